From an optimization exercise on the open Yosys and OpenROAD flow, aimed at small area; shortcuts taken in it are not production practice.
Function was checked by simulation only, so behaviour that the tests miss may differ from the original.
Order is by start time. A run may have started before the one above it ended, and the first run may already hold edits.
The series may have gaps, and a smaller design here may also do less where the tests do not look.

==> design.v <==
package mcd212_pkg;
endpackage
module mcd212 (
    input clk,
    input reset,
    input [22:1] cpu_address,
    input [15:0] cpu_din,
    output bit [15:0] cpu_dout,
    input cpu_uds,
    input cpu_lds,
    input cpu_write_strobe,
    output bit cpu_bus_ack,
    input cs,
    output     [7:0] r,
    output     [7:0] g,
    output     [7:0] b,
    output           hsync,
    output           vsync,
    output bit       hblank,
    output           vblank,
    output bit [24:0] sdram_addr,
    output bit        sdram_rd,
    output bit        sdram_wr,
    output bit        sdram_word,
    output bit [15:0] sdram_din,
    input      [15:0] sdram_dout,
    input             sdram_busy,
    output bit        sdram_burst,
    output bit        sdram_refresh,
    input             sdram_burstdata_valid,
    output irq
);
    bit dcr1_cf;   
    bit dcr1_fd;   
    bit ic0;   
    bit dc0;   
    bit ic1;   
    bit dc1;   
    bit ft0;   
    bit ft1;   
    bit di1;   
    bit crsr_st;   
    bit di2;   
    bit it1;   
    bit it2;
    bit [2:0] early_rom_cnt;
    wire cs_early_rom = !early_rom_cnt[2];
    always_ff @(posedge clk) begin
        if (reset) begin
            early_rom_cnt <= 0;
        end else if (cs && cpu_uds && cs_early_rom && cpu_bus_ack) begin
            early_rom_cnt <= early_rom_cnt + 1;
        end
    end
    wire [22:0] cpu_addressb = {cpu_address[22:1], 1'b0};
    wire cs_ram = cpu_addressb <= 23'h3fffff && cs && !cs_early_rom;   
    wire cs_rom = cpu_addressb >= 23'h400000 && cpu_addressb <= 23'h4ffbff && cs;
    wire cs_channel2 = cpu_addressb >= 23'h4fffe0 && cpu_addressb <= 23'h4fffef && cs;
    wire cs_channel1 = cpu_addressb >= 23'h4ffff0 && cpu_addressb <= 23'h4fffff && cs;
    wire cs_rom_fused = (cs_rom || cs_early_rom) && cs;
    wire [19:1] ram_address = {cpu_address[21], cpu_address[18], cpu_address[17:1]};
    bit sdram_busy_q;
    bit parity;
    wire cpu_sdram_access = (cs_ram || cs_rom_fused) && (cpu_uds || cpu_lds);
    wire sdram_refresh_request;
    typedef enum bit [2:0] {
        REFRESH,
        ICA_DCA0,
        ICA_DCA1,
        FILE0,
        FILE1,
        CPU
    } e_arbit_target;
    e_arbit_target sdram_owner;
    e_arbit_target sdram_owner_q;
    e_arbit_target sdram_owner_next;
    bit [21:0] ica0_adr, ica1_adr, file0_adr, file1_adr;
    bit ica0_as, ica1_as, file0_as, file1_as;
    bit ica0_bus_ack, ica1_bus_ack, file0_bus_ack, file1_bus_ack;
    bit ica0_burstdata_valid, ica1_burstdata_valid, file0_burstdata_valid, file1_burstdata_valid;
    always_comb begin
        sdram_owner_next = CPU;
        if (file0_as) sdram_owner_next = FILE0;
        if (file1_as) sdram_owner_next = FILE1;
        if (ica0_as) sdram_owner_next = ICA_DCA0;
        if (ica1_as) sdram_owner_next = ICA_DCA1;
        if (sdram_refresh_request) sdram_owner_next = REFRESH;
        if (sdram_busy) sdram_owner = sdram_owner_q;
        else sdram_owner = sdram_owner_next;
    end
    assign irq = (it1 && !di1) || (it2 && !di2);
    wire [8:0] video_y;
    wire [15:0] status_register1 = {8'b0, video_y == 0, 1'b0, parity, 5'b0};
    wire [15:0] status_register2 = {13'b0, it1, it2, 1'b0};
    always_comb begin
        cpu_dout = 0;
        sdram_burst = 0;
        sdram_refresh = 0;
        cpu_bus_ack = !cpu_sdram_access;
        file0_bus_ack = 0;
        file0_burstdata_valid = 0;
        ica0_bus_ack = 0;
        ica0_burstdata_valid = 0;
        file1_bus_ack = 0;
        file1_burstdata_valid = 0;
        ica1_bus_ack = 0;
        ica1_burstdata_valid = 0;
        sdram_rd = 0;
        sdram_wr = 0;
        sdram_word = 0;
        sdram_addr = 0;
        if (!reset) begin
            case (sdram_owner)
                REFRESH: begin
                    sdram_refresh = 1;
                    sdram_rd = !sdram_busy;
                end
                ICA_DCA0: begin
                    sdram_word = 1;
                    if (ica0_as) begin
                        sdram_addr[19:1] = ica0_adr[19:1];
                        sdram_rd = !sdram_busy && !sdram_busy_q;
                        sdram_burst = 1;
                    end
                end
                FILE0: begin
                    sdram_word = 1;
                    if (file0_as) begin
                        sdram_addr[19:1] = file0_adr[19:1];
                        sdram_rd = !sdram_busy && !sdram_busy_q;
                        sdram_burst = 1;
                    end
                end
                ICA_DCA1: begin
                    sdram_word = 1;
                    if (ica1_as) begin
                        sdram_addr[18:1] = ica1_adr[18:1];
                        sdram_addr[19] = 1;
                        sdram_rd = !sdram_busy && !sdram_busy_q;
                        sdram_burst = 1;
                    end
                end
                FILE1: begin
                    sdram_word = 1;
                    if (file1_as) begin
                        sdram_addr[18:1] = file1_adr[18:1];
                        sdram_addr[19] = 1;
                        sdram_rd = !sdram_busy && !sdram_busy_q;
                        sdram_burst = 1;
                    end
                end
                CPU: begin
                    if (cpu_sdram_access) begin
                        if (cs_rom_fused) begin
                            sdram_word = 1;
                            sdram_addr[24:1] = {3'b001, cpu_address[21:1]};
                            sdram_addr[0] = 1'b0;
                            sdram_rd = !sdram_busy && !sdram_busy_q;
                            sdram_wr = 1'b0;
                        end else begin
                            sdram_addr[24:1] = {5'b0, ram_address[19:1]};
                            sdram_addr[0] = cpu_write_strobe ? !cpu_lds && cpu_uds : 1'b0;
                            sdram_word = (cpu_lds && cpu_uds) || !cpu_write_strobe;
                            sdram_rd = cs_ram && !cpu_write_strobe && !sdram_busy && !sdram_busy_q;
                            sdram_wr = cs_ram && cpu_write_strobe && !sdram_busy && !sdram_busy_q;
                        end
                    end
                end
                default: begin
                end
            endcase
            case (sdram_owner_q)
                CPU: begin
                    if (cpu_sdram_access) cpu_bus_ack = !sdram_busy && sdram_busy_q;
                end
                FILE0: begin
                    if (file0_as) begin
                        file0_bus_ack = !sdram_busy && sdram_busy_q;
                        file0_burstdata_valid = sdram_burstdata_valid;
                    end
                end
                ICA_DCA0: begin
                    if (ica0_as) begin
                        ica0_bus_ack = !sdram_busy && sdram_busy_q;
                        ica0_burstdata_valid = sdram_burstdata_valid;
                    end
                end
                FILE1: begin
                    if (file1_as) begin
                        file1_bus_ack = !sdram_busy && sdram_busy_q;
                        file1_burstdata_valid = sdram_burstdata_valid;
                    end
                end
                ICA_DCA1: begin
                    if (ica1_as) begin
                        ica1_bus_ack = !sdram_busy && sdram_busy_q;
                        ica1_burstdata_valid = sdram_burstdata_valid;
                    end
                end
                default: begin
                end
            endcase
        end
        sdram_din = cpu_din;
        if (cs_ram || cs_rom_fused) begin
            cpu_dout = sdram_dout;
        end else if (cs_channel1) begin
            if (cpu_addressb[7:0] == 8'hf0) cpu_dout = status_register1;
        end else if (cs_channel2) begin
            if (cpu_addressb[7:0] == 8'he0) cpu_dout = status_register2;
        end
    end
    always_ff @(posedge clk) begin
        if (reset) begin
            sdram_busy_q <= 0;
            sdram_owner_q <= CPU;
        end else begin
            sdram_busy_q  <= sdram_busy;
            sdram_owner_q <= sdram_owner;
        end
    end
    bit [12:0] video_x;
    bit [8:0] video_y_q;
    assign video_y = video_y_q;
    bit vt_hsync, vt_vsync, hblank_vt, vt_vblank, new_frame, new_line;
    assign hsync = vt_hsync;
    assign vsync = vt_vsync;
    assign vblank = vt_vblank;
    bit [12:0] h_total, h_active, h_start, h_sync;
    always_comb begin
        if (crsr_st && dcr1_cf) begin
            h_total  = 120 * 16;
            h_active = 90 * 16;
            h_start  = 23 * 16;
            h_sync   = 9 * 16;
        end else if (dcr1_cf) begin
            h_total  = 120 * 16;
            h_active = 96 * 16;
            h_start  = 20 * 16;
            h_sync   = 9 * 16;
        end else begin
            h_total  = 112 * 16;
            h_active = 90 * 16;
            h_start  = 19 * 16;
            h_sync   = 8 * 16;
        end
    end
    bit [8:0] v_total, v_active, v_start;
    always_comb begin
        if (dcr1_fd) begin
            v_total = 262;
            v_active = 240;
            v_start = 18;
        end else if (crsr_st) begin
            v_total = 312;
            v_active = 240;
            v_start = 46;
        end else begin
            v_total = 312;
            v_active = 280;
            v_start = 26;
        end
    end
    always_ff @(posedge clk) begin
        if (reset) begin
            video_x <= 0;
            video_y_q <= 0;
        end else begin
            if (video_x == (h_total - 1)) begin
                video_x <= 0;
                if (video_y_q == (v_total - 1)) video_y_q <= 0;
                else video_y_q <= video_y_q + 1;
            end else begin
                video_x <= video_x + 1;
            end
        end
    end
    always_ff @(posedge clk) begin
        vt_hsync <= video_x < h_sync;
        vt_vsync <= video_y_q < 3;
        new_frame <= video_x == 0 && video_y_q == 0;
        new_line <= video_x == 0;
        hblank_vt <= !(video_x >= h_start && video_x < (h_start + h_active));
        vt_vblank <= !(video_y_q >= v_start && video_y_q < (v_start + v_active));
    end
    wire new_pixel = video_x[1:0] == 1 && !hblank_vt && !vt_vblank;
    wire new_pixel_hires = video_x[0] == 1 && !hblank_vt && !vt_vblank;
    bit hblank_vt_q;
    assign sdram_refresh_request = video_x < 80 && video_x > 20;
    always_ff @(posedge clk) begin
        if (reset) begin
            hblank_vt_q <= 0;
            hblank <= 0;
            parity <= 0;
        end else begin
            hblank_vt_q <= hblank_vt;
            hblank <= hblank_vt_q;
            if (new_frame) parity <= !parity;
        end
    end
    bit ica0_strobe, ica0_ft1, ica1_strobe, ica1_ft1, ica0_irq, ica1_irq;
    always_ff @(posedge clk) begin
        if (reset) begin
            dcr1_cf <= 0;
            dcr1_fd <= 0;
            ic0 <= 0;
            dc0 <= 0;
            ic1 <= 0;
            dc1 <= 0;
            ft0 <= 0;
            ft1 <= 0;
            di1 <= 0;
            crsr_st <= 0;
            di2 <= 0;
            it1 <= 0;
            it2 <= 0;
        end else begin
            if (ica0_strobe) ft0 <= ica0_ft1;
            if (ica1_strobe) ft1 <= ica1_ft1;
            if ((cpu_lds || cpu_uds) && cs_channel1 && cpu_write_strobe) begin
                if (cpu_addressb[3:0] == 4'h2) begin
                    dcr1_cf <= cpu_din[14];
                    dcr1_fd <= cpu_din[13];
                    ic0 <= cpu_din[9];
                    dc0 <= cpu_din[8];
                end
                if (cpu_addressb[3:0] == 4'h0 && cpu_uds) di1 <= cpu_din[15];
                if (cpu_addressb[3:0] == 4'h0 && cpu_lds) crsr_st <= cpu_din[1];
            end
            if ((cpu_lds || cpu_uds) && cs_channel2 && cpu_write_strobe) begin
                if (cpu_addressb[3:0] == 4'h2) begin
                    ic1 <= cpu_din[9];
                    dc1 <= cpu_din[8];
                end
                if (cpu_addressb[3:0] == 4'h0) di2 <= cpu_din[15];
            end
            if (cpu_lds && cs_channel2 && !cpu_write_strobe && cpu_addressb[3:0] == 0) begin
                it1 <= 0;
                it2 <= 0;
            end
            if (ica0_irq) it1 <= 1;
            if (ica1_irq) it2 <= 1;
        end
    end
    bit plane_a_en;   
    bit plane_b_en;
    wire ica0_reset = new_frame || reset || !ic0;
    wire dca0_read = hblank_vt && !hblank_vt_q && !vt_vblank && dc0;
    bit [21:0] ica0_pointer;
    bit [21:0] dca0_pointer;
    bit [21:0] dca0_next_line_pointer;
    bit [2:0] dca0_burst_cnt;
    bit [31:0] ica0_instruction;
    bit ica0_ended;
    bit dca0_active;
    bit ica0_execute;
    typedef enum bit [3:0] {
        C0_IDLE,
        C0_ICA_READ0,
        C0_ICA_READ1,
        C0_ICA_WAIT_FOR_ACK,
        C0_ICA_EXECUTE,
        C0_DCA_READ0,
        C0_DCA_READ1,
        C0_DCA_READ2,
        C0_DCA_READ3
    } e_ica0_state;
    e_ica0_state ica0_state;
    wire [6:0] ch0_register_adr = ica0_instruction[30:24];
    wire [23:0] ch0_register_data = ica0_instruction[23:0];
    wire ch0_register_write = ica0_execute && ica0_instruction[31];
    wire ica0_reload_vsr = (ica0_execute && ica0_instruction[31:28] == 5) ||
                           (ica0_execute && ica0_ended && ica0_instruction[31:28] == 4);
    always_ff @(posedge clk) begin
        ica0_irq <= 0;
        ica0_strobe <= 0;
        ica0_execute <= 0;
        if (ica0_reset) begin
            ica0_pointer <= 22'h400;
            ica0_as <= 0;
            ica0_state <= C0_IDLE;
            ica0_ended <= 0;
            dca0_burst_cnt <= 0;
            dca0_active <= 0;
            ica0_ft1 <= 0;
            ica0_instruction <= 0;
        end else begin
            case (ica0_state)
                C0_IDLE: begin
                    if (!ica0_ended) begin
                        ica0_state <= C0_ICA_READ0;
                        ica0_adr <= ica0_pointer;
                        ica0_pointer <= ica0_pointer + 4;
                        ica0_as <= 1;
                    end else if (dca0_read) begin
                        dca0_active <= 1;
                        ica0_state <= C0_DCA_READ0;
                        ica0_as <= 1;
                        ica0_adr <= dca0_pointer;
                        dca0_pointer <= dca0_pointer + 8;
                        dca0_next_line_pointer <= dca0_pointer + 8 * 8;
                        dca0_burst_cnt <= 7;
                    end
                end
                C0_ICA_READ0: begin
                    if (ica0_burstdata_valid) begin
                        ica0_instruction[31:16] <= sdram_dout;
                        ica0_state <= C0_ICA_READ1;
                    end
                end
                C0_ICA_READ1: begin
                    if (ica0_burstdata_valid) begin
                        ica0_instruction[15:0] <= sdram_dout;
                        ica0_state <= C0_ICA_WAIT_FOR_ACK;
                        ica0_execute <= 1;
                    end
                end
                C0_ICA_WAIT_FOR_ACK: begin
                    if (ica0_bus_ack) begin
                        ica0_as <= 0;
                        ica0_state <= C0_ICA_EXECUTE;
                    end
                end
                C0_ICA_EXECUTE: begin
                    ica0_state <= C0_IDLE;
                end
                C0_DCA_READ0: begin
                    if (ica0_burstdata_valid) begin
                        ica0_instruction[31:16] <= sdram_dout;
                        ica0_state <= C0_DCA_READ1;
                    end
                end
                C0_DCA_READ1: begin
                    if (ica0_burstdata_valid) begin
                        ica0_instruction[15:0] <= sdram_dout;
                        ica0_state <= C0_DCA_READ2;
                        ica0_execute <= dca0_active;
                    end
                end
                C0_DCA_READ2: begin
                    if (ica0_burstdata_valid) begin
                        ica0_instruction[31:16] <= sdram_dout;
                        ica0_state <= C0_DCA_READ3;
                    end
                end
                C0_DCA_READ3: begin
                    if (ica0_burstdata_valid) begin
                        ica0_instruction[15:0] <= sdram_dout;
                        ica0_execute <= dca0_active;
                    end
                    if (ica0_bus_ack) begin
                        if (dca0_burst_cnt == 0 || !dca0_active) begin
                            ica0_state <= C0_IDLE;
                            dca0_pointer <= dca0_next_line_pointer;
                            dca0_active <= 0;
                            ica0_as <= 0;
                        end else begin
                            ica0_state <= C0_DCA_READ0;
                            ica0_as <= 1;
                            ica0_adr <= dca0_pointer;
                            dca0_pointer <= dca0_pointer + 8;
                            dca0_burst_cnt <= dca0_burst_cnt - 1;
                        end
                    end
                end
                default: begin
                end
            endcase
            if (ica0_execute) begin
                case (ica0_instruction[31:28])
                    0: begin
                        ica0_ended <= 1;
                        dca0_active <= 0;
                    end
                    2: begin
                        if (!ica0_ended) dca0_pointer <= ica0_instruction[21:0];
                    end
                    3: begin
                        dca0_pointer <= ica0_instruction[21:0];
                        dca0_next_line_pointer <= ica0_instruction[21:0];
                        dca0_active <= 0;
                        ica0_ended <= 1;
                    end
                    4: begin
                        ica0_pointer <= ica0_instruction[21:0];
                    end
                    5: begin
                        ica0_ended <= 1;
                        dca0_active <= 0;
                    end
                    6: begin
                        ica0_irq <= 1;
                    end
                    7: begin
                        if (ica0_instruction[27]) begin
                            ica0_ft1 <= ica0_instruction[1];
                            ica0_strobe <= 1;
                        end
                    end
                    default: begin
                    end
                endcase
            end
        end
    end
    wire file0_reset = new_frame || reset || !ic0;
    wire file0_read_pixels = !vt_vblank && plane_a_en;
    bit [21:0] file0_vsr;
    assign file0_adr = file0_vsr;
    bit file0_state;   
    bit [2:0] file0_count;
    wire file0_can_hold_burst = file0_count < 4;
    bit [2:0] file0_burst_index;
    wire file0_burst_overflow = file0_burst_index > 0 && file0_vsr[2:1] == 0 && file0_burstdata_valid;
    wire file0_din_valid = !file0_burst_overflow && file0_burstdata_valid;
    always_ff @(posedge clk) begin
        if (file0_reset) begin
            file0_as <= 0;
            file0_state <= 0;
            file0_vsr <= 0;
            file0_burst_index <= 0;
        end else if (ica0_reload_vsr) begin
            file0_state <= 0;
            file0_vsr <= ica0_instruction[21:0];
            file0_burst_index <= 0;
        end else begin
            if (file0_burstdata_valid) file0_burst_index <= file0_burst_index + 1;
            if (!file0_state) begin
                if (file0_read_pixels && file0_can_hold_burst) begin
                    file0_state <= 1;
                    file0_as <= 1;
                    file0_burst_index <= 0;
                end
            end else begin
                if (file0_bus_ack) begin
                    file0_as <= 0;
                    file0_state <= 0;
                end
                if (file0_din_valid) file0_vsr <= file0_vsr + 2;
            end
        end
    end
    bit [7:0][15:0] file0_mem;
    wire [7:0][15:0] file0_mem_nxt;
    bit [2:0] file0_read_index_d;
    bit [2:0] file0_read_index_q;
    bit [2:0] file0_write_index;
    bit file0_lower_byte;
    bit file0_ieq_q;
    bit file0_out_write;
    bit [7:0] file0_out_pixel;
    bit file0_out_strobe;
    assign file0_out_write = file0_count != 0 && !file0_reset && !file0_ieq_q;
    wire file0_pop = file0_out_strobe && file0_out_write;
    wire file0_fifo_clear = file0_reset || ica0_reload_vsr;
    always_comb begin
        file0_read_index_d = file0_read_index_q;
        if (file0_pop && file0_lower_byte) file0_read_index_d = file0_read_index_q + 1;
    end
    always_ff @(posedge clk) begin
        if (file0_fifo_clear) begin
            file0_write_index <= 0;
            file0_read_index_q <= 0;
            file0_count <= 0;
            file0_lower_byte <= 0;
            file0_ieq_q <= 0;
        end else begin
            if (file0_din_valid && !(file0_pop && file0_lower_byte)) file0_count <= file0_count + 1;
            if (!file0_din_valid && (file0_pop && file0_lower_byte)) file0_count <= file0_count - 1;
            if (file0_din_valid) file0_write_index <= file0_write_index + 1;
            if (file0_pop) file0_lower_byte <= !file0_lower_byte;
            file0_read_index_q <= file0_read_index_d;
            file0_ieq_q <= file0_write_index == file0_read_index_d && file0_din_valid;
        end
    end
    wire [7:0] file0_mem_we;
    for (genvar k = 0; k < 8; k++) begin : g_file0_mem
        assign file0_mem_we[k] = !file0_fifo_clear && file0_din_valid && file0_write_index == 3'(k);
        clut_hold_word #(16) u_hold (.en(file0_mem_we[k]), .d(sdram_dout), .q(file0_mem[k]), .y(file0_mem_nxt[k]));
    end
    always_ff @(posedge clk) file0_mem <= file0_mem_nxt;
    wire [15:0] file0_word = file0_mem[file0_read_index_q];
    assign file0_out_pixel = file0_lower_byte ? file0_word[7:0] : file0_word[15:8];
    wire rle0_reset = vt_vblank || reset || ica0_reload_vsr;
    wire rle0_passthrough = !ft0;
    bit rle0_out_write;
    bit [7:0] rle0_out_pixel;
    bit [1:0] rle0_state;   
    bit [7:0] rle0_counter;
    bit [6:0] rle0_stored_pixel;
    bit [10:0] rle0_pixelcounter;
    always_ff @(posedge clk) begin
        if (rle0_reset || rle0_pixelcounter == 0) rle0_pixelcounter <= 384;
        else if (rle0_out_write && new_pixel) rle0_pixelcounter <= rle0_pixelcounter - 1;
    end
    always_comb begin
        rle0_out_write = 0;
        file0_out_strobe = 0;
        rle0_out_pixel = {1'b0, rle0_stored_pixel};
        if (rle0_passthrough || rle0_reset) begin
            rle0_out_pixel = file0_out_pixel;
            file0_out_strobe = new_pixel;
            rle0_out_write = file0_out_write;
        end else begin
            case (rle0_state)
                0: begin
                    if (file0_out_pixel[7]) begin
                        file0_out_strobe = file0_out_write;
                    end else begin
                        rle0_out_pixel = {1'b0, file0_out_pixel[6:0]};
                        rle0_out_write = file0_out_write;
                        file0_out_strobe = new_pixel;
                    end
                end
                1: begin
                    if (file0_out_write) file0_out_strobe = 1;
                end
                2: begin
                    if (rle0_counter != 0) rle0_out_write = 1;
                end
                3: begin
                    if (rle0_pixelcounter != 0) rle0_out_write = 1;
                end
            endcase
        end
    end
    always_ff @(posedge clk) begin
        if (rle0_reset || rle0_passthrough) begin
            rle0_state <= 0;
            rle0_counter <= 0;
        end else begin
            case (rle0_state)
                0: begin
                    if (file0_out_write && file0_out_pixel[7]) begin
                        rle0_stored_pixel <= file0_out_pixel[6:0];
                        rle0_state <= 1;
                    end
                end
                1: begin
                    if (file0_out_write) begin
                        rle0_counter <= file0_out_pixel;
                        if (file0_out_pixel == 0) rle0_state <= 3;
                        else rle0_state <= 2;
                    end
                end
                2: begin
                    if (rle0_counter == 0) rle0_state <= 0;
                    else if (new_pixel) rle0_counter <= rle0_counter - 1;
                end
                3: begin
                    if (rle0_pixelcounter == 0) rle0_state <= 0;
                end
            endcase
        end
    end
    bit [6:0] synchronized_pixel0;
    always_ff @(posedge clk) begin
        if (new_line) synchronized_pixel0 <= 0;
        else if (rle0_out_write && new_pixel) synchronized_pixel0 <= rle0_out_pixel[6:0];
    end
    wire ica1_reset = new_frame || reset || !ic1;
    wire dca1_read = hblank_vt && !hblank_vt_q && !vt_vblank && dc1;
    bit [21:0] ica1_pointer;
    bit [21:0] dca1_pointer;
    bit [21:0] dca1_next_line_pointer;
    bit [2:0] dca1_burst_cnt;
    bit [31:0] ica1_instruction;
    bit ica1_ended;
    bit dca1_active;
    bit ica1_execute;
    typedef enum bit [3:0] {
        C1_IDLE,
        C1_ICA_READ0,
        C1_ICA_READ1,
        C1_ICA_WAIT_FOR_ACK,
        C1_ICA_EXECUTE,
        C1_DCA_READ0,
        C1_DCA_READ1,
        C1_DCA_READ2,
        C1_DCA_READ3
    } e_ica1_state;
    e_ica1_state ica1_state;
    wire [6:0] ch1_register_adr = ica1_instruction[30:24];
    wire [23:0] ch1_register_data = ica1_instruction[23:0];
    wire ch1_register_write = ica1_execute && ica1_instruction[31];
    wire ica1_reload_vsr = (ica1_execute && ica1_instruction[31:28] == 5) ||
                           (ica1_execute && ica1_ended && ica1_instruction[31:28] == 4);
    always_ff @(posedge clk) begin
        ica1_irq <= 0;
        ica1_strobe <= 0;
        ica1_execute <= 0;
        if (ica1_reset) begin
            ica1_pointer <= 22'h400;
            ica1_as <= 0;
            ica1_state <= C1_IDLE;
            ica1_ended <= 0;
            dca1_burst_cnt <= 0;
            dca1_active <= 0;
            ica1_ft1 <= 0;
            ica1_instruction <= 0;
        end else begin
            case (ica1_state)
                C1_IDLE: begin
                    if (!ica1_ended) begin
                        ica1_state <= C1_ICA_READ0;
                        ica1_adr <= ica1_pointer;
                        ica1_pointer <= ica1_pointer + 4;
                        ica1_as <= 1;
                    end else if (dca1_read) begin
                        dca1_active <= 1;
                        ica1_state <= C1_DCA_READ0;
                        ica1_as <= 1;
                        ica1_adr <= dca1_pointer;
                        dca1_pointer <= dca1_pointer + 8;
                        dca1_next_line_pointer <= dca1_pointer + 8 * 8;
                        dca1_burst_cnt <= 7;
                    end
                end
                C1_ICA_READ0: begin
                    if (ica1_burstdata_valid) begin
                        ica1_instruction[31:16] <= sdram_dout;
                        ica1_state <= C1_ICA_READ1;
                    end
                end
                C1_ICA_READ1: begin
                    if (ica1_burstdata_valid) begin
                        ica1_instruction[15:0] <= sdram_dout;
                        ica1_state <= C1_ICA_WAIT_FOR_ACK;
                        ica1_execute <= 1;
                    end
                end
                C1_ICA_WAIT_FOR_ACK: begin
                    if (ica1_bus_ack) begin
                        ica1_as <= 0;
                        ica1_state <= C1_ICA_EXECUTE;
                    end
                end
                C1_ICA_EXECUTE: begin
                    ica1_state <= C1_IDLE;
                end
                C1_DCA_READ0: begin
                    if (ica1_burstdata_valid) begin
                        ica1_instruction[31:16] <= sdram_dout;
                        ica1_state <= C1_DCA_READ1;
                    end
                end
                C1_DCA_READ1: begin
                    if (ica1_burstdata_valid) begin
                        ica1_instruction[15:0] <= sdram_dout;
                        ica1_state <= C1_DCA_READ2;
                        ica1_execute <= dca1_active;
                    end
                end
                C1_DCA_READ2: begin
                    if (ica1_burstdata_valid) begin
                        ica1_instruction[31:16] <= sdram_dout;
                        ica1_state <= C1_DCA_READ3;
                    end
                end
                C1_DCA_READ3: begin
                    if (ica1_burstdata_valid) begin
                        ica1_instruction[15:0] <= sdram_dout;
                        ica1_execute <= dca1_active;
                    end
                    if (ica1_bus_ack) begin
                        if (dca1_burst_cnt == 0 || !dca1_active) begin
                            ica1_state <= C1_IDLE;
                            dca1_pointer <= dca1_next_line_pointer;
                            dca1_active <= 0;
                            ica1_as <= 0;
                        end else begin
                            ica1_state <= C1_DCA_READ0;
                            ica1_as <= 1;
                            ica1_adr <= dca1_pointer;
                            dca1_pointer <= dca1_pointer + 8;
                            dca1_burst_cnt <= dca1_burst_cnt - 1;
                        end
                    end
                end
                default: begin
                end
            endcase
            if (ica1_execute) begin
                case (ica1_instruction[31:28])
                    0: begin
                        ica1_ended <= 1;
                        dca1_active <= 0;
                    end
                    2: begin
                        if (!ica1_ended) dca1_pointer <= ica1_instruction[21:0];
                    end
                    3: begin
                        dca1_pointer <= ica1_instruction[21:0];
                        dca1_next_line_pointer <= ica1_instruction[21:0];
                        dca1_active <= 0;
                        ica1_ended <= 1;
                    end
                    4: begin
                        ica1_pointer <= ica1_instruction[21:0];
                    end
                    5: begin
                        ica1_ended <= 1;
                        dca1_active <= 0;
                    end
                    6: begin
                        ica1_irq <= 1;
                    end
                    7: begin
                        if (ica1_instruction[27]) begin
                            ica1_ft1 <= ica1_instruction[1];
                            ica1_strobe <= 1;
                        end
                    end
                    default: begin
                    end
                endcase
            end
        end
    end
    wire file1_reset = new_frame || reset || !ic1;
    wire file1_read_pixels = !vt_vblank && plane_b_en;
    bit [21:0] file1_vsr;
    assign file1_adr = file1_vsr;
    bit file1_state;   
    bit [2:0] file1_count;
    wire file1_can_hold_burst = file1_count < 4;
    bit [2:0] file1_burst_index;
    wire file1_burst_overflow = file1_burst_index > 0 && file1_vsr[2:1] == 0 && file1_burstdata_valid;
    wire file1_din_valid = !file1_burst_overflow && file1_burstdata_valid;
    always_ff @(posedge clk) begin
        if (file1_reset) begin
            file1_as <= 0;
            file1_state <= 0;
            file1_vsr <= 0;
            file1_burst_index <= 0;
        end else if (ica1_reload_vsr) begin
            file1_state <= 0;
            file1_vsr <= ica1_instruction[21:0];
            file1_burst_index <= 0;
        end else begin
            if (file1_burstdata_valid) file1_burst_index <= file1_burst_index + 1;
            if (!file1_state) begin
                if (file1_read_pixels && file1_can_hold_burst) begin
                    file1_state <= 1;
                    file1_as <= 1;
                    file1_burst_index <= 0;
                end
            end else begin
                if (file1_bus_ack) begin
                    file1_as <= 0;
                    file1_state <= 0;
                end
                if (file1_din_valid) file1_vsr <= file1_vsr + 2;
            end
        end
    end
    bit [7:0][15:0] file1_mem;
    wire [7:0][15:0] file1_mem_nxt;
    bit [2:0] file1_read_index_d;
    bit [2:0] file1_read_index_q;
    bit [2:0] file1_write_index;
    bit file1_lower_byte;
    bit file1_ieq_q;
    bit file1_out_write;
    bit [7:0] file1_out_pixel;
    bit file1_out_strobe;
    assign file1_out_write = file1_count != 0 && !file1_reset && !file1_ieq_q;
    wire file1_pop = file1_out_strobe && file1_out_write;
    wire file1_fifo_clear = file1_reset || ica1_reload_vsr;
    always_comb begin
        file1_read_index_d = file1_read_index_q;
        if (file1_pop && file1_lower_byte) file1_read_index_d = file1_read_index_q + 1;
    end
    always_ff @(posedge clk) begin
        if (file1_fifo_clear) begin
            file1_write_index <= 0;
            file1_read_index_q <= 0;
            file1_count <= 0;
            file1_lower_byte <= 0;
            file1_ieq_q <= 0;
        end else begin
            if (file1_din_valid && !(file1_pop && file1_lower_byte)) file1_count <= file1_count + 1;
            if (!file1_din_valid && (file1_pop && file1_lower_byte)) file1_count <= file1_count - 1;
            if (file1_din_valid) file1_write_index <= file1_write_index + 1;
            if (file1_pop) file1_lower_byte <= !file1_lower_byte;
            file1_read_index_q <= file1_read_index_d;
            file1_ieq_q <= file1_write_index == file1_read_index_d && file1_din_valid;
        end
    end
    wire [7:0] file1_mem_we;
    for (genvar k = 0; k < 8; k++) begin : g_file1_mem
        assign file1_mem_we[k] = !file1_fifo_clear && file1_din_valid && file1_write_index == 3'(k);
        clut_hold_word #(16) u_hold (.en(file1_mem_we[k]), .d(sdram_dout), .q(file1_mem[k]), .y(file1_mem_nxt[k]));
    end
    always_ff @(posedge clk) file1_mem <= file1_mem_nxt;
    wire [15:0] file1_word = file1_mem[file1_read_index_q];
    assign file1_out_pixel = file1_lower_byte ? file1_word[7:0] : file1_word[15:8];
    wire rle1_reset = vt_vblank || reset || ica1_reload_vsr;
    wire rle1_passthrough = !ft1;
    bit rle1_out_write;
    bit [7:0] rle1_out_pixel;
    bit [1:0] rle1_state;   
    bit [7:0] rle1_counter;
    bit [6:0] rle1_stored_pixel;
    bit [10:0] rle1_pixelcounter;
    always_ff @(posedge clk) begin
        if (rle1_reset || rle1_pixelcounter == 0) rle1_pixelcounter <= 384;
        else if (rle1_out_write && new_pixel) rle1_pixelcounter <= rle1_pixelcounter - 1;
    end
    always_comb begin
        rle1_out_write = 0;
        file1_out_strobe = 0;
        rle1_out_pixel = {1'b0, rle1_stored_pixel};
        if (rle1_passthrough || rle1_reset) begin
            rle1_out_pixel = file1_out_pixel;
            file1_out_strobe = new_pixel;
            rle1_out_write = file1_out_write;
        end else begin
            case (rle1_state)
                0: begin
                    if (file1_out_pixel[7]) begin
                        file1_out_strobe = file1_out_write;
                    end else begin
                        rle1_out_pixel = {1'b0, file1_out_pixel[6:0]};
                        rle1_out_write = file1_out_write;
                        file1_out_strobe = new_pixel;
                    end
                end
                1: begin
                    if (file1_out_write) file1_out_strobe = 1;
                end
                2: begin
                    if (rle1_counter != 0) rle1_out_write = 1;
                end
                3: begin
                    if (rle1_pixelcounter != 0) rle1_out_write = 1;
                end
            endcase
        end
    end
    always_ff @(posedge clk) begin
        if (rle1_reset || rle1_passthrough) begin
            rle1_state <= 0;
            rle1_counter <= 0;
        end else begin
            case (rle1_state)
                0: begin
                    if (file1_out_write && file1_out_pixel[7]) begin
                        rle1_stored_pixel <= file1_out_pixel[6:0];
                        rle1_state <= 1;
                    end
                end
                1: begin
                    if (file1_out_write) begin
                        rle1_counter <= file1_out_pixel;
                        if (file1_out_pixel == 0) rle1_state <= 3;
                        else rle1_state <= 2;
                    end
                end
                2: begin
                    if (rle1_counter == 0) rle1_state <= 0;
                    else if (new_pixel) rle1_counter <= rle1_counter - 1;
                end
                3: begin
                    if (rle1_pixelcounter == 0) rle1_state <= 0;
                end
            endcase
        end
    end
    bit [6:0] synchronized_pixel1;
    always_ff @(posedge clk) begin
        if (new_line) synchronized_pixel1 <= 0;
        else if (rle1_out_write && new_pixel) synchronized_pixel1 <= rle1_out_pixel[6:0];
    end
    bit [1:0] clut_bank0;
    bit [1:0] clut_bank1;
    bit [9:0] cursor_y;
    bit [9:0] cursor_x;
    bit cursor_en;
    bit cursor_cuw;
    bit cursor_yb, cursor_r, cursor_g, cursor_b;
    bit [3:0] backdrop;   
    bit [5:0] weight_a;
    bit [5:0] weight_b;
    bit [17:0] trans_color_plane_a;
    bit [17:0] trans_color_plane_b;
    bit plane_b_in_front_of_a;
    wire [17:0] ch0_color = {ch0_register_data[23:18], ch0_register_data[15:10], ch0_register_data[7:2]};
    wire [17:0] ch1_color = {ch1_register_data[23:18], ch1_register_data[15:10], ch1_register_data[7:2]};
    always_ff @(posedge clk) begin
        if (reset) begin
            clut_bank0 <= 0;
            cursor_y <= 0;
            cursor_x <= 0;
            cursor_en <= 0;
            cursor_cuw <= 0;
            cursor_yb <= 0;
            cursor_r <= 0;
            cursor_g <= 0;
            cursor_b <= 0;
            backdrop <= 0;
            plane_a_en <= 0;
            plane_b_en <= 0;
        end else if (ch0_register_write) begin
            case (ch0_register_adr)
                7'h40: begin
                    plane_b_en <= ch0_register_data[11:8] != 0;
                    plane_a_en <= ch0_register_data[3:0] != 0;
                end
                7'h43: clut_bank0 <= ch0_register_data[1:0];
                7'h4d: begin
                    cursor_y <= ch0_register_data[21:12];
                    cursor_x <= ch0_register_data[9:0];
                end
                7'h4e: begin
                    cursor_en <= ch0_register_data[23];
                    cursor_cuw <= ch0_register_data[15];
                    cursor_yb <= ch0_register_data[3];
                    cursor_r <= ch0_register_data[2];
                    cursor_g <= ch0_register_data[1];
                    cursor_b <= ch0_register_data[0];
                end
                7'h58: backdrop <= ch0_register_data[3:0];
                default: begin
                end
            endcase
        end
    end
    always_ff @(posedge clk) begin
        if (!reset && ch0_register_write) begin
            case (ch0_register_adr)
                7'h42: plane_b_in_front_of_a <= ch0_register_data[0];
                7'h44: trans_color_plane_a <= ch0_color;
                7'h5b: weight_a <= ch0_register_data[5:0];
                default: begin
                end
            endcase
        end
        if (!reset && ch1_register_write) begin
            case (ch1_register_adr)
                7'h46: trans_color_plane_b <= ch1_color;
                7'h5c: weight_b <= ch1_register_data[5:0];
                default: begin
                end
            endcase
        end
    end
    always_ff @(posedge clk) begin
        if (reset) clut_bank1 <= 0;
        else if (ch1_register_write && ch1_register_adr == 7'h43) clut_bank1 <= ch1_register_data[1:0];
    end
    bit [15:0][15:0] cursor;
    wire [15:0][15:0] cursor_nxt;
    for (genvar k = 0; k < 16; k++) begin : g_cursor
        clut_hold_word #(16) u_hold (
            .en(!reset && ch0_register_write && ch0_register_adr == 7'h4f && ch0_register_data[19:16] == 4'(k)),
            .d(ch0_register_data[15:0]), .q(cursor[k]), .y(cursor_nxt[k]));
    end
    always_ff @(posedge clk) cursor <= cursor_nxt;
    bit [9:0] active_line;
    bit [9:0] active_pixel;
    bit [15:0] active_cursor_line;
    bit cursor_pixel;
    bit inside_cursor_window;
    always_ff @(posedge clk) begin
        if (hblank) active_pixel <= 1;
        else if (new_pixel_hires) active_pixel <= active_pixel + 1;
        if (vt_vblank) active_line <= -1;
        else if (new_line) active_line <= active_line + 1;
        active_cursor_line <= cursor[4'(active_line - cursor_y)];
        if (cursor_cuw) begin
            inside_cursor_window <= (active_line >= cursor_y) && (active_line < cursor_y + 16) &&
                                    (active_pixel > cursor_x) && (active_pixel <= cursor_x + 16);
            cursor_pixel <= active_cursor_line[4'(cursor_x - active_pixel)];
        end else begin
            inside_cursor_window <= (active_line >= cursor_y) && (active_line < cursor_y + 16) &&
                                    (active_pixel > cursor_x) && (active_pixel <= cursor_x + 32);
            cursor_pixel <= active_cursor_line[4'((cursor_x - active_pixel) >> 1)];
        end
    end
    wire clut_we0 = ch0_register_adr <= 7'h3f && ch0_register_write;
    wire clut_we1 = ch1_register_adr <= 7'h3f && ch1_register_write;
    wire clut_we = clut_we0 || clut_we1;
    wire [7:0] clut_wa = clut_we0 ? {clut_bank0, ch0_register_adr[5:0]} : {clut_bank1, ch1_register_adr[5:0]};
    wire [17:0] clut_wd = clut_we0 ? ch0_color : ch1_color;
    bit clut_ph;
    always_ff @(posedge clk) clut_ph <= !clut_ph;
    wire clut_now = clut_we && (clut_wa[0] != clut_ph);
    bit clut_pend;
    bit [7:0] clut_pend_a;
    bit [17:0] clut_pend_d;
    always_ff @(posedge clk) begin
        clut_pend <= clut_we && !clut_now;
        clut_pend_a <= clut_wa;
        clut_pend_d <= clut_wd;
    end
    wire clut_cv = clut_now || clut_pend;
    wire [6:0] clut_cm = clut_pend ? clut_pend_a[7:1] : clut_wa[7:1];
    wire [17:0] clut_cd = clut_pend ? clut_pend_d : clut_wd;
    bit [127:0][17:0] clut_head;
    bit [127:0][17:0] clut_tail;
    wire [127:0][17:0] clut_head_nxt;
    for (genvar k = 0; k < 128; k++) begin : g_clut
        clut_hold_word #(18) u_hold (.en(clut_cv && clut_cm == 7'(k)), .d(clut_cd), .q(clut_tail[k]), .y(clut_head_nxt[k]));
    end
    always_ff @(posedge clk) begin
        clut_head <= clut_head_nxt;
        clut_tail <= clut_head;
    end
    wire [6:0] clut_ra0 = {synchronized_pixel0[6:1], synchronized_pixel0[0] ^ clut_ph};
    wire [6:0] clut_ra1 = {synchronized_pixel1[6:1], synchronized_pixel1[0] ^ clut_ph};
    bit [127:0] clut_sel0, clut_sel1;
    always_comb begin
        for (int k = 0; k < 128; k++) begin
            clut_sel0[k] = clut_ra0 == 7'(k);
            clut_sel1[k] = clut_ra1 == 7'(k);
        end
    end
    wire [17:0] clut_ring0, clut_ring1;
    for (genvar j = 0; j < 18; j++) begin : g_clut_rd
        wire [127:0] d0, d1;
        for (genvar k = 0; k < 64; k++) begin : g_col
            assign d0[2*k] = clut_head[k][j];
            assign d0[2*k+1] = clut_tail[k][j];
            assign d1[2*k] = clut_head[64+k][j];
            assign d1[2*k+1] = clut_tail[64+k][j];
        end
        clut_rd128 u_rd0 (.sel(clut_sel0), .d(d0), .y(clut_ring0[j]));
        clut_rd128 u_rd1 (.sel(clut_sel1), .d(d1), .y(clut_ring1[j]));
    end
    wire [17:0] clut_rd0 = clut_pend && clut_pend_a == {1'b0, synchronized_pixel0} ? clut_pend_d : clut_ring0;
    wire [17:0] clut_rd1 = clut_pend && clut_pend_a == {1'b1, synchronized_pixel1} ? clut_pend_d : clut_ring1;
    bit [17:0] clut_out0;
    bit [17:0] clut_out1;
    always_ff @(posedge clk) begin
        clut_out0 <= clut_we0 ? ch0_color : clut_rd0;
        clut_out1 <= clut_we1 ? ch1_color : clut_rd1;
    end
    bit [23:0] plane_a;
    bit [23:0] plane_b;
    bit [23:0] vidout;
    assign {r, g, b} = vidout;
    bit plane_a_visible;
    bit plane_b_visible;
    always_comb begin
        plane_a[23:16] = 8'((12'(clut_out0[17:12]) * (12'(weight_a) + 12'd1)) >> 4);
        plane_a[15:8] = 8'((12'(clut_out0[11:6]) * (12'(weight_a) + 12'd1)) >> 4);
        plane_a[7:0] = 8'((12'(clut_out0[5:0]) * (12'(weight_a) + 12'd1)) >> 4);
        plane_a_visible = (clut_out0 != trans_color_plane_a) && ic0 && plane_a_en;
        plane_b[23:16] = 8'((12'(clut_out1[17:12]) * (12'(weight_b) + 12'd1)) >> 4);
        plane_b[15:8] = 8'((12'(clut_out1[11:6]) * (12'(weight_b) + 12'd1)) >> 4);
        plane_b[7:0] = 8'((12'(clut_out1[5:0]) * (12'(weight_b) + 12'd1)) >> 4);
        plane_b_visible = (clut_out1 != trans_color_plane_b) && ic1 && plane_b_en;
    end
    always_comb begin
        vidout = {{8{backdrop[2]}}, {8{backdrop[1]}}, {8{backdrop[0]}}};
        if (!backdrop[3]) begin
            vidout[23] = 0;
            vidout[15] = 0;
            vidout[7] = 0;
        end
        if (plane_b_in_front_of_a) begin
            if (plane_a_visible) vidout = plane_a;
            if (plane_b_visible) vidout = plane_b;
        end else begin
            if (plane_b_visible) vidout = plane_b;
            if (plane_a_visible) vidout = plane_a;
        end
        if (cursor_pixel && inside_cursor_window && cursor_en) begin
            vidout = {{8{cursor_r}}, {8{cursor_g}}, {8{cursor_b}}};
            if (!cursor_yb) begin
                vidout[23] = 0;
                vidout[15] = 0;
                vidout[7] = 0;
            end
        end
    end
endmodule
module clut_hold_word #(
    parameter int W = 18
) (
    input en,
    input [W-1:0] d,
    input [W-1:0] q,
    output [W-1:0] y
);
    wire en_n = !en;
    for (genvar j = 0; j < W; j++) begin : g
        clut_hold u (.en(en), .en_n(en_n), .d(d[j]), .q(q[j]), .y(y[j]));
    end
endmodule
module clut_hold (
    input en,
    input en_n,
    input d,
    input q,
    output y
);
    assign y = (en && d) || (en_n && q);
endmodule
module clut_aoi3 (
    input s0, d0, s1, d1, s2, d2,
    output y
);
    assign y = !((s0 && d0) || (s1 && d1) || (s2 && d2));
endmodule
module clut_aoi2 (
    input s0, d0, s1, d1,
    output y
);
    assign y = !((s0 && d0) || (s1 && d1));
endmodule
module clut_nand4 (
    input a, b, c, d,
    output y
);
    assign y = !(a && b && c && d);
endmodule
module clut_nand3 (
    input a, b, c,
    output y
);
    assign y = !(a && b && c);
endmodule
module clut_nor4 (
    input a, b, c, d,
    output y
);
    assign y = !(a || b || c || d);
endmodule
module clut_nor3 (
    input a, b, c,
    output y
);
    assign y = !(a || b || c);
endmodule
module clut_rd128 (
    input [127:0] sel,
    input [127:0] d,
    output y
);
    wire [42:0] l1;
    wire [10:0] l2;
    wire [2:0] l3;
    for (genvar i = 0; i < 42; i++) begin : g1
        clut_aoi3 u (
            .s0(sel[3*i]), .d0(d[3*i]), .s1(sel[3*i+1]), .d1(d[3*i+1]),
            .s2(sel[3*i+2]), .d2(d[3*i+2]), .y(l1[i]));
    end
    clut_aoi2 u42 (.s0(sel[126]), .d0(d[126]), .s1(sel[127]), .d1(d[127]), .y(l1[42]));
    for (genvar i = 0; i < 10; i++) begin : g2
        clut_nand4 u (.a(l1[4*i]), .b(l1[4*i+1]), .c(l1[4*i+2]), .d(l1[4*i+3]), .y(l2[i]));
    end
    clut_nand3 u10 (.a(l1[40]), .b(l1[41]), .c(l1[42]), .y(l2[10]));
    clut_nor4 u20 (.a(l2[0]), .b(l2[1]), .c(l2[2]), .d(l2[3]), .y(l3[0]));
    clut_nor4 u21 (.a(l2[4]), .b(l2[5]), .c(l2[6]), .d(l2[7]), .y(l3[1]));
    clut_nor3 u22 (.a(l2[8]), .b(l2[9]), .c(l2[10]), .y(l3[2]));
    clut_nand3 u30 (.a(l3[0]), .b(l3[1]), .c(l3[2]), .y(y));
endmodule
==> run.sh <==
#!/bin/bash
# synth_recipe.tcl (not shown) runs the flow's synth.tcl, then flattens the netlist and writes it again
# the make line also repeats each setting of config.mk as NAME=value (left out here)
make -C /OpenROAD-flow-scripts/flow DESIGN_CONFIG=/design/flow/config.mk WORK_HOME=/design/flow/orfs CLKGATE_MAP_FILE= SYNTH_SCRIPT=/design/flow/synth_recipe.tcl finish
==> config.mk <==
export PLATFORM = sky130hd
export DESIGN_NAME = mcd212
export DESIGN_NICKNAME = mcd212
export VERILOG_FILES = /design/flow/design.v
export SDC_FILE = /design/flow/constraint.sdc
export NUM_CORES = 4
export LEC_CHECK = 0
export CAP_MARGIN = 10
export CORE_MARGIN = 2
export CORE_UTILIZATION = 65
export CTS_BUF_LIST = sky130_fd_sc_hd__clkbuf_8 sky130_fd_sc_hd__clkbuf_16
export CTS_CLUSTER_DIAMETER = 80
export CTS_CLUSTER_SIZE = 25
export GPL_TIMING_DRIVEN = 0
export PLACE_DENSITY = 0.75
export SLEW_MARGIN = 10
export SYNTH_HIERARCHICAL = 1
export SYNTH_MEMORY_MAX_BITS = 8192
export SYNTH_MINIMUM_KEEP_SIZE = 0
==> constraint.sdc <==
create_clock -name core_clock -period 15.0 [get_ports {clk}]
set_input_delay 3.0000 -clock core_clock [delete_from_list [all_inputs] [get_ports {clk}]]
set_output_delay 3.0000 -clock core_clock [all_outputs]
set_load 0.01 [all_outputs]
==> results of run 1 <==
[synthesized netlist by cell type (13+ instances only)]
cell type  number  area [um^2]
a22oi_1        67          503
fa_1          124         2480
and2_1        118          738
xnor2_1       150         1310
a22o_1       2830        24800
nand3_1       183          916
a31oi_1        46          288
a22oi_2        37          463
buf_2          22          110
nor3_2         42          420
or3_1          33          206
a21o_1         19          143
nand4_1       420         2630
clkbuf_1      257          965
nor3_1         97          485
nor4_2         73          913
xor2_1        146         1280
nand3b_1       13         97.6
inv_1         403         1510
a222oi_1     1514        15200
nand2b_1       50          313
buf_4          19          143
mux4_2        158         3560
and3_1         52          325
edfxtp_1      174         5230
a311oi_1       14          123
a21oi_1       243         1220
o21ai_0       228         1140
buf_1          24         90.1
ha_1          212         2650
nor4_1         34          213
nand2_1       524         1970
nor2b_1       152          951
a211oi_1      102          766
mux2_2         63          709
nor2_1        892         3350
mux2i_1       178         1780
dfxtp_1      5563       111000
[worst max-delay path by stage]
stage | from | end | slack [ns] | cells after the start
6_report | weight_b[0] | r[6] | 4.23 | 19
5_1_grt | weight_b[0] | r[6] | 3.95 | 19
4_1_cts | weight_a[0] | b[6] | 4.39 | 19
3_5_place_dp | weight_a[0] | b[6] | 5.42 | 19
3_3_place_gp | sdram_busy | ica0_adr[13] | 4.94 | 6
2_1_floorplan | reset | ica0_adr[10] | 7.06 | 6
[per-module statistics from Yosys, one instance, submodules excluded, excerpt]
| module | flip-flops and latches | cell area (um^2) | times used |
|---|---|---|---|
| clut_nand4 | 0 | 6.26 | 360 |
| clut_nor3 | 0 | 10.0 | 36 |
| clut_nor4 | 0 | 12.5 | 72 |
| clut_nand3 | 0 | 5.00 | 72 |
| mcd212 | 5737 | 148000 | 1 |
| clut_aoi2 | 0 | 12.5 | 36 |
[final cells by class]
| cell class | count | area (um^2) |
|---|---|---|
| diodes | 7 | 17.5 |
| inverters | 404 | 1520 |
| plain buffers | 327 | 1360 |
| clock inverters | 52 | 490 |
| fillers | 21009 | 84400 |
| well taps | 3939 | 4930 |
| repair buffers | 363 | 4890 |
| flip-flops and latches | 5737 | 117000 |
| clock buffers | 280 | 6980 |
| multi-input cells | 9014 | 74900 |
[layer usage]
metal	track usage, %	up-vias	wire length [um]	part of all wire [%]
met5	0.380	-	271	0.044
met4	19.5	25	35500	5.7
met3	10.7	1552	80800	13
met2	57.3	9309	259000	42
met1	55.2	72926	245000	39
li1	-	63218	-	-
[per-stage QoR]
stage,instances,hold WS [ns],setup slack (ns),instance area [um^2]
final,20123,0.304,4.23,212000
after global routing,20117,0.323,3.95,212000
after CTS,20115,0.314,4.39,212000
after detailed placement,19783,0.335,5.42,204000
after global placement,19561,0.330,4.94,199000
after floorplan,15482,0.330,7.06,193000
[flip-flops by register name, summed over array words and instances (netlist names), 19 cells and up]
| register | flops |
|---|---|
| ica1_instruction | 32 |
| file1_mem | 128 |
| cursor | 256 |
| dca0_next_line_pointer | 19 |
| dca0_pointer | 19 |
| ica0_adr | 19 |
| clut_tail | 2304 |
| file0_vsr | 19 |
| ica0_pointer | 19 |
| file0_mem | 128 |
| clut_head | 2304 |
| ica0_instruction | 32 |
[critical path, stage by stage, from the launching register on]
cell,delay [ns]
edfxtp_1,0.56
nand3_1,0.16
xor2_1,0.75
clkbuf_1,0.55
nor2b_1,0.15
fa_1,0.57
inv_1,0.05
fa_1,0.48
fa_1,0.55
inv_1,0.04
ha_1,0.34
a21oi_1,0.15
o31ai_1,0.13
a211oi_1,0.38
o21bai_1,0.12
a21oi_1,0.19
xor2_1,0.11
a22o_1,0.22
o21ai_0,0.65
clkdlybuf4s50_1,0.68
[logic make-up after synthesis]
group,synth area share [%]
adders and majority gates,2.66
muxes,3.13
other,0.00389
buffers and inverters,1.49
xor gates and xnor gates,1.34
and+or+nand+nor,7.32
DFF,60.4
AOI/OAI and AO/OA,23.6
==> out/metrics.csv, run 1 <==
metric,value,unit
clock.fmax,0.0928,GHz
setup_viol,0,
final_common_cell,dfxtp_1,
clock_skew,0.0639,ns
synth-edff-count,174,
die_h,549,um
r2r_start,synchronized_pixel1[5],
status,failed layout checks,
cp_max_fo,10,
final_cell_mix,"5551 x dfxtp_1, 2830 x a22o_1, 1514 x a222oi_1",
hold_violations,0,
ff2ff_setup_slack,8.56,ns
path_clk_slew,0.10,ns
overflow,0,
check.faults,"capacitance limit, slew limit",
async_flop_share,0,%
dr.pass1.iters,13,
cp-start-kind,flip-flop,
viasPerCell,7.31,
drv_slew,32,
row_count,200,
period_share,71.8,%
hpwl,400,mm
synth_flop_cell,dfxtp_1,
cts_buffers,272,
cts-root-buf,clkbuf_16,
relSlewSlack,-4.00,%
hold_buffers,0,
cts_tree,yes,
crit_type,flip-flop to primary output,
worstPathRequired,12.00,ns
die_w,549,um
cts_max_level,5,
rsz0062_at_grt,no,
cts_resized,0,
utilization,71.5,%
numClockSinks,5737,
grt_max_degree,77,
grt_usage,39.7,%
core_area,296000,um^2
ant_nets,0,
post_cts_buffers,0,
dieArea,301000,um^2
drv_cap,5,
tns,0,ns
r2r_end,clut_out1[1],
io_pins,154,
portBuffers,140,
worstHoldEndpoint,clut_tail[1022],
hold_depth,0,
ys_seq_area_share,60.4,%
antenna_found_initial,18,
synthCells,15480,
routed_wl,621,mm
ys_ff_latch,5737,
endpoint_kind,primary output,
clk_latency,0.98,ns
drc_errors,0,
ys_warn_count,7,
finalCriticalPeriod,10.77,ns
grt_pass1_vias,139744,
via_count,147030,
nets,16517,
hp-class,flip-flop to flip-flop,
worst_pin_slew,1.56,ns
syn_area,193000,um^2
cp.arrival,7.77,ns
gp_congestion,0.982,
initial_utilization,65.2,%
hold_start,clut_head[1022],
grt_first_pass_wirelength,914,mm
rr_worst_depth,12,
routedWlPerCell,30.8,um
syn_area_per_cell,12.5,um^2
synth.distinct_cells,92,
cts_max_path_buffers,4,
drtIter0Drc,24970,
drive_above_1_share,8.88,%
areaGrowthSynthToFinish,9.69,%
Power of run 1 is not shown: the default activity estimate is doubtful for this run.
==> run 2, diff against run 1 <==
--- a/design.v
+++ b/design.v
@@ -380,10 +380,7 @@
             ica0_as <= 0;
             ica0_state <= C0_IDLE;
             ica0_ended <= 0;
-            dca0_burst_cnt <= 0;
             dca0_active <= 0;
-            ica0_ft1 <= 0;
-            ica0_instruction <= 0;
         end else begin
             case (ica0_state)
                 C0_IDLE: begin
@@ -579,8 +576,18 @@
         clut_hold_word #(16) u_hold (.en(file0_mem_we[k]), .d(sdram_dout), .q(file0_mem[k]), .y(file0_mem_nxt[k]));
     end
     always_ff @(posedge clk) file0_mem <= file0_mem_nxt;
-    wire [15:0] file0_word = file0_mem[file0_read_index_q];
-    assign file0_out_pixel = file0_lower_byte ? file0_word[7:0] : file0_word[15:8];
+    bit [15:0] file0_bsel;
+    always_comb begin
+        for (int k = 0; k < 16; k++) file0_bsel[k] = {file0_read_index_q, file0_lower_byte} == 4'(k);
+    end
+    for (genvar j = 0; j < 8; j++) begin : g_file0_rd
+        wire [15:0] d;
+        for (genvar k = 0; k < 8; k++) begin : w
+            assign d[2*k] = file0_mem[k][8+j];
+            assign d[2*k+1] = file0_mem[k][j];
+        end
+        clut_rd16 u_rd (.sel(file0_bsel), .d(d), .y(file0_out_pixel[j]));
+    end
     wire rle0_reset = vt_vblank || reset || ica0_reload_vsr;
     wire rle0_passthrough = !ft0;
     bit rle0_out_write;
@@ -694,10 +701,7 @@
             ica1_as <= 0;
             ica1_state <= C1_IDLE;
             ica1_ended <= 0;
-            dca1_burst_cnt <= 0;
             dca1_active <= 0;
-            ica1_ft1 <= 0;
-            ica1_instruction <= 0;
         end else begin
             case (ica1_state)
                 C1_IDLE: begin
@@ -893,8 +897,18 @@
         clut_hold_word #(16) u_hold (.en(file1_mem_we[k]), .d(sdram_dout), .q(file1_mem[k]), .y(file1_mem_nxt[k]));
     end
     always_ff @(posedge clk) file1_mem <= file1_mem_nxt;
-    wire [15:0] file1_word = file1_mem[file1_read_index_q];
-    assign file1_out_pixel = file1_lower_byte ? file1_word[7:0] : file1_word[15:8];
+    bit [15:0] file1_bsel;
+    always_comb begin
+        for (int k = 0; k < 16; k++) file1_bsel[k] = {file1_read_index_q, file1_lower_byte} == 4'(k);
+    end
+    for (genvar j = 0; j < 8; j++) begin : g_file1_rd
+        wire [15:0] d;
+        for (genvar k = 0; k < 8; k++) begin : w
+            assign d[2*k] = file1_mem[k][8+j];
+            assign d[2*k+1] = file1_mem[k][j];
+        end
+        clut_rd16 u_rd (.sel(file1_bsel), .d(d), .y(file1_out_pixel[j]));
+    end
     wire rle1_reset = vt_vblank || reset || ica1_reload_vsr;
     wire rle1_passthrough = !ft1;
     bit rle1_out_write;
@@ -1049,14 +1063,6 @@
         if (reset) clut_bank1 <= 0;
         else if (ch1_register_write && ch1_register_adr == 7'h43) clut_bank1 <= ch1_register_data[1:0];
     end
-    bit [15:0][15:0] cursor;
-    wire [15:0][15:0] cursor_nxt;
-    for (genvar k = 0; k < 16; k++) begin : g_cursor
-        clut_hold_word #(16) u_hold (
-            .en(!reset && ch0_register_write && ch0_register_adr == 7'h4f && ch0_register_data[19:16] == 4'(k)),
-            .d(ch0_register_data[15:0]), .q(cursor[k]), .y(cursor_nxt[k]));
-    end
-    always_ff @(posedge clk) cursor <= cursor_nxt;
     bit [9:0] active_line;
     bit [9:0] active_pixel;
     bit [15:0] active_cursor_line;
@@ -1067,7 +1073,7 @@
         else if (new_pixel_hires) active_pixel <= active_pixel + 1;
         if (vt_vblank) active_line <= -1;
         else if (new_line) active_line <= active_line + 1;
-        active_cursor_line <= cursor[4'(active_line - cursor_y)];
+        active_cursor_line <= cursor_line;
         if (cursor_cuw) begin
             inside_cursor_window <= (active_line >= cursor_y) && (active_line < cursor_y + 16) &&
                                     (active_pixel > cursor_x) && (active_pixel <= cursor_x + 16);
@@ -1083,8 +1089,9 @@
     wire clut_we = clut_we0 || clut_we1;
     wire [7:0] clut_wa = clut_we0 ? {clut_bank0, ch0_register_adr[5:0]} : {clut_bank1, ch1_register_adr[5:0]};
     wire [17:0] clut_wd = clut_we0 ? ch0_color : ch1_color;
-    bit clut_ph;
-    always_ff @(posedge clk) clut_ph <= !clut_ph;
+    bit [1:0] clut_cnt;
+    always_ff @(posedge clk) clut_cnt <= clut_cnt + 1;
+    wire clut_ph = clut_cnt[0];
     wire clut_now = clut_we && (clut_wa[0] != clut_ph);
     bit clut_pend;
     bit [7:0] clut_pend_a;
@@ -1097,11 +1104,12 @@
     wire clut_cv = clut_now || clut_pend;
     wire [6:0] clut_cm = clut_pend ? clut_pend_a[7:1] : clut_wa[7:1];
     wire [17:0] clut_cd = clut_pend ? clut_pend_d : clut_wd;
+    wire [17:0] clut_cd_n = ~(clut_cd ^ {18{clut_cnt[1] ^ clut_cnt[0]}});
     bit [127:0][17:0] clut_head;
     bit [127:0][17:0] clut_tail;
     wire [127:0][17:0] clut_head_nxt;
     for (genvar k = 0; k < 128; k++) begin : g_clut
-        clut_hold_word #(18) u_hold (.en(clut_cv && clut_cm == 7'(k)), .d(clut_cd), .q(clut_tail[k]), .y(clut_head_nxt[k]));
+        clut_load_word_n #(18) u_load (.en(clut_cv && clut_cm == 7'(k)), .d(clut_cd_n), .q(clut_tail[k]), .y(clut_head_nxt[k]));
     end
     always_ff @(posedge clk) begin
         clut_head <= clut_head_nxt;
@@ -1128,8 +1136,53 @@
         clut_rd128 u_rd0 (.sel(clut_sel0), .d(d0), .y(clut_ring0[j]));
         clut_rd128 u_rd1 (.sel(clut_sel1), .d(d1), .y(clut_ring1[j]));
     end
-    wire [17:0] clut_rd0 = clut_pend && clut_pend_a == {1'b0, synchronized_pixel0} ? clut_pend_d : clut_ring0;
-    wire [17:0] clut_rd1 = clut_pend && clut_pend_a == {1'b1, synchronized_pixel1} ? clut_pend_d : clut_ring1;
+    wire clut_pol0 = clut_cnt[1] ^ (synchronized_pixel0[0] && !clut_cnt[0]);
+    wire clut_pol1 = clut_cnt[1] ^ (synchronized_pixel1[0] && !clut_cnt[0]);
+    wire [17:0] clut_rd0 = clut_pend && clut_pend_a == {1'b0, synchronized_pixel0} ? clut_pend_d : clut_ring0 ^ {18{clut_pol0}};
+    wire [17:0] clut_rd1 = clut_pend && clut_pend_a == {1'b1, synchronized_pixel1} ? clut_pend_d : clut_ring1 ^ {18{clut_pol1}};
+    wire cur_we = !reset && ch0_register_write && ch0_register_adr == 7'h4f;
+    wire [3:0] cur_wa = ch0_register_data[19:16];
+    wire [15:0] cur_wd = ch0_register_data[15:0];
+    wire cur_now = cur_we && (cur_wa[0] != clut_ph);
+    bit cur_pend;
+    bit [3:0] cur_pend_a;
+    bit [15:0] cur_pend_d;
+    always_ff @(posedge clk) begin
+        cur_pend <= cur_we && !cur_now;
+        cur_pend_a <= cur_wa;
+        cur_pend_d <= cur_wd;
+    end
+    wire cur_cv = cur_now || cur_pend;
+    wire [2:0] cur_cm = cur_pend ? cur_pend_a[3:1] : cur_wa[3:1];
+    wire [15:0] cur_cd = cur_pend ? cur_pend_d : cur_wd;
+    wire [15:0] cur_cd_n = ~(cur_cd ^ {16{clut_cnt[1] ^ clut_cnt[0]}});
+    bit [7:0][15:0] cursor_head;
+    bit [7:0][15:0] cursor_tail;
+    wire [7:0][15:0] cursor_head_nxt;
+    for (genvar k = 0; k < 8; k++) begin : g_cursor
+        clut_load_word_n #(16) u_load (.en(cur_cv && cur_cm == 3'(k)), .d(cur_cd_n), .q(cursor_tail[k]), .y(cursor_head_nxt[k]));
+    end
+    always_ff @(posedge clk) begin
+        cursor_head <= cursor_head_nxt;
+        cursor_tail <= cursor_head;
+    end
+    wire [3:0] cur_row = 4'(active_line - cursor_y);
+    wire [3:0] cur_ra = {cur_row[3:1], cur_row[0] ^ clut_ph};
+    bit [15:0] cur_sel;
+    always_comb begin
+        for (int k = 0; k < 16; k++) cur_sel[k] = cur_ra == 4'(k);
+    end
+    wire [15:0] cur_raw;
+    for (genvar j = 0; j < 16; j++) begin : g_cur_rd
+        wire [15:0] d;
+        for (genvar k = 0; k < 8; k++) begin : w
+            assign d[2*k] = cursor_head[k][j];
+            assign d[2*k+1] = cursor_tail[k][j];
+        end
+        clut_rd16 u_rd (.sel(cur_sel), .d(d), .y(cur_raw[j]));
+    end
+    wire cur_pol = clut_cnt[1] ^ (cur_row[0] && !clut_cnt[0]);
+    wire [15:0] cursor_line = cur_pend && cur_pend_a == cur_row ? cur_pend_d : cur_raw ^ {16{cur_pol}};
     bit [17:0] clut_out0;
     bit [17:0] clut_out1;
     always_ff @(posedge clk) begin
@@ -1142,14 +1195,16 @@
     assign {r, g, b} = vidout;
     bit plane_a_visible;
     bit plane_b_visible;
+    wire [17:0] clut_out0_n = ~clut_out0;
+    wire [17:0] clut_out1_n = ~clut_out1;
+    wire [5:0] weight_a_n = ~weight_a;
+    wire [5:0] weight_b_n = ~weight_b;
+    for (genvar k = 0; k < 3; k++) begin : g_weigh
+        clut_wmul u_a (.x(clut_out0[6*k+5:6*k]), .xn(clut_out0_n[6*k+5:6*k]), .wn(weight_a_n), .y(plane_a[8*k+7:8*k]));
+        clut_wmul u_b (.x(clut_out1[6*k+5:6*k]), .xn(clut_out1_n[6*k+5:6*k]), .wn(weight_b_n), .y(plane_b[8*k+7:8*k]));
+    end
     always_comb begin
-        plane_a[23:16] = 8'((12'(clut_out0[17:12]) * (12'(weight_a) + 12'd1)) >> 4);
-        plane_a[15:8] = 8'((12'(clut_out0[11:6]) * (12'(weight_a) + 12'd1)) >> 4);
-        plane_a[7:0] = 8'((12'(clut_out0[5:0]) * (12'(weight_a) + 12'd1)) >> 4);
         plane_a_visible = (clut_out0 != trans_color_plane_a) && ic0 && plane_a_en;
-        plane_b[23:16] = 8'((12'(clut_out1[17:12]) * (12'(weight_b) + 12'd1)) >> 4);
-        plane_b[15:8] = 8'((12'(clut_out1[11:6]) * (12'(weight_b) + 12'd1)) >> 4);
-        plane_b[7:0] = 8'((12'(clut_out1[5:0]) * (12'(weight_b) + 12'd1)) >> 4);
         plane_b_visible = (clut_out1 != trans_color_plane_b) && ic1 && plane_b_en;
     end
     always_comb begin
@@ -1189,6 +1244,19 @@
         clut_hold u (.en(en), .en_n(en_n), .d(d[j]), .q(q[j]), .y(y[j]));
     end
 endmodule
+module clut_load_word_n #(
+    parameter int W = 18
+) (
+    input en,
+    input [W-1:0] d,
+    input [W-1:0] q,
+    output [W-1:0] y
+);
+    wire en_n = !en;
+    for (genvar j = 0; j < W; j++) begin : g
+        clut_oai22 u (.en(en), .en_n(en_n), .d(d[j]), .q(q[j]), .y(y[j]));
+    end
+endmodule
 module clut_hold (
     input en,
     input en_n,
@@ -1204,11 +1272,35 @@
 );
     assign y = !((s0 && d0) || (s1 && d1) || (s2 && d2));
 endmodule
-module clut_aoi2 (
-    input s0, d0, s1, d1,
+module clut_oai22 (
+    input en, en_n, d, q,
+    output y
+);
+    assign y = !((q || en) && (d || en_n));
+endmodule
+module clut_fa (
+    input a, b, c,
+    output s, co
+);
+    assign {co, s} = 2'(a) + 2'(b) + 2'(c);
+endmodule
+module clut_ha (
+    input a, b,
+    output s, co
+);
+    assign {co, s} = 2'(a) + 2'(b);
+endmodule
+module clut_nor2 (
+    input a, b,
+    output y
+);
+    assign y = !(a || b);
+endmodule
+module clut_nand2 (
+    input a, b,
     output y
 );
-    assign y = !((s0 && d0) || (s1 && d1));
+    assign y = !(a && b);
 endmodule
 module clut_nand4 (
     input a, b, c, d,
@@ -1222,24 +1314,47 @@
 );
     assign y = !(a && b && c);
 endmodule
-module clut_nor4 (
+module clut_or4 (
     input a, b, c, d,
     output y
 );
-    assign y = !(a || b || c || d);
+    assign y = a || b || c || d;
 endmodule
-module clut_nor3 (
+module clut_or3 (
     input a, b, c,
     output y
 );
-    assign y = !(a || b || c);
+    assign y = a || b || c;
+endmodule
+module clut_rd16 (
+    input [15:0] sel,
+    input [15:0] d,
+    output y
+);
+    wire [5:0] l1;
+    wire [1:0] l2;
+    for (genvar i = 0; i < 5; i++) begin : g1
+        clut_aoi3 u (
+            .s0(sel[3*i]), .d0(d[3*i]), .s1(sel[3*i+1]), .d1(d[3*i+1]),
+            .s2(sel[3*i+2]), .d2(d[3*i+2]), .y(l1[i]));
+    end
+    clut_nand2 u5 (.a(sel[15]), .b(d[15]), .y(l1[5]));
+    clut_nand4 u20 (.a(l1[0]), .b(l1[1]), .c(l1[2]), .d(l1[3]), .y(l2[0]));
+    clut_nand2 u21 (.a(l1[4]), .b(l1[5]), .y(l2[1]));
+    clut_or2 u30 (.a(l2[0]), .b(l2[1]), .y(y));
+endmodule
+module clut_or2 (
+    input a, b,
+    output y
+);
+    assign y = a || b;
 endmodule
 module clut_rd128 (
     input [127:0] sel,
     input [127:0] d,
     output y
 );
-    wire [42:0] l1;
+    wire [43:0] l1;
     wire [10:0] l2;
     wire [2:0] l3;
     for (genvar i = 0; i < 42; i++) begin : g1
@@ -1247,13 +1362,94 @@
             .s0(sel[3*i]), .d0(d[3*i]), .s1(sel[3*i+1]), .d1(d[3*i+1]),
             .s2(sel[3*i+2]), .d2(d[3*i+2]), .y(l1[i]));
     end
-    clut_aoi2 u42 (.s0(sel[126]), .d0(d[126]), .s1(sel[127]), .d1(d[127]), .y(l1[42]));
-    for (genvar i = 0; i < 10; i++) begin : g2
+    clut_nand2 u42 (.a(sel[126]), .b(d[126]), .y(l1[42]));
+    clut_nand2 u43 (.a(sel[127]), .b(d[127]), .y(l1[43]));
+    for (genvar i = 0; i < 11; i++) begin : g2
         clut_nand4 u (.a(l1[4*i]), .b(l1[4*i+1]), .c(l1[4*i+2]), .d(l1[4*i+3]), .y(l2[i]));
     end
-    clut_nand3 u10 (.a(l1[40]), .b(l1[41]), .c(l1[42]), .y(l2[10]));
-    clut_nor4 u20 (.a(l2[0]), .b(l2[1]), .c(l2[2]), .d(l2[3]), .y(l3[0]));
-    clut_nor4 u21 (.a(l2[4]), .b(l2[5]), .c(l2[6]), .d(l2[7]), .y(l3[1]));
-    clut_nor3 u22 (.a(l2[8]), .b(l2[9]), .c(l2[10]), .y(l3[2]));
-    clut_nand3 u30 (.a(l3[0]), .b(l3[1]), .c(l3[2]), .y(y));
+    clut_or4 u20 (.a(l2[0]), .b(l2[1]), .c(l2[2]), .d(l2[3]), .y(l3[0]));
+    clut_or4 u21 (.a(l2[4]), .b(l2[5]), .c(l2[6]), .d(l2[7]), .y(l3[1]));
+    clut_or3 u22 (.a(l2[8]), .b(l2[9]), .c(l2[10]), .y(l3[2]));
+    clut_or3 u30 (.a(l3[0]), .b(l3[1]), .c(l3[2]), .y(y));
+endmodule
+module clut_wmul (
+    input [5:0] x,
+    input [5:0] xn,
+    input [5:0] wn,
+    output [7:0] y
+);
+    wire p1, p2, p3, p4, p5, p6, p7, p8, p9, p10, p11, p12, p13, p14, p15, p16, p17, p18, p19, p20, p21, p22, p23, p24, p25, p26, p27, p28, p29, p30, p31, p32, p33, p34, p35, p36, s37, c38, s39, c40, s41, c42, s43, c44, s45, c46, s47, c48, s49, c50, s51, c52, s53, c54, s55, c56, s57, c58, s59, c60, s61, c62, s63, c64, s65, c66, s67, c68, s69, c70, s71, c72, s73, c74, s75, c76, s77, c78, s79, c80, s81, c82, s83, c84, s85, c86, s87, c88, s89, c90, s91, c92, s93, c94, s95, c96, s97, c98, s99, c100, s101, c102, s103, c104, s105, c106, s107, c108;
+    clut_nor2 u_p1 (.a(xn[0]), .b(wn[0]), .y(p1));
+    clut_nor2 u_p2 (.a(xn[0]), .b(wn[1]), .y(p2));
+    clut_nor2 u_p3 (.a(xn[0]), .b(wn[2]), .y(p3));
+    clut_nor2 u_p4 (.a(xn[0]), .b(wn[3]), .y(p4));
+    clut_nor2 u_p5 (.a(xn[0]), .b(wn[4]), .y(p5));
+    clut_nor2 u_p6 (.a(xn[0]), .b(wn[5]), .y(p6));
+    clut_nor2 u_p7 (.a(xn[1]), .b(wn[0]), .y(p7));
+    clut_nor2 u_p8 (.a(xn[1]), .b(wn[1]), .y(p8));
+    clut_nor2 u_p9 (.a(xn[1]), .b(wn[2]), .y(p9));
+    clut_nor2 u_p10 (.a(xn[1]), .b(wn[3]), .y(p10));
+    clut_nor2 u_p11 (.a(xn[1]), .b(wn[4]), .y(p11));
+    clut_nor2 u_p12 (.a(xn[1]), .b(wn[5]), .y(p12));
+    clut_nor2 u_p13 (.a(xn[2]), .b(wn[0]), .y(p13));
+    clut_nor2 u_p14 (.a(xn[2]), .b(wn[1]), .y(p14));
+    clut_nor2 u_p15 (.a(xn[2]), .b(wn[2]), .y(p15));
+    clut_nor2 u_p16 (.a(xn[2]), .b(wn[3]), .y(p16));
+    clut_nor2 u_p17 (.a(xn[2]), .b(wn[4]), .y(p17));
+    clut_nor2 u_p18 (.a(xn[2]), .b(wn[5]), .y(p18));
+    clut_nor2 u_p19 (.a(xn[3]), .b(wn[0]), .y(p19));
+    clut_nor2 u_p20 (.a(xn[3]), .b(wn[1]), .y(p20));
+    clut_nor2 u_p21 (.a(xn[3]), .b(wn[2]), .y(p21));
+    clut_nor2 u_p22 (.a(xn[3]), .b(wn[3]), .y(p22));
+    clut_nor2 u_p23 (.a(xn[3]), .b(wn[4]), .y(p23));
+    clut_nor2 u_p24 (.a(xn[3]), .b(wn[5]), .y(p24));
+    clut_nor2 u_p25 (.a(xn[4]), .b(wn[0]), .y(p25));
+    clut_nor2 u_p26 (.a(xn[4]), .b(wn[1]), .y(p26));
+    clut_nor2 u_p27 (.a(xn[4]), .b(wn[2]), .y(p27));
+    clut_nor2 u_p28 (.a(xn[4]), .b(wn[3]), .y(p28));
+    clut_nor2 u_p29 (.a(xn[4]), .b(wn[4]), .y(p29));
+    clut_nor2 u_p30 (.a(xn[4]), .b(wn[5]), .y(p30));
+    clut_nor2 u_p31 (.a(xn[5]), .b(wn[0]), .y(p31));
+    clut_nor2 u_p32 (.a(xn[5]), .b(wn[1]), .y(p32));
+    clut_nor2 u_p33 (.a(xn[5]), .b(wn[2]), .y(p33));
+    clut_nor2 u_p34 (.a(xn[5]), .b(wn[3]), .y(p34));
+    clut_nor2 u_p35 (.a(xn[5]), .b(wn[4]), .y(p35));
+    clut_nor2 u_p36 (.a(xn[5]), .b(wn[5]), .y(p36));
+    clut_ha u_s37 (.a(p6), .b(p11), .s(s37), .co(c38));
+    clut_ha u_s39 (.a(p4), .b(p9), .s(s39), .co(c40));
+    clut_fa u_s41 (.a(p5), .b(p10), .c(p15), .s(s41), .co(c42));
+    clut_ha u_s43 (.a(p20), .b(p25), .s(s43), .co(c44));
+    clut_fa u_s45 (.a(s37), .b(p16), .c(p21), .s(s45), .co(c46));
+    clut_fa u_s47 (.a(p26), .b(p31), .c(x[5]), .s(s47), .co(c48));
+    clut_fa u_s49 (.a(p12), .b(p17), .c(p22), .s(s49), .co(c50));
+    clut_fa u_s51 (.a(p27), .b(p32), .c(c38), .s(s51), .co(c52));
+    clut_fa u_s53 (.a(p18), .b(p23), .c(p28), .s(s53), .co(c54));
+    clut_ha u_s55 (.a(p3), .b(p8), .s(s55), .co(c56));
+    clut_fa u_s57 (.a(s39), .b(p14), .c(p19), .s(s57), .co(c58));
+    clut_fa u_s59 (.a(s41), .b(s43), .c(x[4]), .s(s59), .co(c60));
+    clut_fa u_s61 (.a(s45), .b(s47), .c(c42), .s(s61), .co(c62));
+    clut_fa u_s63 (.a(s49), .b(s51), .c(c46), .s(s63), .co(c64));
+    clut_fa u_s65 (.a(s53), .b(p33), .c(c50), .s(s65), .co(c66));
+    clut_fa u_s67 (.a(p24), .b(p29), .c(p34), .s(s67), .co(c68));
+    clut_ha u_s69 (.a(p2), .b(p7), .s(s69), .co(c70));
+    clut_fa u_s71 (.a(s55), .b(p13), .c(x[2]), .s(s71), .co(c72));
+    clut_fa u_s73 (.a(s57), .b(x[3]), .c(c56), .s(s73), .co(c74));
+    clut_fa u_s75 (.a(s59), .b(c40), .c(c58), .s(s75), .co(c76));
+    clut_fa u_s77 (.a(s61), .b(c44), .c(c60), .s(s77), .co(c78));
+    clut_fa u_s79 (.a(s63), .b(c48), .c(c62), .s(s79), .co(c80));
+    clut_fa u_s81 (.a(s65), .b(c52), .c(c64), .s(s81), .co(c82));
+    clut_fa u_s83 (.a(s67), .b(c54), .c(c66), .s(s83), .co(c84));
+    clut_fa u_s85 (.a(p30), .b(p35), .c(c68), .s(s85), .co(c86));
+    clut_ha u_s87 (.a(p1), .b(x[0]), .s(s87), .co(c88));
+    clut_fa u_s89 (.a(s69), .b(x[1]), .c(c88), .s(s89), .co(c90));
+    clut_fa u_s91 (.a(s71), .b(c70), .c(c90), .s(s91), .co(c92));
+    clut_fa u_s93 (.a(s73), .b(c72), .c(c92), .s(s93), .co(c94));
+    clut_fa u_s95 (.a(s75), .b(c74), .c(c94), .s(s95), .co(c96));
+    clut_fa u_s97 (.a(s77), .b(c76), .c(c96), .s(s97), .co(c98));
+    clut_fa u_s99 (.a(s79), .b(c78), .c(c98), .s(s99), .co(c100));
+    clut_fa u_s101 (.a(s81), .b(c80), .c(c100), .s(s101), .co(c102));
+    clut_fa u_s103 (.a(s83), .b(c82), .c(c102), .s(s103), .co(c104));
+    clut_fa u_s105 (.a(s85), .b(c84), .c(c104), .s(s105), .co(c106));
+    clut_fa u_s107 (.a(p36), .b(c86), .c(c106), .s(s107), .co(c108));
+    assign y = {c108, s107, s105, s103, s101, s99, s97, s95};
 endmodule
--- a/config.mk
+++ b/config.mk
@@ -5,7 +5,7 @@
 export SDC_FILE = /design/flow/constraint.sdc
 export NUM_CORES = 4
 export LEC_CHECK = 0
-export CAP_MARGIN = 10
+export CAP_MARGIN = 20
 export CORE_MARGIN = 2
 export CORE_UTILIZATION = 65
 export CTS_BUF_LIST = sky130_fd_sc_hd__clkbuf_8 sky130_fd_sc_hd__clkbuf_16
@@ -13,7 +13,7 @@
 export CTS_CLUSTER_SIZE = 25
 export GPL_TIMING_DRIVEN = 0
 export PLACE_DENSITY = 0.75
-export SLEW_MARGIN = 10
+export SLEW_MARGIN = 20
 export SYNTH_HIERARCHICAL = 1
 export SYNTH_MEMORY_MAX_BITS = 8192
 export SYNTH_MINIMUM_KEEP_SIZE = 0
==> run 2 against run 1 <==
Compared with the run above:
- the run now finishes clean
- global-route usage grew 1.2 points
- count of clock-buffer cells in the layout grew 5
- clock skew shrank 0.0030 ns
- highest routed layer unchanged
==> out/metrics.csv, run 2 <==
metric,value,unit,change
synth_compound_area_share,21.4,%,-2.2 points
dr.pass1.iters,13,,unchanged
antenna_found_initial,33,,+15
synthAdderAreaFrac,2.99,%,+0.33 points
worstPathRequired,12.00,ns,about the same
portBuffers,140,,unchanged
yosys.area_share.simple,7.54,%,+0.22 points
grt_usage,40.9,%,+1.2 points
yosys.area.top_type_share,59.8,%,+2.1 points
ys_ff_latch,5759,,+0.38%
die_w,537,um,-2.2%
core_area,282000,um^2,-4.6%
die_h,537,um,-2.2%
grt_pass1_vias,139066,,-0.49%
max_stage_delay,0.74,ns,about the same
io_pins,154,,unchanged
numClockSinks,5759,,+0.38%
hpwl,419,mm,+4.7%
ff2ff_setup_slack,8.72,ns,+0.16 ns
muxShareOfSynthArea,1.08,%,-2.1 points
initial_utilization,65.3,%,+0.16 points
drive_above_1_share,8.29,%,-0.59 points
yosys-top-cells-area,"dfxtp_1 60%, a222oi_1 9.1%, o22ai_1 8.3%, edfxtp_1 4.0%, nor2_1 2.2%",,
cts_resized,0,,unchanged
cts_max_level,5,,unchanged
setup_viol,0,,unchanged
cts_max_path_buffers,4,,unchanged
cpMostUsedCell,fa_1,,
relSlewSlack,14.2,%,+18 points
synth.distinct_cells,93,,+1.1%
hp-class,flip-flop to flip-flop,,
gp_congestion,1.00,,+1.9%
synth-edff-count,246,,+41%
crit_chain,inv_1 -> nor2_1 -> ha_1 -> fa_1 -> fa_1 -> fa_1 -> fa_1 -> fa_1 -> fa_1 -> fa_1 -> fa_1 -> fa_1 -> fa_1 -> buf_4 -> o21ai_0 -> o21ai_0 -> clkdlybuf4s50_1,,
final_common_cell,dfxtp_1,,
path_clk_slew,0.10,ns,about the same
clock.fmax,0.0874,GHz,-5.9%
layout.cells.non_filler,20006,,-0.58%
areaGrowthSynthToFinish,11.8,%,
routed_wl,615,mm,-0.96%
drtIter0Drc,25989,,+4.1%
finalCriticalPeriod,11.45,ns,+0.675 ns
synth_most_common_cell,dfxtp_1,,
cts_buffers,275,,+1.1%
ys_seq_area_share,63.8,%,+3.4 points
tns,0,ns,unchanged
largest_registers,"clut_head: 2304 flops, clut_tail: 2304 flops",,
routedWlPerCell,30.7,um,-0.38%
synth_top_family_by_area,compound AO/OA/AOI/OAI gates,,
worst_pin_slew,1.28,ns,-0.276 ns
rsz0062_at_grt,no,,
drv_slew,0,,-100%
row_count,195,,-2.5%
overflow,0,,unchanged
final_cell_mix,"5513 x dfxtp_1, 2449 x o22ai_1, 1678 x a222oi_1",,
synthTopCellsByCount,"5513 x dfxtp_1, 2449 x o22ai_1, 1678 x a222oi_1",,
synth_xor_area_share,1.60,%,+0.26 points
nets,16570,,+0.32%
cp-start-kind,flip-flop,,
clock_skew,0.0608,ns,-0.00302 ns
syn_area_per_cell,12.0,um^2,-4.0%
period_share,76.3,%,+4.5 points
crit_type,flip-flop to primary output,,
ant_nets,0,,unchanged
grt_first_pass_wirelength,903,mm,-1.3%
synth_area_leader_cell,dfxtp_1,,
post_cts_buffers,0,,unchanged
cpMaxStageDelayCell,o21ai_0,,
syn_area,184000,um^2,-4.4%
hold_buffers,0,,unchanged
drv_cap,0,,-5
cp.arrival,8.45,ns,+0.68 ns
clk_latency,0.96,ns,-0.02 ns
place_inst,19641,,-0.72%
dieArea,288000,um^2,-4.4%
viasPerCell,7.41,,+1.4%
async_flop_share,0,%,unchanged
cts-root-buf,clkbuf_16,,
synthCells,15415,,-0.42%
ys_warn_count,7,,unchanged
drc_errors,0,,unchanged
via_count,148258,,+0.84%
synth_flop_cell,dfxtp_1,,
hold_violations,0,,unchanged
cp_max_fo,18,,+8
grt_max_degree,48,,-38%
path_buf_inv,3,,-1
cts_tree,yes,,
critical_path.top_delay_family,adder cells,,
status,timing/DRC/antenna clean,,
endpoint_kind,primary output,,
## run 2: kinds of logic (layout without fill, tap and decap cells)
kind of cell | Yosys count | count (layout)
compound gates | 5214 | 5214
xor+xnor | 337 | 337
fa+ha+maj | 330 | 330
buf+inv | 670 | 1489
flops | 5759 | 5759
mux | 188 | 188
other cells | 1 | 30
simple gates | 2916 | 2916
## run 2: path summary, 6_finish.rpt
path                   startpoint               to  cells after the start
setup / recovery      weight_a[3]             g[6]                     17
hold / removal    clut_head[1798]  clut_tail[1798]                      0
setup reg to reg      clut_cnt[0]     clut_out1[5]                     14
hold reg to reg   clut_head[1798]  clut_tail[1798]                      0
## run 2: Yosys stat by module (local to each module, per instance), excerpt
module | flip-flops and latches | cells inside | area [um^2] | times used
mcd212 | 5759 | 9683 | 140000 | 1
clut_ha | 0 | 1 | 12.5 | 36
clut_oai22 | 0 | 1 | 6.26 | 2432
clut_or3 | 0 | 1 | 6.26 | 72
clut_hold | 0 | 1 | 8.76 | 256
clut_nand4 | 0 | 1 | 6.26 | 428
clut_wmul | 0 | 8 | 60.1 | 6
clut_fa | 0 | 1 | 20.0 | 180
clut_nor2 | 0 | 1 | 3.75 | 216
clut_aoi3 | 0 | 1 | 10.0 | 1672
clut_nand2 | 0 | 1 | 3.75 | 136
## run 2: final cells by class
type	instances	area [um^2]
antenna	27	67.6
buffer	354	1660
clock buffer	285	7110
clock inverter	50	507
fill	19714	76000
inverter	316	1190
multi-input combinational	8988	65500
sequential	5759	118000
tap	3743	4680
timing repair buffer	484	7810
## run 2: routing by layer
metal | routed length, um | global-route usage [%]
met3 | 82400 | 10.6
met1 | 234000 | 56.2
met4 | 41200 | 23.3
met2 | 257000 | 58.8
met5 | 156 | 0
## run 2: through the flow
step / setup slack (ns) / hold WS, ns / instance area [um^2] / utilization, %
2_1_floorplan: 6.13 / 0.330 / 184000 / -
3_3_place_gp: 0.904 / 0.330 / 191000 / 67.5
3_5_place_dp: 4.58 / 0.335 / 198000 / 70.3
4_1_cts: 3.59 / 0.313 / 206000 / 73.0
5_1_grt: 3.26 / 0.327 / 206000 / 73.0
6_report: 3.55 / 0.322 / 206000 / 73.1
Power of run 2 is not shown: the default activity estimate is doubtful for this run.
==> run 3, diff against run 2 <==
==> flow/run.sh (new file) <==
#!/bin/bash
# Layout: the standard flow (standard.sh, all of synthesis to the final
# layout), with two changes made through ORFS's own variables:
#  - the input and output ports get the smallest buffer cell, buf_1;
#  - the resizer's first repair pass (after global placement) does not use
#    buffers larger than buf_6 (see pre_resize.tcl).
# The full output of the flow goes to standard.log in the work folder; ORFS's
# per-step logs are under orfs/logs/.
set -euo pipefail
work=$(pwd)
flowdir=$(cd "$(dirname "${BASH_SOURCE[0]}")" && pwd)
export BUFFER_PORTS_ARGS="-buffer_cell sky130_fd_sc_hd__buf_1"
export PRE_RESIZE_TCL="$flowdir/pre_resize.tcl"
bash "$work/standard.sh" > "$work/standard.log" 2>&1
==> flow/pre_resize.tcl (new file) <==
# Sourced before the resizer's first repair pass (ORFS hook PRE_RESIZE_TCL):
# repair long and high-fanout nets with buffers of at most x6 drive, rather
# than the x8 to x16 buffers it otherwise picks for them.
set_dont_use {sky130_fd_sc_hd__buf_8 sky130_fd_sc_hd__buf_12 sky130_fd_sc_hd__buf_16}
==> standard.sh (new file) <==
#!/bin/bash
# synth_recipe.tcl (not shown) runs the flow's synth.tcl, then flattens the netlist and writes it again
# the make line also repeats each setting of config.mk as NAME=value (left out here)
make -C /OpenROAD-flow-scripts/flow DESIGN_CONFIG=/design/flow/config.mk WORK_HOME=/design/flow/orfs CLKGATE_MAP_FILE= SYNTH_SCRIPT=/design/flow/synth_recipe.tcl "${@:-finish}"
removed: run.sh
==> run 3 against run 2 <==
Compared with the run above:
- the layout now fails its checks (antenna rules)
- critical path type unchanged
- hold slack worse by 0.023 ns
- global-route usage fell by 0.41 points
- maximum frequency up 4.2%
- sequential share of layout area increased by 1.1 points
- routed wire length shrank 0.84%
==> out/metrics.csv, run 3 <==
metric,value,unit,change
multi_input_area,65500,um^2,about the same
endpoint_kind,primary output,,
top_usage_layer,met2,,
drc_errors,0,,unchanged
drv_cap,0,,unchanged
clock.fmax,0.0910,GHz,+4.2%
yosys.area.top_type_share,59.8,%,unchanged
gp_congestion,0.975,,-2.6%
use_met3,10.4,%,-0.18 points
viasPerCell,7.37,,-0.54%
cp.arrival,7.98,ns,-0.47 ns
clock_skew,0.0942,ns,+0.0334 ns
numClockSinks,5759,,unchanged
grt_pass1_vias,137203,,-1.3%
synth_most_common_cell,dfxtp_1,,
routed_wl,610,mm,-0.84%
seq_area,118000,um^2,unchanged
row_count,195,,unchanged
worstPathRequired,12.00,ns,about the same
r2r_end,clut_out0[17],,
syn_area,184000,um^2,unchanged
dr.pass1.iters,13,,unchanged
rsz0062_at_grt,no,,
cts_max_path_buffers,4,,unchanged
synth.distinct_cells,93,,unchanged
cp-start-kind,flip-flop,,
yosys-top-cells-area,"dfxtp_1 60%, a222oi_1 9.1%, o22ai_1 8.3%, edfxtp_1 4.0%, nor2_1 2.2%",,
hold_buffers,0,,unchanged
routedWlPerCell,30.6,um,-0.56%
tns,0,ns,unchanged
ys_ff_latch,5759,,unchanged
async_flop_share,0,%,unchanged
hpwl,411,mm,-1.8%
worstHoldEndpoint,clut_tail[1785],,
cts_buffers,274,,-0.36%
max_stage_delay,0.74,ns,about the same
cts-root-buf,clkbuf_16,,
ff2ff_setup_slack,8.57,ns,-0.15 ns
dieArea,288000,um^2,unchanged
final_common_cell,dfxtp_1,,
core_area,282000,um^2,unchanged
use_met2,58.2,%,-0.65 points
relSlewSlack,10.4,%,-3.8 points
path_clk_slew,0.10,ns,about the same
crit_type,flip-flop to primary output,,
ys_warn_count,7,,unchanged
drv_slew,0,,unchanged
die_h,537,um,unchanged
status,failed layout checks,,
io_pins,154,,unchanged
syn_area_per_cell,12.0,um^2,unchanged
hp-class,flip-flop to flip-flop,,
period_share,73.2,%,-3.1 points
synthCells,15415,,unchanged
final_cell_mix,"5513 x dfxtp_1, 2449 x o22ai_1, 1678 x a222oi_1",,
critical_path.top_delay_family,adder cells,,
check.faults,antenna rules,,
crit_chain,inv_1 -> nor2_1 -> ha_1 -> fa_1 -> fa_1 -> fa_1 -> fa_1 -> fa_1 -> fa_1 -> fa_1 -> fa_1 -> fa_1 -> fa_1 -> buf_4 -> mux2i_1 -> nand2_1 -> o21ai_0 -> o21ai_1 -> buf_1,,
path_buf_inv,3,,unchanged
drive_above_1_share,8.00,%,-0.29 points
ys_seq_area_share,63.8,%,unchanged
cpMostUsedCell,fa_1,,
cpMaxStageDelayCell,o21ai_1,,
initial_utilization,65.3,%,unchanged
areaGrowthSynthToFinish,9.67,%,
hold_depth,0,,unchanged
synth_area_leader_cell,dfxtp_1,,
synth-edff-count,246,,unchanged
fillers,20392,,+3.4%
die_w,537,um,unchanged
largest_registers,"clut_head: 2304 flops, clut_tail: 2304 flops",,
synthTopCellsByCount,"5513 x dfxtp_1, 2449 x o22ai_1, 1678 x a222oi_1",,
cts_tree,yes,,
cp_max_fo,18,,unchanged
portBuffers,140,,unchanged
grt_first_pass_wirelength,892,mm,-1.2%
cts_max_level,5,,unchanged
clk_latency,0.99,ns,+0.03 ns
overflow,0,,unchanged
hold_violations,0,,unchanged
via_count,147051,,-0.81%
finalCriticalPeriod,10.98,ns,-0.462 ns
post_cts_buffers,0,,unchanged
setup_viol,0,,unchanged
grt_max_degree,48,,unchanged
cts_resized,0,,unchanged
nets,16522,,-0.29%
rr_worst_depth,13,,-1
r2r_start,clut_cnt[0],,
synth_flop_cell,dfxtp_1,,
hold_start,clut_head[1785],,
ant_nets,1,,+1
drtIter0Drc,26582,,+2.3%
antenna_found_initial,41,,+24%
worst_pin_slew,1.34,ns,+0.0570 ns
grt_usage,40.5,%,-0.41 points
use_met1,56.1,%,about the same
## run 3: changes by cell type in the layout (fill, tap and decap cells not counted), moves of 8 or more
cell | before | now
buf_1 | 13 | 137
buf_12 | 22 | 0
buf_16 | 141 | 0
buf_6 | 115 | 282
buf_8 | 53 | 2
clkdlybuf4s50_1 | 124 | 0
diode_2 | 27 | 19
## run 3: metrics by stage
stage / util [%] / hold WS (ns) / instance area [um^2] / worst slack (ns) / std cells
2_1_floorplan: - / 0.330 / 184000 / 6.13 / 15417
3_3_place_gp: 67.2 / 0.330 / 190000 / 0.455 / 19300
3_5_place_dp: 68.9 / 0.335 / 195000 / 5.05 / 19595
4_1_cts: 71.6 / 0.325 / 202000 / 4.04 / 19930
5_1_grt: 71.7 / 0.315 / 202000 / 3.84 / 19935
6_report: 71.7 / 0.299 / 202000 / 4.02 / 19951
## run 3: cell families (layout without fill, tap and decap cells)
group,count (synthesis),count (layout),synth area share (%)
simple gates,2916,2916,7.54
compound gates,5214,5214,21.4
mux,188,188,1.08
other cells,1,22,0.00203
buf+inv,670,1442,1.53
xor+xnor,337,337,1.60
flops,5759,5759,63.8
fa+ha+maj,330,330,2.99
## run 3: area by class of cell
type / count / area share, %
Clock buffer: 289 / 3.56
Sequential cell: 5759 / 58.2
Antenna cell: 19 / 0.0235
Inverter: 316 / 0.586
Clock inverter: 46 / 0.227
Multi-Input combinational cell: 8988 / 32.4
Buffer: 354 / 0.819
Timing Repair Buffer: 437 / 1.89
Tap cell: 3743 / 2.31
## run 3: how the worst max path moves through the flow
stage,endpoint,from,cells past startpoint,slack (ns)
2_1_floorplan,b[6],weight_a[3],17,6.13
3_3_place_gp,clut_head[681],ica0_instruction[30],10,0.46
3_5_place_dp,r[6],weight_b[3],19,5.05
4_1_cts,r[6],weight_b[3],19,4.04
5_1_grt,b[6],weight_b[2],19,3.84
6_report,r[6],weight_b[3],19,4.02
## run 3: layer usage
layer | share of wire [%] | routed length, um
met4 | 6.5 | 39800
met1 | 38 | 234000
met5 | 0.045 | 277
met3 | 13 | 80800
met2 | 42 | 255000
## run 3: per-module statistics from Yosys (local to each module, per instance), excerpt
module      times used  flops+latches
mcd212               1           5759
clut_wmul            6              0
clut_fa            180              0
clut_or4            72              0
clut_nor2          216              0
clut_oai22        2432              0
clut_ha             36              0
clut_nand2         136              0
clut_or3            72              0
clut_aoi3         1672              0
clut_hold          256              0
Power of run 3 is not shown: the default activity estimate is doubtful for this run.
==> run 4, diff against run 3 <==
--- a/config.mk
+++ b/config.mk
@@ -10,7 +10,7 @@
 export CORE_UTILIZATION = 65
 export CTS_BUF_LIST = sky130_fd_sc_hd__clkbuf_8 sky130_fd_sc_hd__clkbuf_16
 export CTS_CLUSTER_DIAMETER = 80
-export CTS_CLUSTER_SIZE = 25
+export CTS_CLUSTER_SIZE = 27
 export GPL_TIMING_DRIVEN = 0
 export PLACE_DENSITY = 0.75
 export SLEW_MARGIN = 20
==> run 4 against run 3 <==
Compared with the run above:
- now clean on timing, DRC and antenna
- maximum frequency fell by 1.2%
- setup slack got worse by 0.13 ns
- cell area fell by 0.47%
- register-to-register slack improved by 0.05 ns
- count of clock-buffer cells in the layout fell by 37
- via count fell by 0.12%
- routed wire length fell by 0.15%
- flip-flop and latch count did not move
- synthesized cell count did not move
==> out/metrics.csv, run 4 <==
metric,value,unit,change
worstPathRequired,12.00,ns,about the same
io_pins,154,,unchanged
areaGrowthSynthToFinish,9.15,%,
worst_pin_slew,1.35,ns,+0.0129 ns
yosys-top-cells-area,"dfxtp_1 60%, a222oi_1 9.1%, o22ai_1 8.3%, edfxtp_1 4.0%, nor2_1 2.2%",,
cp-startpoint,weight_b[3],,
final_cell_mix,"5513 x dfxtp_1, 2449 x o22ai_1, 1678 x a222oi_1",,
cp.arrival,8.11,ns,+0.13 ns
synth_flop_cell,dfxtp_1,,
cts_max_path_buffers,4,,unchanged
antenna_found_initial,47,,+15%
row_count,195,,unchanged
status,timing/DRC/antenna clean,,
path_clk_slew,0.10,ns,about the same
clock_skew,0.0969,ns,+0.00271 ns
hold_buffers,0,,unchanged
drv_slew,0,,unchanged
async_flop_share,0,%,unchanged
ys_seq_area_share,63.8,%,unchanged
synthCells,15415,,unchanged
endpoint_kind,primary output,,
tns,0,ns,unchanged
drtIter0Drc,26220,,-1.4%
yosys.area.top_type_share,59.8,%,unchanged
grt_max_degree,48,,unchanged
largest_registers,"clut_head: 2304 flops, clut_tail: 2304 flops",,
grt_pass1_vias,136761,,-0.32%
cts_buffers,243,,-11%
ff2ff_setup_slack,8.62,ns,+0.05 ns
numClockSinks,5759,,unchanged
clock.fmax,0.0900,GHz,-1.2%
nets,16490,,-0.19%
die_h,537,um,unchanged
portBuffers,140,,unchanged
synth_area_leader_cell,dfxtp_1,,
seq_area,118000,um^2,unchanged
post_cts_buffers,0,,unchanged
initial_utilization,65.3,%,unchanged
overflow,0,,unchanged
syn_area_per_cell,12.0,um^2,unchanged
period_share,74.1,%,+0.87 points
cp-start-kind,flip-flop,,
relSlewSlack,9.54,%,-0.86 points
gp_congestion,0.975,,unchanged
finalCriticalPeriod,11.11,ns,+0.130 ns
r2r_start,clut_cnt[0],,
routed_wl,609,mm,-0.15%
final_common_cell,dfxtp_1,,
synth_most_common_cell,dfxtp_1,,
crit_type,flip-flop to primary output,,
hpwl,411,mm,unchanged
cts-root-buf,clkbuf_16,,
drv_cap,0,,unchanged
cts_tree,yes,,
core_area,282000,um^2,unchanged
synth.distinct_cells,93,,unchanged
rsz0062_at_grt,no,,
die_w,537,um,unchanged
ys_warn_count,7,,unchanged
setup_viol,0,,unchanged
drive_above_1_share,7.79,%,-0.21 points
ys_ff_latch,5759,,unchanged
hold_start,clut_head[1803],,
dr.pass1.iters,13,,unchanged
cts_max_level,4,,-1
ant_nets,0,,-1
viasPerCell,7.38,,about the same
via_count,146876,,-0.12%
multi_input_area,65500,um^2,about the same
synth-edff-count,246,,unchanged
synthTopCellsByCount,"5513 x dfxtp_1, 2449 x o22ai_1, 1678 x a222oi_1",,
syn_area,184000,um^2,unchanged
grt_first_pass_wirelength,889,mm,-0.29%
drc_errors,0,,unchanged
dieArea,288000,um^2,unchanged
routedWlPerCell,30.6,um,about the same
cts_resized,0,,unchanged
fillers,20506,,+0.56%
hp-class,flip-flop to flip-flop,,
grt_usage,40.4,%,-0.12 points
cp_max_fo,18,,unchanged
clk_latency,1.03,ns,+0.04 ns
hold_violations,0,,unchanged
==> run 4: path summary, 6_finish.rpt <==
| check | endpoint | depth (start not counted) |
|---|---|---|
| min | clut_tail[1803] | 0 |
| max | b[6] | 19 |
| max reg2reg | clut_out0[17] | 13 |
| min reg2reg | clut_tail[1803] | 0 |
==> run 4: worst max-delay path, cell delays in order (launching register included) <==
cell,delay (ns)
edfxtp_1,0.39
inv_1,0.49
nor2_1,0.12
ha_1,0.34
fa_1,0.52
fa_1,0.52
fa_1,0.46
fa_1,0.39
fa_1,0.41
fa_1,0.40
fa_1,0.39
fa_1,0.41
fa_1,0.40
fa_1,0.50
buf_4,0.12
mux2i_1,0.06
nand2_1,0.10
o21ai_0,0.08
o21ai_0,0.82
buf_1,0.24
==> run 4: cell families after synthesis <==
family                     share of synthesized area (%)
other                                            0.00203
buffers and inverters                               1.53
adders and majority gates                           2.99
muxes                                               1.08
DFF                                                 63.8
and+or+nand+nor                                     7.54
xor gates and xnor gates                            1.60
AOI/OAI and AO/OA                                   21.4
==> run 4: area by class of cell <==
type,count,share of cell area (%)
clock buffers,252,3.11
plain buffers,354,0.823
flip-flops and latches,5759,58.5
multi-input cells,8988,32.5
diodes,20,0.0249
inverters,316,0.589
clock inverters,43,0.229
repair buffers,436,1.89
well taps,3743,2.33
==> run 4: stage by stage <==
| stage | hold WS [ns] | setup slack (ns) | area [um^2] | instances | util (%) |
|---|---|---|---|---|---|
| after floorplan | 0.330 | 6.13 | 184000 | 15417 | - |
| after global placement | 0.330 | 0.455 | 190000 | 19300 | 67.2 |
| after detailed placement | 0.335 | 5.05 | 195000 | 19595 | 68.9 |
| after CTS | 0.281 | 4.02 | 201000 | 19890 | 71.3 |
| after global routing | 0.291 | 3.79 | 201000 | 19894 | 71.3 |
| final | 0.269 | 3.89 | 201000 | 19911 | 71.3 |
==> run 4: per-layer routing <==
metal  vias to the layer above  share of wire, %  track usage [%]
met4                        24               6.0             20.7
met1                     72188                39             56.2
met3                      1555                13             10.3
li1                      63247                 -                -
met2                      9862                42             58.3
met5                         -             0.041                0
==> run 4: per-module statistics from Yosys (local to each module, per instance), a selection <==
module	cell area, um^2	cells inside	times used	flops+latches
clut_aoi3	10.0	1	1672	0
clut_fa	20.0	1	180	0
clut_ha	12.5	1	36	0
clut_hold	8.76	1	256	0
clut_nand2	3.75	1	136	0
clut_nand4	6.26	1	428	0
clut_nor2	3.75	1	216	0
clut_oai22	6.26	1	2432	0
clut_or2	6.26	1	32	0
clut_or3	6.26	1	72	0
clut_or4	7.51	1	72	0
clut_wmul	60.1	8	6	0
mcd212	140000	9683	1	5759
Power of run 4 is not shown: the default activity estimate is doubtful for this run.

[re-timing with driven ports]
No port has a modelled driver above. Below, the same layouts with a new extraction and two added sets of constraints.
Step 1: set_driving_cell puts a clkbuf_16 on clk and a buf_2 on each other input, an assumption about the parent block.
Step 2 also shifts input and output timing later by t, the mid clock arrival at the registers, as if the neighbouring blocks saw the same clock.
Slacks: no drivers / after step 1 / after step 2; pairs: no drivers / after step 1.
| run | t (ns) | setup WS [ns] | worst hold slack (ns) | worst setup path at the end | worst data-port slew with drivers (ns) |
|---|---|---|---|---|---|
| run 1 | 1.042 | 4.229 / 4.126 / 5.168 | 0.304 / 0.304 / 0.304 | register to output | 0.06 |
| run 2 | 1.036 | 3.554 / 3.450 / 4.487 | 0.322 / 0.322 / 0.322 | register to output | 0.09 |
| run 3 | 1.048 | 4.016 / 3.909 / 4.957 | 0.299 / 0.299 / 0.299 | register to output | 0.08 |
| run 4 | 1.073 | 3.886 / 3.797 / 4.869 | 0.269 / 0.269 / 0.269 | register to output | 0.10 |
